Context: an optimization exercise on an open-source flow, tuned for a short achievable clock period and few clock cycles. The choices shown serve that exercise and are no tape-out recipe.
At most, simulation tests tie the RTL to the original design; equivalence was not proved.
Order is by start time. A run may have started before the one above it ended, and the first run may already hold edits.
The series may have gaps, and a smaller design here may also do less where the tests do not look.
Function not checked in run 2: the RTL went through the layout flow alone.
Power figures rest on the tool's default switching activity, not on a simulated workload.

**flow/design.v**
```verilog
module pc(
    input wire clk,
    input wire reset,
    input wire [31:0] next_pc,
    output reg [31:0] pc_out
);
    always @(posedge clk) begin
        if (reset)
            pc_out <= 32'h00000000;
        else
            pc_out <= next_pc;
    end
endmodule
module cpu_fetch (
    input  wire        clk,
    input  wire        reset,
    input  wire        halt,            
    input  wire        jal,             
    input  wire        jalr,            
    input  wire        branch,          
    input  wire        branch_taken,    
    input  wire [31:0] branch_target,   
    input  wire [31:0] jalr_target,     
    output wire [31:0] pc_out
);
    wire [31:0] next_pc;
    pc pc_inst (
        .clk(clk),
        .reset(reset),
        .next_pc(next_pc),
        .pc_out(pc_out)
    );
    wire [31:0] pc_plus4 = pc_out + 4;
    assign next_pc = halt ? pc_out        :
                     jal  ? branch_target :
                     jalr ? jalr_target  :
                     (branch && branch_taken) ? branch_target :
                     pc_plus4;
endmodule
module regfile (
    input wire clk,
    input wire reset,
    input wire we,                          
    input wire [4:0] rs1, rs2, rd,          
    input wire [31:0] wd,                   
    output wire [31:0] rd1, rd2             
);
    reg [31:0] regs [0:31];
    assign rd1 = (rs1 == 0) ? 0 : regs[rs1];
    assign rd2 = (rs2 == 0) ? 0 : regs[rs2];
    integer i;
    always @(posedge clk) begin
        if (reset) begin
            for (i = 0; i < 32; i = i + 1)
                regs[i] <= 0;
        end else if (we && (rd != 0)) begin
            regs[rd] <= wd;
        end
    end
endmodule
module imm_gen (
    input wire [31:0] instr,
    output reg [31:0] imm_out
);
    always @(*) begin
        case (instr[6:0])
            7'b0010011,  
            7'b0000011,  
            7'b1100111:  
                imm_out = {{20{instr[31]}}, instr[31:20]};
            7'b0100011:  
                imm_out = {{20{instr[31]}}, instr[31:25], instr[11:7]};
            7'b1100011:  
                imm_out = {{19{instr[31]}}, instr[31], instr[7], instr[30:25], instr[11:8], 1'b0};
            7'b0110111,  
            7'b0010111:  
                imm_out = {instr[31:12], 12'b0};
            7'b1101111:  
                imm_out = {{11{instr[31]}}, instr[31], instr[19:12], instr[20], instr[30:21], 1'b0};
            default:
                imm_out = 32'b0;
        endcase
    end
endmodule
module alu_control (
    input wire [1:0] ALUOp,
    input wire [2:0] funct3,
    input wire [6:0] funct7,
    output reg [3:0] alu_control
);
    always @(*) begin
        case (ALUOp)
            2'b00: alu_control = 4'b0010;   
            2'b01: alu_control = 4'b0110;   
            2'b10: begin   
                case ({funct7, funct3})
                    10'b0000000_000: alu_control = 4'b0010;  
                    10'b0100000_000: alu_control = 4'b0110;  
                    10'b0000000_001: alu_control = 4'b0100;  
                    10'b0000000_010: alu_control = 4'b0111;  
                    10'b0000000_011: alu_control = 4'b1000;  
                    10'b0000000_100: alu_control = 4'b0011;  
                    10'b0000000_101: alu_control = 4'b0101;  
                    10'b0100000_101: alu_control = 4'b1101;  
                    10'b0000000_110: alu_control = 4'b0001;  
                    10'b0000000_111: alu_control = 4'b0000;  
                    10'b0000001_000: alu_control = 4'b1001;  
                    default: alu_control = 4'b1111;  
                endcase
            end
            2'b11: begin   
                case (funct3)
                    3'b000: alu_control = 4'b0010;  
                    3'b010: alu_control = 4'b0111;  
                    3'b011: alu_control = 4'b1000;  
                    3'b100: alu_control = 4'b0011;  
                    3'b110: alu_control = 4'b0001;  
                    3'b111: alu_control = 4'b0000;  
                    3'b001: alu_control = 4'b0100;  
                    3'b101: alu_control = (funct7[5]) ? 4'b1101 : 4'b0101;  
                    default: alu_control = 4'b1111;
                endcase
            end
            default: alu_control = 4'b1111;
        endcase
    end
endmodule
module control_unit(
    input  wire [6:0] opcode,
    input  wire [2:0] funct3,
    input  wire [6:0] funct7,
    output reg  [1:0] ALUOp,
    output reg  RegWrite,
    output reg  MemRead,
    output reg  MemWrite,
    output reg  Branch,
    output reg  Jump,
    output reg  ALUSrc,
    output wire alu_ctrl_relu,
    output wire alu_ctrl_matmul,
    output wire alu_ctrl_dotprod
);
    wire is_custom0 = (opcode == 7'b0001011);
    assign alu_ctrl_relu    = is_custom0 && (funct3 == 3'b000);
    assign alu_ctrl_matmul  = is_custom0 && (funct3 == 3'b001);
    assign alu_ctrl_dotprod = is_custom0 && (funct3 == 3'b010);
    always @(*) begin
        ALUOp    = 2'b00;
        RegWrite = 0;
        MemRead  = 0;
        MemWrite = 0;
        Branch   = 0;
        Jump     = 0;
        ALUSrc   = 0;
        case (opcode)
            7'b0110011: begin  
                RegWrite = 1;
                ALUOp    = 2'b10;
                ALUSrc   = 0;
            end
            7'b0010011: begin  
                RegWrite = 1;
                ALUOp    = 2'b11;
                ALUSrc   = 1;
            end
            7'b0000011: begin  
                RegWrite = 1;
                MemRead  = 1;
                ALUOp    = 2'b00;
                ALUSrc   = 1;
            end
            7'b0100011: begin  
                MemWrite = 1;
                ALUOp    = 2'b00;
                ALUSrc   = 1;
            end
            7'b1100011: begin  
                Branch   = 1;
                ALUOp    = 2'b01;
                ALUSrc   = 0;
            end
            7'b1101111: begin  
                Jump     = 1;
                RegWrite = 1;
            end
            7'b1100111: begin  
                Jump     = 1;
                RegWrite = 1;
                ALUSrc   = 1;
                ALUOp    = 2'b00;
            end
            7'b0001011: begin  
                RegWrite = 1;
                ALUOp    = 2'b10;
            end
            default: begin
            end
        endcase
    end
endmodule
module alu (
    input wire [31:0] a, b,
    input wire [3:0] alu_control,
    input wire alu_ctrl_relu,
    input wire alu_ctrl_matmul,
    input wire alu_ctrl_dotprod,
    output reg [31:0] result,
    output wire zero
);
    assign zero = (result == 0);
    wire [31:0] relu_out = (a[31] == 1'b1) ? 32'd0 : a;
    wire [15:0] aa = a[15:0];
    wire [15:0] bb = a[31:16];
    wire [15:0] cc = b[15:0];
    wire [15:0] dd = b[31:16];
    wire [31:0] dot_out    = $signed(aa)*$signed(cc) + $signed(bb)*$signed(dd);
    wire [31:0] matmul_out = dot_out;
    always @(*) begin
        case (1'b1)
            alu_ctrl_relu:    result = relu_out;
            alu_ctrl_matmul:  result = matmul_out;
            alu_ctrl_dotprod: result = dot_out;
            default: begin
                case (alu_control)
                    4'b0000: result = a & b;                      
                    4'b0001: result = a | b;                      
                    4'b0010: result = a + b;                      
                    4'b0110: result = a - b;                      
                    4'b0011: result = a ^ b;                      
                    4'b0100: result = a << b[4:0];                
                    4'b0101: result = a >> b[4:0];                
                    4'b1101: result = $signed(a) >>> b[4:0];      
                    4'b0111: result = ($signed(a) < $signed(b)) ? 1 : 0;  
                    4'b1000: result = (a < b) ? 1 : 0;            
                    4'b1001: result = a * b;                      
                    default: result = 0;
                endcase
            end
        endcase
    end
endmodule
module execute (
    input wire clk,
    input wire reset,
    input wire we,                      
    input wire [1:0] alu_op,           
    input wire [4:0] rs1, rs2, rd,     
    input wire [31:0] instr,           
    input wire alu_src,                
    input wire [2:0] funct3,
    input wire [6:0] funct7,
    input wire alu_ctrl_relu,
    input wire alu_ctrl_matmul,
    input wire alu_ctrl_dotprod,
    input wire [31:0] wb_data,         
    output wire [31:0] alu_result,
    output wire zero,
    output wire [31:0] rd1, rd2
);
    wire [31:0] op2;
    wire [3:0] alu_control;
    wire [31:0] imm;
    regfile rf (
        .clk(clk),
        .reset(reset),
        .we(we),
        .rs1(rs1),
        .rs2(rs2),
        .rd(rd),
        .wd(wb_data),
        .rd1(rd1),
        .rd2(rd2)
    );
    alu_control alu_ctl (
        .ALUOp(alu_op),
        .funct3(funct3),
        .funct7(funct7),
        .alu_control(alu_control)
    );
    imm_gen imm_generator (
        .instr(instr),
        .imm_out(imm)
    );
    assign op2 = (alu_src) ? imm : rd2;
    alu alu_core (
        .a(rd1),
        .b(op2),
        .alu_control(alu_control),
        .alu_ctrl_relu(alu_ctrl_relu),
        .alu_ctrl_matmul(alu_ctrl_matmul),
        .alu_ctrl_dotprod(alu_ctrl_dotprod),
        .result(alu_result),
        .zero(zero)
    );
endmodule
module cpu (
    input  wire        clk,
    input  wire        reset,
    output wire [31:0] imem_addr,
    input  wire [31:0] imem_rdata,
    output wire [31:0] dmem_addr,
    output wire [31:0] dmem_wdata,
    output wire        dmem_we,
    input  wire [31:0] dmem_rdata,
    output wire        halted
);
    wire [31:0] instr = imem_rdata;
    wire [31:0] pc_out;
    wire jal, jalr;
    wire branch_taken;
    wire [31:0] branch_target, jalr_target;
    wire halt = (instr == 32'h0010_0073);
    cpu_fetch fetch_unit(
        .clk(clk),
        .reset(reset),
        .halt(halt),
        .jal(jal),
        .jalr(jalr),
        .branch(Branch),
        .branch_taken(branch_taken),
        .branch_target(branch_target),
        .jalr_target(jalr_target),
        .pc_out(pc_out)
    );
    assign imem_addr = pc_out;
    assign halted    = halt;
    wire [6:0] opcode = instr[6:0];
    wire [2:0] funct3 = instr[14:12];
    wire [6:0] funct7 = instr[31:25];
    wire [4:0] rd  = instr[11:7];
    wire [4:0] rs1 = instr[19:15];
    wire [4:0] rs2 = instr[24:20];
    wire [31:0] imm;
    imm_gen imm_unit(
        .instr(instr),
        .imm_out(imm)
    );
    wire [1:0] ALUOp;
    wire RegWrite, MemRead, MemWrite, Branch, Jump, ALUSrc;
    wire alu_ctrl_relu, alu_ctrl_matmul, alu_ctrl_dotprod;
    control_unit cu(
        .opcode(opcode),
        .funct3(funct3),
        .funct7(funct7),
        .ALUOp(ALUOp),
        .RegWrite(RegWrite),
        .MemRead(MemRead),
        .MemWrite(MemWrite),
        .Branch(Branch),
        .Jump(Jump),
        .ALUSrc(ALUSrc),
        .alu_ctrl_relu(alu_ctrl_relu),
        .alu_ctrl_matmul(alu_ctrl_matmul),
        .alu_ctrl_dotprod(alu_ctrl_dotprod)
    );
    wire [31:0] alu_result;
    wire zero;
    wire [31:0] rd1, rd2;
    wire [31:0] write_back_data;
    wire [31:0] mem_data = dmem_rdata;
    assign dmem_addr  = alu_result;
    assign dmem_wdata = rd2;
    assign dmem_we    = MemWrite;
    execute exec_unit(
        .clk(clk),
        .reset(reset),
        .we(RegWrite),
        .alu_op(ALUOp),
        .rs1(rs1),
        .rs2(rs2),
        .rd(rd),
        .instr(instr),
        .alu_src(ALUSrc),
        .funct3(funct3),
        .funct7(funct7),
        .alu_ctrl_relu(alu_ctrl_relu),
        .alu_ctrl_matmul(alu_ctrl_matmul),
        .alu_ctrl_dotprod(alu_ctrl_dotprod),
        .wb_data(write_back_data),
        .alu_result(alu_result),
        .zero(zero),
        .rd1(rd1),
        .rd2(rd2)
    );
    wire [31:0] pc_plus4 = pc_out + 4;
    assign branch_target = pc_out + imm;
    assign jalr_target   = (rd1 + imm) & 32'hffff_fffe;
    wire eq      = (rd1 == rd2);
    wire slt     = ($signed(rd1) < $signed(rd2));
    wire sltu    = (rd1 < rd2);
    reg branch_cond;
    always @(*) begin
        case (funct3)
            3'b000: branch_cond = eq;           
            3'b001: branch_cond = !eq;          
            3'b100: branch_cond = slt;          
            3'b101: branch_cond = !slt;         
            3'b110: branch_cond = sltu;         
            3'b111: branch_cond = !sltu;        
            default: branch_cond = 1'b0;
        endcase
    end
    assign branch_taken = Branch && branch_cond;
    assign jal  = Jump && (opcode == 7'b1101111);
    assign jalr = Jump && (opcode == 7'b1100111);
    assign write_back_data = jal | jalr ? pc_plus4 :
                              MemRead    ? mem_data  :
                              alu_result;
endmodule
```
**flow/run.sh**
```bash
#!/bin/bash
# synth_recipe.tcl (not shown) runs the flow's synth.tcl, then flattens the netlist and writes it again
# the make line also repeats each setting of config.mk as NAME=value (left out here)
make -C /OpenROAD-flow-scripts/flow DESIGN_CONFIG=/design/flow/config.mk WORK_HOME=/design/flow/orfs CLKGATE_MAP_FILE= SYNTH_SCRIPT=/design/flow/synth_recipe.tcl finish
```
**flow/config.mk**
```make
export PLATFORM = sky130hd
export DESIGN_NAME = cpu
export DESIGN_NICKNAME = cpu
export VERILOG_FILES = /design/flow/design.v
export SDC_FILE = /design/flow/constraint.sdc
export NUM_CORES = 4
export LEC_CHECK = 0
export ABC_AREA = 0
export CAP_MARGIN = 20
export CORE_MARGIN = 2
export CORE_UTILIZATION = 40
export SLEW_MARGIN = 20
```
**flow/constraint.sdc**
```tcl
create_clock -name core_clock -period 24.0 [get_ports {clk}]
set_input_delay 4.8000 -clock core_clock [delete_from_list [all_inputs] [get_ports {clk}]]
set_output_delay 4.8000 -clock core_clock [all_outputs]
set_load 0.01 [all_outputs]
```
==> impl_metrics.env, run 1 <==
export IMPL_outcome="timing/DRC/antenna clean"
export IMPL_critPathKind="input pin to output port"
export IMPL_max_freq_ghz=0.0430
export IMPL_fp_row_count=184
export IMPL_max_slew_margin=0.0992
export IMPL_fp_dieW_microns=506
export IMPL_wire_per_inst_microns=37.6
export IMPL_place_congestion=1.08
export IMPL_final_seq_area_sq_um=31400
export IMPL_cts_tree="built"
export IMPL_num_fill_cells=23700
export IMPL_syn_avg_cell_area_sq_um=10.5
export IMPL_dp_cells=12800
export IMPL_initial_core_util=0.401
export IMPL_layout_cells_non_filler=13000
export IMPL_async_flop_share=0
export IMPL_worstReg2RegStart="exec_unit.rf.regs[13][5]"
export IMPL_min_period_ns=23.24
export IMPL_insertion_delay_ns=0.76
export IMPL_synth_compound_area_frac=0.0914
export IMPL_ant_nets=0
export IMPL_area_growth_pct=9.68
export IMPL_synth_main_ff_cell="edfxtp_1"
export IMPL_synth_top_family_by_area="adder cells"
export IMPL_ys_seq_area_frac=0.312
export IMPL_synth_edf_count=1024
export IMPL_ys_seq_elements=1056
export IMPL_cts_buffers=104
export IMPL_core_sq_um=251000
export IMPL_worst_pin_slew_ns=1.35
export IMPL_startpoint_type="input pin"
export IMPL_grt_pass1_vias=85300
export IMPL_dr_first_iter_drc_count=11900
export IMPL_cp_end_kind="output port"
export IMPL_htree_levels=3
export IMPL_skew_ns=0.0304
export IMPL_synthTopCellsByArea="edfxtp_1 (31%), fa_1 (18%), mux4_2 (12%), nor2_1 (5.7%), ha_1 (5.6%)"
export IMPL_hp_start="fetch_unit.pc_inst.pc_out[14]"
export IMPL_multi_input_area_sq_um=62400
export IMPL_crit_path_max_incr_delay_ns=0.95
export IMPL_slowest_stage="clkinv_1"
export IMPL_cts_root_buffer="clkbuf_16"
export IMPL_hold_buffers=0
export IMPL_period_share=0.968
export IMPL_synth_xor_area_frac=0.0203
export IMPL_cp_common_cell="fa_1"
export IMPL_drive_gt1_frac=0.138
export IMPL_port_buffers=163
export IMPL_pin_count=164
export IMPL_cts_resized=0
export IMPL_path_clk_slew_ns=0.06
export IMPL_hp_class="register to register"
export IMPL_vias=84600
export IMPL_die_area_sq_um=256000
export IMPL_post_cts_repair_setup_buffers=0
export IMPL_cp_required_ns=19.20
export IMPL_die_h_microns=506
export IMPL_tns_ns=0
export IMPL_synth_most_common_cell="nor2_1"
export IMPL_grt_util_all_layers=0.379
export IMPL_syn_instance_count=9591
export IMPL_grt_pass1_wl_microns=675000
export IMPL_ys_top_cells_by_count="nor2_1 (1,533), inv_1 (1,144), edfxtp_1 (1,024)"
export IMPL_place_hpwl_microns=351000
export IMPL_yosys_area_top_type="edfxtp_1"
export IMPL_cap_viol_max_count=0
export IMPL_first_pass_iters=7
export IMPL_overflow=0
export IMPL_yosys_area_share_adder=0.234
export IMPL_setup_violations_final=0
export IMPL_arrival_ns=18.44
export IMPL_synthDistinctLibCells=106
export IMPL_slew_viol_final=0
export IMPL_drc_errors=0
export IMPL_clkSinkCount=1056
export IMPL_crit_start="imem_rdata[20]"
export IMPL_grt_max_degree=84
export IMPL_routed_wl_microns=490000
export IMPL_rsz0062_at_grt="false"
export IMPL_hold_viol=0
export IMPL_synthMuxAreaShare=0.144
export IMPL_synth_simple_area_share=0.122
export IMPL_syn_area_sq_um=101000
export IMPL_path_max_fanout=69
export IMPL_viasPerCell=6.49
export IMPL_antenna_found_initial=31
export IMPL_yosysTopAreaCellShare=0.306
export IMPL_clk_path_buf_depth=3
export IMPL_ys_warn_count=7
export IMPL_final_nets=11000
## critical path, delay by kind of cell
family,cells,cell delay (ns)
compound gates,10,3.51
xor+xnor,1,0.43
simple gates,2,0.46
mux,1,0.58
buf+inv,12,3.82
fa+ha+maj,10,4.69
## area by class of cell
class,count,area share
Antenna cell,26,0.000590
Timing Repair Buffer,544,0.0417
Multi-Input combinational cell,6698,0.565
Tap cell,3348,0.0380
Sequential cell,1056,0.284
Inverter,1175,0.0400
Clock buffer,131,0.0247
Clock inverter,57,0.00532
## metrics by stage
step / cell area, sq um / util / hold slack [ns] / setup slack, ns
4_1_cts: 110000 / 0.440 / 0.552 / 1.08
3_3_place_gp: 107000 / 0.427 / 0.529 / 0.860
3_5_place_dp: 107000 / 0.427 / 0.540 / 1.10
5_1_grt: 110000 / 0.440 / 0.571 / 0.460
2_1_floorplan: 101000 / - / 0.514 / 4.38
6_report: 110000 / 0.440 / 0.556 / 0.761
## cell usage in the layout, fill, tap and decap left out, types with 91 or more instances in the layout
master           netlist  routed
nor2_1              1533    1521
inv_1               1144    1137
edfxtp_1            1024    1024
fa_1                 898     898
nand2_1              791     728
mux4_2               520     520
ha_1                 449     449
buf_4                 54     375
a21oi_1              334     320
o21ai_0              247     238
nor3_1               219     214
mux2i_1              184     183
xnor2_1              171     171
clkdlybuf4s50_1        0     152
a21o_1               106     106
clkbuf_16              0     105
nand3_1               91      91
## flip-flops by register name (all words and copies together), names as in the netlist
name,cells
exec_unit.rf.regs,1024
fetch_unit.pc_inst.pc_out,32
## path summary, 6_finish.rpt
check	end	slack, ns	cells after the start
worst min register to register	fetch_unit.pc_inst.pc_out[14]	0.56	2
worst max register to register	exec_unit.rf.regs[17][23]	10.51	34
worst max-delay path	dmem_addr[31]	0.76	36
worst min-delay path	fetch_unit.pc_inst.pc_out[14]	0.56	2
## logic make-up after synthesis
group | after synthesis
adder cells (fa/ha/maj) | 1347
AO/OA/AOI/OAI | 1369
multiplexers | 788
other | 1
AND/OR/NAND/NOR | 2933
flip-flops | 1056
buffers and inverters | 1868
XOR/XNOR | 229
## layer usage
layer  track usage  share of wire  vias to the layer above  wire [microns]
li1              -              -                    33100               -
met1         0.449           0.34                    42800          165000
met2         0.566           0.43                     6786          212000
met3         0.111           0.12                     1918           61000
met4         0.323           0.11                       18           52000
met5             0        0.00024                        -             117
Testbench counts, summed over its fixed seeds: cycles 50,059.
Power of run 1 is not shown: default switching activity piles up to over one toggle a cycle in this logic, so the estimate is an artifact.
## Run 2: large edit since run 1, in outline
flow/design.v: 409 -> 2360 lines; modules unchanged: 0
  mul_s1: new, 908 lines, not shown
  mul_s2: new, 121 lines
  dot_s1: new, 934 lines, shown in part
  dot_s2: new, 125 lines
  cpu: edited, 114 -> 272 lines
  removed: pc, cpu_fetch, regfile, imm_gen, alu_control, control_unit, alu, execute
==> module mul_s2 as of run 2 <==
module mul_s2 (input wire [121:0] cs, output wire [31:0] p);
  wire mul_b0 = cs[6]^cs[7];
  wire mul_b1 = cs[6]&cs[7];
  wire mul_b2 = cs[10]^cs[11]^cs[12];
  wire mul_b3 = (cs[10]&cs[11])|(cs[10]&cs[12])|(cs[11]&cs[12]);
  wire mul_b4 = cs[14]^cs[15]^cs[16];
  wire mul_b5 = (cs[14]&cs[15])|(cs[14]&cs[16])|(cs[15]&cs[16]);
  wire mul_b6 = cs[18]^cs[19]^cs[20];
  wire mul_b7 = (cs[18]&cs[19])|(cs[18]&cs[20])|(cs[19]&cs[20]);
  wire mul_b8 = cs[22]^cs[23]^cs[24];
  wire mul_b9 = (cs[22]&cs[23])|(cs[22]&cs[24])|(cs[23]&cs[24]);
  wire mul_b10 = cs[26]^cs[27]^cs[28];
  wire mul_b11 = (cs[26]&cs[27])|(cs[26]&cs[28])|(cs[27]&cs[28]);
  wire mul_b12 = cs[30]^cs[31]^cs[32];
  wire mul_b13 = (cs[30]&cs[31])|(cs[30]&cs[32])|(cs[31]&cs[32]);
  wire mul_b14 = cs[34]^cs[35]^cs[36];
  wire mul_b15 = (cs[34]&cs[35])|(cs[34]&cs[36])|(cs[35]&cs[36]);
  wire mul_b16 = cs[38]^cs[39]^cs[40];
  wire mul_b17 = (cs[38]&cs[39])|(cs[38]&cs[40])|(cs[39]&cs[40]);
  wire mul_b18 = cs[42]^cs[43]^cs[44];
  wire mul_b19 = (cs[42]&cs[43])|(cs[42]&cs[44])|(cs[43]&cs[44]);
  wire mul_b20 = cs[46]^cs[47]^cs[48];
  wire mul_b21 = (cs[46]&cs[47])|(cs[46]&cs[48])|(cs[47]&cs[48]);
  wire mul_b22 = cs[50]^cs[51]^cs[52];
  wire mul_b23 = (cs[50]&cs[51])|(cs[50]&cs[52])|(cs[51]&cs[52]);
  wire mul_b24 = cs[54]^cs[55]^cs[56];
  wire mul_b25 = (cs[54]&cs[55])|(cs[54]&cs[56])|(cs[55]&cs[56]);
  wire mul_b26 = cs[58]^cs[59]^cs[60];
  wire mul_b27 = (cs[58]&cs[59])|(cs[58]&cs[60])|(cs[59]&cs[60]);
  wire mul_b28 = cs[62]^cs[63]^cs[64];
  wire mul_b29 = (cs[62]&cs[63])|(cs[62]&cs[64])|(cs[63]&cs[64]);
  wire mul_b30 = cs[66]^cs[67]^cs[68];
  wire mul_b31 = (cs[66]&cs[67])|(cs[66]&cs[68])|(cs[67]&cs[68]);
  wire mul_b32 = cs[70]^cs[71]^cs[72];
  wire mul_b33 = (cs[70]&cs[71])|(cs[70]&cs[72])|(cs[71]&cs[72]);
  wire mul_b34 = cs[74]^cs[75]^cs[76];
  wire mul_b35 = (cs[74]&cs[75])|(cs[74]&cs[76])|(cs[75]&cs[76]);
  wire mul_b36 = cs[78]^cs[79]^cs[80];
  wire mul_b37 = (cs[78]&cs[79])|(cs[78]&cs[80])|(cs[79]&cs[80]);
  wire mul_b38 = cs[82]^cs[83]^cs[84];
  wire mul_b39 = (cs[82]&cs[83])|(cs[82]&cs[84])|(cs[83]&cs[84]);
  wire mul_b40 = cs[86]^cs[87]^cs[88];
  wire mul_b41 = (cs[86]&cs[87])|(cs[86]&cs[88])|(cs[87]&cs[88]);
  wire mul_b42 = cs[90]^cs[91]^cs[92];
  wire mul_b43 = (cs[90]&cs[91])|(cs[90]&cs[92])|(cs[91]&cs[92]);
  wire mul_b44 = cs[94]^cs[95]^cs[96];
  wire mul_b45 = (cs[94]&cs[95])|(cs[94]&cs[96])|(cs[95]&cs[96]);
  wire mul_b46 = cs[98]^cs[99]^cs[100];
  wire mul_b47 = (cs[98]&cs[99])|(cs[98]&cs[100])|(cs[99]&cs[100]);
  wire mul_b48 = cs[102]^cs[103]^cs[104];
  wire mul_b49 = (cs[102]&cs[103])|(cs[102]&cs[104])|(cs[103]&cs[104]);
  wire mul_b50 = cs[106]^cs[107]^cs[108];
  wire mul_b51 = (cs[106]&cs[107])|(cs[106]&cs[108])|(cs[107]&cs[108]);
  wire mul_b52 = cs[110]^cs[111]^cs[112];
  wire mul_b53 = (cs[110]&cs[111])|(cs[110]&cs[112])|(cs[111]&cs[112]);
  wire mul_b54 = cs[114]^cs[115]^cs[116];
  wire mul_b55 = (cs[114]&cs[115])|(cs[114]&cs[116])|(cs[115]&cs[116]);
  wire mul_b56 = cs[118]^cs[119]^cs[120];
  wire mul_b57 = cs[3]^cs[4];
  wire mul_b58 = cs[3]&cs[4];
  wire mul_b59 = mul_b0^cs[8]^cs[9];
  wire mul_b60 = (mul_b0&cs[8])|(mul_b0&cs[9])|(cs[8]&cs[9]);
  wire mul_b61 = mul_b1^mul_b2^cs[13];
  wire mul_b62 = (mul_b1&mul_b2)|(mul_b1&cs[13])|(mul_b2&cs[13]);
  wire mul_b63 = mul_b3^mul_b4^cs[17];
  wire mul_b64 = (mul_b3&mul_b4)|(mul_b3&cs[17])|(mul_b4&cs[17]);
  wire mul_b65 = mul_b5^mul_b6^cs[21];
  wire mul_b66 = (mul_b5&mul_b6)|(mul_b5&cs[21])|(mul_b6&cs[21]);
  wire mul_b67 = mul_b7^mul_b8^cs[25];
  wire mul_b68 = (mul_b7&mul_b8)|(mul_b7&cs[25])|(mul_b8&cs[25]);
  wire mul_b69 = mul_b9^mul_b10^cs[29];
  wire mul_b70 = (mul_b9&mul_b10)|(mul_b9&cs[29])|(mul_b10&cs[29]);
  wire mul_b71 = mul_b11^mul_b12^cs[33];
  wire mul_b72 = (mul_b11&mul_b12)|(mul_b11&cs[33])|(mul_b12&cs[33]);
  wire mul_b73 = mul_b13^mul_b14^cs[37];
  wire mul_b74 = (mul_b13&mul_b14)|(mul_b13&cs[37])|(mul_b14&cs[37]);
  wire mul_b75 = mul_b15^mul_b16^cs[41];
  wire mul_b76 = (mul_b15&mul_b16)|(mul_b15&cs[41])|(mul_b16&cs[41]);
  wire mul_b77 = mul_b17^mul_b18^cs[45];
  wire mul_b78 = (mul_b17&mul_b18)|(mul_b17&cs[45])|(mul_b18&cs[45]);
  wire mul_b79 = mul_b19^mul_b20^cs[49];
  wire mul_b80 = (mul_b19&mul_b20)|(mul_b19&cs[49])|(mul_b20&cs[49]);
  wire mul_b81 = mul_b21^mul_b22^cs[53];
  wire mul_b82 = (mul_b21&mul_b22)|(mul_b21&cs[53])|(mul_b22&cs[53]);
  wire mul_b83 = mul_b23^mul_b24^cs[57];
  wire mul_b84 = (mul_b23&mul_b24)|(mul_b23&cs[57])|(mul_b24&cs[57]);
  wire mul_b85 = mul_b25^mul_b26^cs[61];
  wire mul_b86 = (mul_b25&mul_b26)|(mul_b25&cs[61])|(mul_b26&cs[61]);
  wire mul_b87 = mul_b27^mul_b28^cs[65];
  wire mul_b88 = (mul_b27&mul_b28)|(mul_b27&cs[65])|(mul_b28&cs[65]);
  wire mul_b89 = mul_b29^mul_b30^cs[69];
  wire mul_b90 = (mul_b29&mul_b30)|(mul_b29&cs[69])|(mul_b30&cs[69]);
  wire mul_b91 = mul_b31^mul_b32^cs[73];
  wire mul_b92 = (mul_b31&mul_b32)|(mul_b31&cs[73])|(mul_b32&cs[73]);
  wire mul_b93 = mul_b33^mul_b34^cs[77];
  wire mul_b94 = (mul_b33&mul_b34)|(mul_b33&cs[77])|(mul_b34&cs[77]);
  wire mul_b95 = mul_b35^mul_b36^cs[81];
  wire mul_b96 = (mul_b35&mul_b36)|(mul_b35&cs[81])|(mul_b36&cs[81]);
  wire mul_b97 = mul_b37^mul_b38^cs[85];
  wire mul_b98 = (mul_b37&mul_b38)|(mul_b37&cs[85])|(mul_b38&cs[85]);
  wire mul_b99 = mul_b39^mul_b40^cs[89];
  wire mul_b100 = (mul_b39&mul_b40)|(mul_b39&cs[89])|(mul_b40&cs[89]);
  wire mul_b101 = mul_b41^mul_b42^cs[93];
  wire mul_b102 = (mul_b41&mul_b42)|(mul_b41&cs[93])|(mul_b42&cs[93]);
  wire mul_b103 = mul_b43^mul_b44^cs[97];
  wire mul_b104 = (mul_b43&mul_b44)|(mul_b43&cs[97])|(mul_b44&cs[97]);
  wire mul_b105 = mul_b45^mul_b46^cs[101];
  wire mul_b106 = (mul_b45&mul_b46)|(mul_b45&cs[101])|(mul_b46&cs[101]);
  wire mul_b107 = mul_b47^mul_b48^cs[105];
  wire mul_b108 = (mul_b47&mul_b48)|(mul_b47&cs[105])|(mul_b48&cs[105]);
  wire mul_b109 = mul_b49^mul_b50^cs[109];
  wire mul_b110 = (mul_b49&mul_b50)|(mul_b49&cs[109])|(mul_b50&cs[109]);
  wire mul_b111 = mul_b51^mul_b52^cs[113];
  wire mul_b112 = (mul_b51&mul_b52)|(mul_b51&cs[113])|(mul_b52&cs[113]);
  wire mul_b113 = mul_b53^mul_b54^cs[117];
  wire mul_b114 = (mul_b53&mul_b54)|(mul_b53&cs[117])|(mul_b54&cs[117]);
  wire mul_b115 = mul_b55^mul_b56^cs[121];
  wire [31:0] r0 = {mul_b114, mul_b112, mul_b110, mul_b108, mul_b106, mul_b104, mul_b102, mul_b100, mul_b98, mul_b96, mul_b94, mul_b92, mul_b90, mul_b88, mul_b86, mul_b84, mul_b82, mul_b80, mul_b78, mul_b76, mul_b74, mul_b72, mul_b70, mul_b68, mul_b66, mul_b64, mul_b62, mul_b60, mul_b58, mul_b57, cs[1], cs[0]};
  wire [31:0] r1 = {mul_b115, mul_b113, mul_b111, mul_b109, mul_b107, mul_b105, mul_b103, mul_b101, mul_b99, mul_b97, mul_b95, mul_b93, mul_b91, mul_b89, mul_b87, mul_b85, mul_b83, mul_b81, mul_b79, mul_b77, mul_b75, mul_b73, mul_b71, mul_b69, mul_b67, mul_b65, mul_b63, mul_b61, mul_b59, cs[5], cs[2], 1'b0};
  assign p = r0 + r1;
endmodule
==> module dot_s1 as of run 2, first 26 of 934 lines <==
module dot_s1 (input wire [31:0] a, input wire [31:0] b, output wire [121:0] cs);
  wire dot_a0 = (a[0]&b[14])^(a[1]&b[13])^(a[2]&b[12]);
  wire dot_a1 = ((a[0]&b[14])&(a[1]&b[13]))|((a[0]&b[14])&(a[2]&b[12]))|((a[1]&b[13])&(a[2]&b[12]));
  wire dot_a2 = (a[1]&b[14])^(a[2]&b[13])^(a[3]&b[12]);
  wire dot_a3 = ((a[1]&b[14])&(a[2]&b[13]))|((a[1]&b[14])&(a[3]&b[12]))|((a[2]&b[13])&(a[3]&b[12]));
  wire dot_a4 = (a[4]&b[11])^(a[5]&b[10])^(a[6]&b[9]);
  wire dot_a5 = ((a[4]&b[11])&(a[5]&b[10]))|((a[4]&b[11])&(a[6]&b[9]))|((a[5]&b[10])&(a[6]&b[9]));
  wire dot_a6 = (a[7]&b[8])^(a[8]&b[7]);
  wire dot_a7 = (a[7]&b[8])&(a[8]&b[7]);
  wire dot_a8 = (a[2]&b[14])^(a[3]&b[13])^(a[4]&b[12]);
  wire dot_a9 = ((a[2]&b[14])&(a[3]&b[13]))|((a[2]&b[14])&(a[4]&b[12]))|((a[3]&b[13])&(a[4]&b[12]));
  wire dot_a10 = (a[5]&b[11])^(a[6]&b[10])^(a[7]&b[9]);
  wire dot_a11 = ((a[5]&b[11])&(a[6]&b[10]))|((a[5]&b[11])&(a[7]&b[9]))|((a[6]&b[10])&(a[7]&b[9]));
  wire dot_a12 = (a[8]&b[8])^(a[9]&b[7]);
  wire dot_a13 = (a[8]&b[8])&(a[9]&b[7]);
  wire dot_a14 = (a[3]&b[14])^(a[4]&b[13])^(a[5]&b[12]);
  wire dot_a15 = ((a[3]&b[14])&(a[4]&b[13]))|((a[3]&b[14])&(a[5]&b[12]))|((a[4]&b[13])&(a[5]&b[12]));
  wire dot_a16 = (a[6]&b[11])^(a[7]&b[10])^(a[8]&b[9]);
  wire dot_a17 = ((a[6]&b[11])&(a[7]&b[10]))|((a[6]&b[11])&(a[8]&b[9]))|((a[7]&b[10])&(a[8]&b[9]));
  wire dot_a18 = (a[0]&b[9])^(a[1]&b[8]);
  wire dot_a19 = (a[0]&b[9])&(a[1]&b[8]);
  wire dot_a20 = (a[0]&b[10])^(a[1]&b[9])^(a[2]&b[8]);
  wire dot_a21 = ((a[0]&b[10])&(a[1]&b[9]))|((a[0]&b[10])&(a[2]&b[8]))|((a[1]&b[9])&(a[2]&b[8]));
  wire dot_a22 = (a[3]&b[7])^(a[4]&b[6])^(a[5]&b[5]);
  wire dot_a23 = ((a[3]&b[7])&(a[4]&b[6]))|((a[3]&b[7])&(a[5]&b[5]))|((a[4]&b[6])&(a[5]&b[5]));
  wire dot_a24 = (a[0]&b[11])^(a[1]&b[10])^(a[2]&b[9]);
==> module dot_s2 as of run 2 <==
module dot_s2 (input wire [121:0] cs, output wire [31:0] p);
  wire dot_b0 = cs[2]^cs[3];
  wire dot_b1 = cs[2]&cs[3];
  wire dot_b2 = cs[6]^cs[7]^cs[8];
  wire dot_b3 = (cs[6]&cs[7])|(cs[6]&cs[8])|(cs[7]&cs[8]);
  wire dot_b4 = cs[10]^cs[11]^cs[12];
  wire dot_b5 = (cs[10]&cs[11])|(cs[10]&cs[12])|(cs[11]&cs[12]);
  wire dot_b6 = cs[14]^cs[15]^cs[16];
  wire dot_b7 = (cs[14]&cs[15])|(cs[14]&cs[16])|(cs[15]&cs[16]);
  wire dot_b8 = cs[18]^cs[19]^cs[20];
  wire dot_b9 = (cs[18]&cs[19])|(cs[18]&cs[20])|(cs[19]&cs[20]);
  wire dot_b10 = cs[22]^cs[23]^cs[24];
  wire dot_b11 = (cs[22]&cs[23])|(cs[22]&cs[24])|(cs[23]&cs[24]);
  wire dot_b12 = cs[26]^cs[27]^cs[28];
  wire dot_b13 = (cs[26]&cs[27])|(cs[26]&cs[28])|(cs[27]&cs[28]);
  wire dot_b14 = cs[30]^cs[31]^cs[32];
  wire dot_b15 = (cs[30]&cs[31])|(cs[30]&cs[32])|(cs[31]&cs[32]);
  wire dot_b16 = cs[34]^cs[35]^cs[36];
  wire dot_b17 = (cs[34]&cs[35])|(cs[34]&cs[36])|(cs[35]&cs[36]);
  wire dot_b18 = cs[38]^cs[39]^cs[40];
  wire dot_b19 = (cs[38]&cs[39])|(cs[38]&cs[40])|(cs[39]&cs[40]);
  wire dot_b20 = cs[42]^cs[43]^cs[44];
  wire dot_b21 = (cs[42]&cs[43])|(cs[42]&cs[44])|(cs[43]&cs[44]);
  wire dot_b22 = cs[46]^cs[47]^cs[48];
  wire dot_b23 = (cs[46]&cs[47])|(cs[46]&cs[48])|(cs[47]&cs[48]);
  wire dot_b24 = cs[50]^cs[51]^cs[52];
  wire dot_b25 = (cs[50]&cs[51])|(cs[50]&cs[52])|(cs[51]&cs[52]);
  wire dot_b26 = cs[54]^cs[55]^cs[56];
  wire dot_b27 = (cs[54]&cs[55])|(cs[54]&cs[56])|(cs[55]&cs[56]);
  wire dot_b28 = cs[58]^cs[59]^cs[60];
  wire dot_b29 = (cs[58]&cs[59])|(cs[58]&cs[60])|(cs[59]&cs[60]);
  wire dot_b30 = cs[62]^cs[63]^cs[64];
  wire dot_b31 = (cs[62]&cs[63])|(cs[62]&cs[64])|(cs[63]&cs[64]);
  wire dot_b32 = cs[66]^cs[67]^cs[68];
  wire dot_b33 = (cs[66]&cs[67])|(cs[66]&cs[68])|(cs[67]&cs[68]);
  wire dot_b34 = cs[70]^cs[71]^cs[72];
  wire dot_b35 = (cs[70]&cs[71])|(cs[70]&cs[72])|(cs[71]&cs[72]);
  wire dot_b36 = cs[74]^cs[75]^cs[76];
  wire dot_b37 = (cs[74]&cs[75])|(cs[74]&cs[76])|(cs[75]&cs[76]);
  wire dot_b38 = cs[78]^cs[79]^cs[80];
  wire dot_b39 = (cs[78]&cs[79])|(cs[78]&cs[80])|(cs[79]&cs[80]);
  wire dot_b40 = cs[82]^cs[83]^cs[84];
  wire dot_b41 = (cs[82]&cs[83])|(cs[82]&cs[84])|(cs[83]&cs[84]);
  wire dot_b42 = cs[86]^cs[87]^cs[88];
  wire dot_b43 = (cs[86]&cs[87])|(cs[86]&cs[88])|(cs[87]&cs[88]);
  wire dot_b44 = cs[90]^cs[91]^cs[92];
  wire dot_b45 = (cs[90]&cs[91])|(cs[90]&cs[92])|(cs[91]&cs[92]);
  wire dot_b46 = cs[94]^cs[95]^cs[96];
  wire dot_b47 = (cs[94]&cs[95])|(cs[94]&cs[96])|(cs[95]&cs[96]);
  wire dot_b48 = cs[98]^cs[99]^cs[100];
  wire dot_b49 = (cs[98]&cs[99])|(cs[98]&cs[100])|(cs[99]&cs[100]);
  wire dot_b50 = cs[102]^cs[103]^cs[104];
  wire dot_b51 = (cs[102]&cs[103])|(cs[102]&cs[104])|(cs[103]&cs[104]);
  wire dot_b52 = cs[106]^cs[107]^cs[108];
  wire dot_b53 = (cs[106]&cs[107])|(cs[106]&cs[108])|(cs[107]&cs[108]);
  wire dot_b54 = cs[110]^cs[111]^cs[112];
  wire dot_b55 = (cs[110]&cs[111])|(cs[110]&cs[112])|(cs[111]&cs[112]);
  wire dot_b56 = cs[114]^cs[115]^cs[116];
  wire dot_b57 = (cs[114]&cs[115])|(cs[114]&cs[116])|(cs[115]&cs[116]);
  wire dot_b58 = cs[118]^cs[119]^cs[120];
  wire dot_b59 = (cs[118]&cs[119])|(cs[118]&cs[120])|(cs[119]&cs[120]);
  wire dot_b60 = dot_b0^cs[4];
  wire dot_b61 = dot_b0&cs[4];
  wire dot_b62 = dot_b1^dot_b2^cs[9];
  wire dot_b63 = (dot_b1&dot_b2)|(dot_b1&cs[9])|(dot_b2&cs[9]);
  wire dot_b64 = dot_b3^dot_b4^cs[13];
  wire dot_b65 = (dot_b3&dot_b4)|(dot_b3&cs[13])|(dot_b4&cs[13]);
  wire dot_b66 = dot_b5^dot_b6^cs[17];
  wire dot_b67 = (dot_b5&dot_b6)|(dot_b5&cs[17])|(dot_b6&cs[17]);
  wire dot_b68 = dot_b7^dot_b8^cs[21];
  wire dot_b69 = (dot_b7&dot_b8)|(dot_b7&cs[21])|(dot_b8&cs[21]);
  wire dot_b70 = dot_b9^dot_b10^cs[25];
  wire dot_b71 = (dot_b9&dot_b10)|(dot_b9&cs[25])|(dot_b10&cs[25]);
  wire dot_b72 = dot_b11^dot_b12^cs[29];
  wire dot_b73 = (dot_b11&dot_b12)|(dot_b11&cs[29])|(dot_b12&cs[29]);
  wire dot_b74 = dot_b13^dot_b14^cs[33];
  wire dot_b75 = (dot_b13&dot_b14)|(dot_b13&cs[33])|(dot_b14&cs[33]);
  wire dot_b76 = dot_b15^dot_b16^cs[37];
  wire dot_b77 = (dot_b15&dot_b16)|(dot_b15&cs[37])|(dot_b16&cs[37]);
  wire dot_b78 = dot_b17^dot_b18^cs[41];
  wire dot_b79 = (dot_b17&dot_b18)|(dot_b17&cs[41])|(dot_b18&cs[41]);
  wire dot_b80 = dot_b19^dot_b20^cs[45];
  wire dot_b81 = (dot_b19&dot_b20)|(dot_b19&cs[45])|(dot_b20&cs[45]);
  wire dot_b82 = dot_b21^dot_b22^cs[49];
  wire dot_b83 = (dot_b21&dot_b22)|(dot_b21&cs[49])|(dot_b22&cs[49]);
  wire dot_b84 = dot_b23^dot_b24^cs[53];
  wire dot_b85 = (dot_b23&dot_b24)|(dot_b23&cs[53])|(dot_b24&cs[53]);
  wire dot_b86 = dot_b25^dot_b26^cs[57];
  wire dot_b87 = (dot_b25&dot_b26)|(dot_b25&cs[57])|(dot_b26&cs[57]);
  wire dot_b88 = dot_b27^dot_b28^cs[61];
  wire dot_b89 = (dot_b27&dot_b28)|(dot_b27&cs[61])|(dot_b28&cs[61]);
  wire dot_b90 = dot_b29^dot_b30^cs[65];
  wire dot_b91 = (dot_b29&dot_b30)|(dot_b29&cs[65])|(dot_b30&cs[65]);
  wire dot_b92 = dot_b31^dot_b32^cs[69];
  wire dot_b93 = (dot_b31&dot_b32)|(dot_b31&cs[69])|(dot_b32&cs[69]);
  wire dot_b94 = dot_b33^dot_b34^cs[73];
  wire dot_b95 = (dot_b33&dot_b34)|(dot_b33&cs[73])|(dot_b34&cs[73]);
  wire dot_b96 = dot_b35^dot_b36^cs[77];
  wire dot_b97 = (dot_b35&dot_b36)|(dot_b35&cs[77])|(dot_b36&cs[77]);
  wire dot_b98 = dot_b37^dot_b38^cs[81];
  wire dot_b99 = (dot_b37&dot_b38)|(dot_b37&cs[81])|(dot_b38&cs[81]);
  wire dot_b100 = dot_b39^dot_b40^cs[85];
  wire dot_b101 = (dot_b39&dot_b40)|(dot_b39&cs[85])|(dot_b40&cs[85]);
  wire dot_b102 = dot_b41^dot_b42^cs[89];
  wire dot_b103 = (dot_b41&dot_b42)|(dot_b41&cs[89])|(dot_b42&cs[89]);
  wire dot_b104 = dot_b43^dot_b44^cs[93];
  wire dot_b105 = (dot_b43&dot_b44)|(dot_b43&cs[93])|(dot_b44&cs[93]);
  wire dot_b106 = dot_b45^dot_b46^cs[97];
  wire dot_b107 = (dot_b45&dot_b46)|(dot_b45&cs[97])|(dot_b46&cs[97]);
  wire dot_b108 = dot_b47^dot_b48^cs[101];
  wire dot_b109 = (dot_b47&dot_b48)|(dot_b47&cs[101])|(dot_b48&cs[101]);
  wire dot_b110 = dot_b49^dot_b50^cs[105];
  wire dot_b111 = (dot_b49&dot_b50)|(dot_b49&cs[105])|(dot_b50&cs[105]);
  wire dot_b112 = dot_b51^dot_b52^cs[109];
  wire dot_b113 = (dot_b51&dot_b52)|(dot_b51&cs[109])|(dot_b52&cs[109]);
  wire dot_b114 = dot_b53^dot_b54^cs[113];
  wire dot_b115 = (dot_b53&dot_b54)|(dot_b53&cs[113])|(dot_b54&cs[113]);
  wire dot_b116 = dot_b55^dot_b56^cs[117];
  wire dot_b117 = (dot_b55&dot_b56)|(dot_b55&cs[117])|(dot_b56&cs[117]);
  wire dot_b118 = dot_b57^dot_b58^cs[121];
  wire dot_b119 = (dot_b57&dot_b58)|(dot_b57&cs[121])|(dot_b58&cs[121]);
  wire [31:0] r0 = {dot_b119, dot_b117, dot_b115, dot_b113, dot_b111, dot_b109, dot_b107, dot_b105, dot_b103, dot_b101, dot_b99, dot_b97, dot_b95, dot_b93, dot_b91, dot_b89, dot_b87, dot_b85, dot_b83, dot_b81, dot_b79, dot_b77, dot_b75, dot_b73, dot_b71, dot_b69, dot_b67, dot_b65, dot_b63, dot_b61, dot_b60, cs[0]};
  wire [31:0] r1 = {dot_b59, dot_b118, dot_b116, dot_b114, dot_b112, dot_b110, dot_b108, dot_b106, dot_b104, dot_b102, dot_b100, dot_b98, dot_b96, dot_b94, dot_b92, dot_b90, dot_b88, dot_b86, dot_b84, dot_b82, dot_b80, dot_b78, dot_b76, dot_b74, dot_b72, dot_b70, dot_b68, dot_b66, dot_b64, dot_b62, cs[5], cs[1]};
  assign p = r0 + r1;
endmodule
==> module cpu as of run 2 <==
module cpu (
    input  wire        clk,
    input  wire        reset,
    output wire [31:0] imem_addr,
    input  wire [31:0] imem_rdata,
    output wire [31:0] dmem_addr,
    output wire [31:0] dmem_wdata,
    output wire        dmem_we,
    input  wire [31:0] dmem_rdata,
    output wire        halted
);
    localparam MUL_W = 122;
    localparam DOT_W = 122;
    reg  [31:0] pc_f;
    reg  [31:0] imem_addr_r;    
    reg         halted_o;       
    reg         rst_q;          
    reg         v_x;
    reg  [31:0] op1_x, op2_x, opb_x;    
    reg  [31:0] link_x;                 
    reg  [31:0] alt_x;                  
    reg         pred_x;
    reg  [4:0]  rd_x;
    reg         wx_x;                   
    reg         wl_x;                   
    reg         ld_x, st_x, br_x, jalr_x, dot_x, mulop_x, ebreak_x;
    reg         stall_x;                
    reg         fix1_x, fix2_x, fixb_x;  
    reg  [5:0]  bc_x;                   
    reg  [12:0] sel_x;                  
    reg         halted_r;
    reg  [31:0] dmem_addr_r;
    reg  [31:0] dmem_wdata_r;
    reg         dmem_we_r;
    reg         m_load;
    reg         m_mul;
    reg         m_dot;
    reg  [4:0]  m_rd;
    reg  [MUL_W-1:0] m_mcs;
    reg  [DOT_W-1:0] m_dcs;
    reg  [31:0] regs [0:31];
    assign imem_addr  = imem_addr_r;
    assign dmem_addr  = dmem_addr_r;
    assign dmem_wdata = dmem_wdata_r;
    assign dmem_we    = dmem_we_r;
    assign halted     = halted_o;
    wire stall = v_x & stall_x;
    wire ex    = v_x & ~stall_x & ~halted_r;
    wire [31:0] sum  = op1_x + opb_x;
    wire [31:0] diff = op1_x - opb_x;
    wire        lts  = $signed(op1_x) < $signed(opb_x);
    wire        ltu  = op1_x < opb_x;
    wire [31:0] shl  = op1_x << opb_x[4:0];
    wire [31:0] shr  = {{32{sel_x[7] & op1_x[31]}}, op1_x} >> opb_x[4:0];
    wire [31:0] relu = op1_x[31] ? 32'd0 : op1_x;
    wire [31:0] wa_val = ({32{sel_x[0]}}  & sum)
                       | ({32{sel_x[1]}}  & diff)
                       | ({32{sel_x[2]}}  & shl)
                       | ({32{sel_x[3]}}  & {31'd0, lts})
                       | ({32{sel_x[4]}}  & {31'd0, ltu})
                       | ({32{sel_x[5]}}  & (op1_x ^ opb_x))
                       | ({32{sel_x[6] | sel_x[7]}} & shr)
                       | ({32{sel_x[8]}}  & (op1_x | opb_x))
                       | ({32{sel_x[9]}}  & (op1_x & opb_x))
                       | ({32{sel_x[10]}} & relu)
                       | ({32{sel_x[11]}} & link_x);
    wire wa_en = ex & wx_x;
    wire beq  = op1_x == op2_x;
    wire blt  = $signed(op1_x) < $signed(op2_x);
    wire bltu = op1_x < op2_x;
    wire bcond = (bc_x[0] & beq) | (bc_x[1] & ~beq) | (bc_x[2] & blt) |
                 (bc_x[3] & ~blt) | (bc_x[4] & bltu) | (bc_x[5] & ~bltu);
    wire redirect = ex & ((br_x & (bcond ^ pred_x)) | (jalr_x & ~pred_x));
    wire [31:0] redirect_pc = jalr_x ? {sum[31:1], 1'b0} : alt_x;
    wire halt_now = ex & ebreak_x;
    wire [MUL_W-1:0] mcs;
    wire [DOT_W-1:0] dcs;
    mul_s1 u_mul1 (.a(op1_x), .b(op2_x), .cs(mcs));
    dot_s1 u_dot1 (.a(op1_x), .b(op2_x), .cs(dcs));
    wire [31:0] mul_p, dot_p;
    mul_s2 u_mul2 (.cs(m_mcs), .p(mul_p));
    dot_s2 u_dot2 (.cs(m_dcs), .p(dot_p));
    wire        wb_en  = m_load | m_mul;
    wire [31:0] wb_val = m_load ? dmem_rdata : (m_dot ? dot_p : mul_p);
    wire [31:0] fi = imem_rdata;
    wire [6:0] f_opc = fi[6:0];
    wire [2:0] f_f3  = fi[14:12];
    wire [6:0] f_f7  = fi[31:25];
    wire [4:0] f_rd  = fi[11:7];
    wire [4:0] f_rs1 = fi[19:15];
    wire [4:0] f_rs2 = fi[24:20];
    wire f_r      = f_opc == 7'b0110011;
    wire f_i      = f_opc == 7'b0010011;
    wire f_load   = f_opc == 7'b0000011;
    wire f_store  = f_opc == 7'b0100011;
    wire f_branch = f_opc == 7'b1100011;
    wire f_jal    = f_opc == 7'b1101111;
    wire f_jalr   = f_opc == 7'b1100111;
    wire f_cust   = f_opc == 7'b0001011;
    wire f_ebreak = fi == 32'h0010_0073;
    wire f_mul  = f_r & ({f_f7, f_f3} == 10'b0000001_000);
    wire f_dot  = f_cust & (f_f3 == 3'b001 | f_f3 == 3'b010);
    wire f_relu = f_cust & (f_f3 == 3'b000);
    wire f_rtab = (f_r & ~f_mul) | (f_cust & (f_f3[2] | f_f3 == 3'b011));
    wire f_rdnz = f_rd != 5'd0;
    wire f_wx   = (f_r & ~f_mul) | f_i | f_jal | f_jalr | (f_cust & ~f_dot);
    wire f_wl   = f_load | f_mul | f_dot;
    wire f_use1 = f_r | f_i | f_load | f_store | f_branch | f_jalr | f_cust;
    wire f_use2 = f_r | f_store | f_branch | f_cust;
    wire f_immb = f_i | f_load | f_store | f_jalr;    
    wire [31:0] f_imm_i = {{20{fi[31]}}, fi[31:20]};
    wire [31:0] f_imm_s = {{20{fi[31]}}, fi[31:25], fi[11:7]};
    wire [31:0] f_imm_b = {{19{fi[31]}}, fi[31], fi[7], fi[30:25], fi[11:8], 1'b0};
    wire [31:0] f_imm_j = {{11{fi[31]}}, fi[31], fi[19:12], fi[20], fi[30:21], 1'b0};
    wire [31:0] f_imm   = f_store ? f_imm_s : f_imm_i;
    reg [9:0] f_tab;    
    always @(*) begin
        f_tab = 10'd0;
        case ({f_f7, f_f3})
            10'b0000000_000: f_tab[0] = 1'b1;
            10'b0100000_000: f_tab[1] = 1'b1;
            10'b0000000_001: f_tab[2] = 1'b1;
            10'b0000000_010: f_tab[3] = 1'b1;
            10'b0000000_011: f_tab[4] = 1'b1;
            10'b0000000_100: f_tab[5] = 1'b1;
            10'b0000000_101: f_tab[6] = 1'b1;
            10'b0100000_101: f_tab[7] = 1'b1;
            10'b0000000_110: f_tab[8] = 1'b1;
            10'b0000000_111: f_tab[9] = 1'b1;
            default: ;
        endcase
    end
    reg [9:0] f_itab;   
    always @(*) begin
        f_itab = 10'd0;
        case (f_f3)
            3'b000: f_itab[0] = 1'b1;
            3'b001: f_itab[2] = 1'b1;
            3'b010: f_itab[3] = 1'b1;
            3'b011: f_itab[4] = 1'b1;
            3'b100: f_itab[5] = 1'b1;
            3'b101: if (f_f7[5]) f_itab[7] = 1'b1; else f_itab[6] = 1'b1;
            3'b110: f_itab[8] = 1'b1;
            default: f_itab[9] = 1'b1;
        endcase
    end
    wire [12:0] f_sel = {1'b0, f_jal | f_jalr, f_relu,
                         ({10{f_i}} & f_itab) | ({10{f_rtab}} & f_tab)};
    wire [5:0] f_bc = {6{f_branch}} & {f_f3 == 3'b111, f_f3 == 3'b110, f_f3 == 3'b101,
                                        f_f3 == 3'b100, f_f3 == 3'b001, f_f3 == 3'b000};
    wire byx1 = wa_en & (rd_x == f_rs1);
    wire byx2 = wa_en & (rd_x == f_rs2);
    wire bym1 = wb_en & (m_rd == f_rs1);
    wire bym2 = wb_en & (m_rd == f_rs2);
    wire [31:0] rf1 = rst_q ? 32'd0 : regs[f_rs1];
    wire [31:0] rf2 = rst_q ? 32'd0 : regs[f_rs2];
    wire [31:0] f_rv1 = byx1 ? wa_val : bym1 ? wb_val : rf1;
    wire [31:0] f_rv2 = byx2 ? wa_val : bym2 ? wb_val : rf2;
    wire late_x = ex & wl_x;
    wire f_w1 = late_x & f_use1 & (rd_x == f_rs1);
    wire f_w2 = late_x & f_use2 & (rd_x == f_rs2);
    wire [31:0] f_seq = pc_f + 32'd4;
    wire [19:0] pcb_hi   = pc_f[31:12];
    wire [19:0] pcb_inc  = pcb_hi + 20'd1;
    wire [19:0] pcb_dec  = pcb_hi - 20'd1;
    wire [12:0] bsum     = {1'b0, pc_f[11:0]} + {1'b0, fi[7], fi[30:25], fi[11:8], 1'b0};
    wire [19:0] bhi      = (fi[31] == bsum[12]) ? pcb_hi : (bsum[12] ? pcb_inc : pcb_dec);
    wire [31:0] f_tgt_b  = {bhi, bsum[11:0]};
    wire [11:0] pcj_hi   = pc_f[31:20];
    wire [11:0] pcj_inc  = pcj_hi + 12'd1;
    wire [11:0] pcj_dec  = pcj_hi - 12'd1;
    wire [20:0] jsum     = {1'b0, pc_f[19:0]} + {1'b0, fi[19:12], fi[20], fi[30:21], 1'b0};
    wire [11:0] jhi      = (fi[31] == jsum[20]) ? pcj_hi : (jsum[20] ? pcj_inc : pcj_dec);
    wire [31:0] f_tgt_j  = {jhi, jsum[19:0]};
    wire [31:0] f_tgt    = f_jal ? f_tgt_j : f_tgt_b;
    wire x_add  = wa_en & sel_x[0];             
    wire f_fast = x_add & (rd_x == f_rs1);      
    wire [31:0] f_jtgt = sum + f_imm_i;
    wire sum_z = sum == 32'd0;
    reg  f_bz;    
    always @(*) begin
        case (f_f3)
            3'b000:  f_bz = sum_z;
            3'b001:  f_bz = ~sum_z;
            3'b100:  f_bz = sum[31];
            3'b101:  f_bz = ~sum[31];
            3'b111:  f_bz = 1'b1;
            default: f_bz = 1'b0;
        endcase
    end
    wire f_bfast  = f_branch & f_fast & (f_rs2 == 5'd0);
    wire f_jfast  = f_jalr & f_fast;
    wire f_bstat  = fi[31] & (f_f3[2:1] != 2'b01);
    wire f_pred   = f_jal | f_jfast | (f_branch & (f_bfast ? f_bz : f_bstat));
    wire [31:0] f_npc = f_jfast ? {f_jtgt[31:1], 1'b0} : f_pred ? f_tgt : f_seq;
    wire hold = halted_r | halt_now | stall;
    always @(posedge clk) begin
        rst_q <= reset;
        if (reset) begin
            pc_f      <= 32'd0;
            imem_addr_r <= 32'd0;
            halted_o  <= 1'b0;
            v_x       <= 1'b0;
            stall_x   <= 1'b0;
            halted_r  <= 1'b0;
            dmem_we_r <= 1'b0;
            m_load    <= 1'b0;
            m_mul     <= 1'b0;
        end else begin
            if (halt_now)
                halted_r <= 1'b1;
            if (v_x & ~stall_x & ebreak_x)
                halted_o <= 1'b1;
            if (!(halt_now | stall))
                imem_addr_r <= redirect ? redirect_pc : f_npc;
            if (!hold) begin
                pc_f    <= redirect ? redirect_pc : f_npc;
                v_x     <= ~redirect;
                stall_x <= f_w1 | f_w2;
            end else if (stall) begin
                stall_x <= 1'b0;
            end
            dmem_we_r <= ex & st_x;
            m_load    <= ex & ld_x & wl_x;
            m_mul     <= ex & mulop_x & wl_x;
        end
        if (!hold) begin
            op1_x    <= f_rv1;
            op2_x    <= f_rv2;
            opb_x    <= f_immb ? f_imm : f_rv2;
            link_x   <= f_seq;
            alt_x    <= f_pred ? f_seq : f_tgt;
            pred_x   <= f_pred;
            rd_x     <= f_rd;
            wx_x     <= f_wx & f_rdnz;
            wl_x     <= f_wl & f_rdnz;
            ld_x     <= f_load;
            st_x     <= f_store;
            br_x     <= f_branch;
            jalr_x   <= f_jalr;
            dot_x    <= f_dot;
            mulop_x  <= f_mul | f_dot;
            ebreak_x <= f_ebreak;
            fix1_x   <= f_w1;
            fix2_x   <= f_w2;
            fixb_x   <= f_w2 & ~f_immb;
            bc_x     <= f_bc;
            sel_x    <= f_sel;
        end else if (stall) begin
            if (fix1_x) op1_x <= wb_val;
            if (fix2_x) op2_x <= wb_val;
            if (fixb_x) opb_x <= wb_val;
        end
        dmem_addr_r  <= sum;
        dmem_wdata_r <= op2_x;
        m_dot        <= dot_x;
        m_rd         <= rd_x;
        m_mcs        <= mcs;
        m_dcs        <= dcs;
    end
    integer i;
    always @(posedge clk) begin
        for (i = 0; i < 32; i = i + 1) begin
            if (rst_q || i == 0)
                regs[i] <= 32'd0;
            else if (wa_en && rd_x == i)
                regs[i] <= wa_val;
            else if (wb_en && m_rd == i)
                regs[i] <= wb_val;
        end
    end
endmodule
removed: flow/run.sh
==> flow/flow/run.sh (new file) <==
#!/bin/bash
# Standard ORFS layout, with timing repair aimed below the clock period so that
# the optimiser keeps working after the constraint is met.
set -o pipefail
MARGIN=$(cat flow/margin.txt)
bash standard.sh SETUP_SLACK_MARGIN=$MARGIN finish > flow_make.log 2>&1
==> flow/flow/margin.txt (new file) <==
18
==> flow/standard.sh (new file) <==
#!/bin/bash
# synth_recipe.tcl (not shown) runs the flow's synth.tcl, then flattens the netlist and writes it again
# the make line also repeats each setting of config.mk as NAME=value (left out here)
make -C /OpenROAD-flow-scripts/flow DESIGN_CONFIG=/design/flow/config.mk WORK_HOME=/design/flow/orfs CLKGATE_MAP_FILE= SYNTH_SCRIPT=/design/flow/synth_recipe.tcl "${@:-finish}"
--- a/flow/config.mk
+++ b/flow/config.mk
@@ -9,4 +9,6 @@
 export CAP_MARGIN = 20
 export CORE_MARGIN = 2
-export CORE_UTILIZATION = 40
+export CORE_UTILIZATION = 30
+export GPL_ROUTABILITY_DRIVEN = 1
+export MIN_ROUTING_LAYER = met2
 export SLEW_MARGIN = 20
==> run 2 against run 1 <==
The flow now stops in global routing; synthesized area rose by 14%; synthesized cell count rose by 44%.
==> impl_metrics.env, run 2 <==
export IMPL_place_hpwl_microns=488000
export IMPL_cts_root_buffer="clkbuf_16"
export IMPL_cts_buffers=197
export IMPL_grt_max_degree=100
export IMPL_place_area_sq_um=126000
export IMPL_synthDistinctLibCells=102
export IMPL_failed_stage="global routing"
export IMPL_ys_seq_elements=1570
export IMPL_fp_dieW_microns=623
export IMPL_port_buffers=163
export IMPL_clk_path_buf_depth=4
export IMPL_htree_levels=4
export IMPL_hold_buffers=0
export IMPL_clkSinkCount=1570
export IMPL_pin_count=164
export IMPL_synth_edf_count=195
export IMPL_ys_seq_area_frac=0.290
export IMPL_stop_error="[ERROR GRT-0116] Global routing finished with congestion. Check the congestion regions in the DRC Viewer."
export IMPL_ys_top_cells_by_count="nor2_1 (1,974), dfxtp_1 (1,375), clkbuf_1 (1,144)"
export IMPL_syn_area_sq_um=115000
export IMPL_synth_main_ff_cell="dfxtp_1"
export IMPL_yosys_area_top_type="dfxtp_1"
export IMPL_syn_avg_cell_area_sq_um=8.34
export IMPL_synth_most_common_cell="nor2_1"
export IMPL_outcome="aborted with a tool error"
export IMPL_synthTopCellsByArea="dfxtp_1 (24%), fa_1 (15%), a211oi_1 (6.7%), nor2_1 (6.4%), edfxtp_1 (5.1%)"
export IMPL_ys_warn_count=2
export IMPL_yosysTopAreaCellShare=0.239
export IMPL_syn_instance_count=13800
export IMPL_async_flop_share=0
export IMPL_initial_core_util=0.301
export IMPL_fp_row_count=227
export IMPL_place_congestion=1.15
export IMPL_die_h_microns=623
## run 2: changes by cell type after synthesis, sizes merged, moves of 313 or more
cell	change
a211oi	+962
a21oi	+380
dfxtp	+1343
nor2	+440
mux4	-495
a221oi	+325
clkbuf	+756
a22oi	+313
edfxtp	-829
o21ai	+621
## run 2: logic make-up after synthesis
family / after synthesis / share of synthesized area
and+or+nand+nor: 3857 / 0.141
AOI/OAI and AO/OA: 4489 / 0.272
muxes: 162 / 0.0171
buffers and inverters: 2246 / 0.0740
DFF: 1570 / 0.290
xor gates and xnor gates: 262 / 0.0200
adders and majority gates: 1199 / 0.186
## run 2: worst min-delay path by stage
stage	startpoint	to	slack, ns	cells past startpoint
after floorplan	dot_x	m_dot	0.32	0
after CTS	dot_x	m_dot	0.37	0
after global placement	dot_x	m_dot	0.35	0
after detailed placement	dot_x	m_dot	0.36	0
## run 2: through the flow
step / worst slack (ns) / instances
2_1_floorplan: 15.12 / 13800
3_3_place_gp: 12.85 / 18300
3_5_place_dp: 12.95 / 18300
4_1_cts: 15.36 / 19100
## run 2: repair_timing
action	CTS
resized for setup	1577
setup buffers	450
pin swaps	308
gates cloned	31
endpoints found under the setup margin	534
==> run 3, diff against run 2 <==
--- a/flow/design.v
+++ b/flow/design.v
@@ -2106,11 +2106,18 @@
     reg         v_x;
     reg  [31:0] op1_x, op2_x, opb_x;    
+    reg  [31:0] mop1_x, mop2_x;         
+    reg  [31:0] sh_x;                   
+    reg  [4:0]  shamt_x;                
     reg  [31:0] link_x;                 
-    reg  [31:0] alt_x;                  
+    reg  [31:0] pc_x;                   
+    reg  [31:0] immbj_x;                
+    reg         jal_x;
     reg         pred_x;
     reg  [4:0]  rd_x;
+    reg  [31:0] rdoh_x;                 
+    reg  [31:0] rdoh_m;                 
     reg         wx_x;                   
     reg         wl_x;                   
-    reg         ld_x, st_x, br_x, jalr_x, dot_x, mulop_x, ebreak_x;
+    reg         ld_x, st_x, br_x, jalr_x, dot_x, mulop_x, ebreak_x, shift_x;
     reg         stall_x;                
     reg         fix1_x, fix2_x, fixb_x;  
@@ -2139,6 +2146,6 @@
     wire        lts  = $signed(op1_x) < $signed(opb_x);
     wire        ltu  = op1_x < opb_x;
-    wire [31:0] shl  = op1_x << opb_x[4:0];
-    wire [31:0] shr  = {{32{sel_x[7] & op1_x[31]}}, op1_x} >> opb_x[4:0];
+    wire [31:0] shl  = sh_x << shamt_x;
+    wire [31:0] shr  = {{32{sel_x[7] & sh_x[31]}}, sh_x} >> shamt_x;
     wire [31:0] relu = op1_x[31] ? 32'd0 : op1_x;
     wire [31:0] wa_val = ({32{sel_x[0]}}  & sum)
@@ -2159,11 +2166,13 @@
     wire bcond = (bc_x[0] & beq) | (bc_x[1] & ~beq) | (bc_x[2] & blt) |
                  (bc_x[3] & ~blt) | (bc_x[4] & bltu) | (bc_x[5] & ~bltu);
-    wire redirect = ex & ((br_x & (bcond ^ pred_x)) | (jalr_x & ~pred_x));
-    wire [31:0] redirect_pc = jalr_x ? {sum[31:1], 1'b0} : alt_x;
+    wire [31:0] tgt_x    = pc_x + immbj_x;
+    wire redirect = ex & ((br_x & (bcond ^ pred_x)) | ((jalr_x | jal_x) & ~pred_x));
+    wire [31:0] redirect_pc = jalr_x ? {sum[31:1], 1'b0} :
+                              (jal_x | bcond) ? tgt_x : link_x;
     wire halt_now = ex & ebreak_x;
     wire [MUL_W-1:0] mcs;
     wire [DOT_W-1:0] dcs;
-    mul_s1 u_mul1 (.a(op1_x), .b(op2_x), .cs(mcs));
-    dot_s1 u_dot1 (.a(op1_x), .b(op2_x), .cs(dcs));
+    mul_s1 u_mul1 (.a(mop1_x), .b(mop2_x), .cs(mcs));
+    dot_s1 u_dot1 (.a(mop1_x), .b(mop2_x), .cs(dcs));
     wire [31:0] mul_p, dot_p;
     mul_s2 u_mul2 (.cs(m_mcs), .p(mul_p));
@@ -2233,14 +2242,45 @@
         endcase
     end
+    wire f_shift = (f_i & (f_f3 == 3'b001 | f_f3 == 3'b101)) | (f_rtab & (f_f3 == 3'b001 | f_f3 == 3'b101));
     wire [12:0] f_sel = {1'b0, f_jal | f_jalr, f_relu,
                          ({10{f_i}} & f_itab) | ({10{f_rtab}} & f_tab)};
     wire [5:0] f_bc = {6{f_branch}} & {f_f3 == 3'b111, f_f3 == 3'b110, f_f3 == 3'b101,
                                         f_f3 == 3'b100, f_f3 == 3'b001, f_f3 == 3'b000};
-    wire byx1 = wa_en & (rd_x == f_rs1);
-    wire byx2 = wa_en & (rd_x == f_rs2);
-    wire bym1 = wb_en & (m_rd == f_rs1);
-    wire bym2 = wb_en & (m_rd == f_rs2);
-    wire [31:0] rf1 = rst_q ? 32'd0 : regs[f_rs1];
-    wire [31:0] rf2 = rst_q ? 32'd0 : regs[f_rs2];
+    wire [31:0] rs1_oh, rs2_oh;
+    genvar g;
+    generate
+        for (g = 0; g < 32; g = g + 1) begin : g_dec
+            assign rs1_oh[g] = f_rs1 == g;
+            assign rs2_oh[g] = f_rs2 == g;
+        end
+    endgenerate
+    wire byx1 = wa_en & |(rs1_oh & rdoh_x);
+    wire byx2 = wa_en & |(rs2_oh & rdoh_x);
+    wire bym1 = |(rs1_oh & rdoh_m);
+    wire bym2 = |(rs2_oh & rdoh_m);
+    wire [31:0] t1a [0:15], t1b [0:15];
+    wire [31:0] t2a [0:7],  t2b [0:7];
+    wire [31:0] t3a [0:3],  t3b [0:3];
+    wire [31:0] t4a [0:1],  t4b [0:1];
+    generate
+        for (g = 0; g < 16; g = g + 1) begin : g_t1
+            assign t1a[g] = f_rs1[0] ? regs[2*g+1] : regs[2*g];
+            assign t1b[g] = f_rs2[0] ? regs[2*g+1] : regs[2*g];
+        end
+        for (g = 0; g < 8; g = g + 1) begin : g_t2
+            assign t2a[g] = f_rs1[1] ? t1a[2*g+1] : t1a[2*g];
+            assign t2b[g] = f_rs2[1] ? t1b[2*g+1] : t1b[2*g];
+        end
+        for (g = 0; g < 4; g = g + 1) begin : g_t3
+            assign t3a[g] = f_rs1[2] ? t2a[2*g+1] : t2a[2*g];
+            assign t3b[g] = f_rs2[2] ? t2b[2*g+1] : t2b[2*g];
+        end
+        for (g = 0; g < 2; g = g + 1) begin : g_t4
+            assign t4a[g] = f_rs1[3] ? t3a[2*g+1] : t3a[2*g];
+            assign t4b[g] = f_rs2[3] ? t3b[2*g+1] : t3b[2*g];
+        end
+    endgenerate
+    wire [31:0] rf1 = rst_q ? 32'd0 : (f_rs1[4] ? t4a[1] : t4a[0]);
+    wire [31:0] rf2 = rst_q ? 32'd0 : (f_rs2[4] ? t4b[1] : t4b[0]);
     wire [31:0] f_rv1 = byx1 ? wa_val : bym1 ? wb_val : rf1;
     wire [31:0] f_rv2 = byx2 ? wa_val : bym2 ? wb_val : rf2;
@@ -2249,21 +2289,20 @@
     wire f_w2 = late_x & f_use2 & (rd_x == f_rs2);
     wire [31:0] f_seq = pc_f + 32'd4;
-    wire [19:0] pcb_hi   = pc_f[31:12];
-    wire [19:0] pcb_inc  = pcb_hi + 20'd1;
-    wire [19:0] pcb_dec  = pcb_hi - 20'd1;
-    wire [12:0] bsum     = {1'b0, pc_f[11:0]} + {1'b0, fi[7], fi[30:25], fi[11:8], 1'b0};
-    wire [19:0] bhi      = (fi[31] == bsum[12]) ? pcb_hi : (bsum[12] ? pcb_inc : pcb_dec);
-    wire [31:0] f_tgt_b  = {bhi, bsum[11:0]};
-    wire [11:0] pcj_hi   = pc_f[31:20];
-    wire [11:0] pcj_inc  = pcj_hi + 12'd1;
-    wire [11:0] pcj_dec  = pcj_hi - 12'd1;
-    wire [20:0] jsum     = {1'b0, pc_f[19:0]} + {1'b0, fi[19:12], fi[20], fi[30:21], 1'b0};
-    wire [11:0] jhi      = (fi[31] == jsum[20]) ? pcj_hi : (jsum[20] ? pcj_inc : pcj_dec);
-    wire [31:0] f_tgt_j  = {jhi, jsum[19:0]};
-    wire [31:0] f_tgt    = f_jal ? f_tgt_j : f_tgt_b;
+    wire [10:0] lsum_b = {1'b0, pc_f[9:0]} + {1'b0, fi[29:25], fi[11:8], 1'b0};
+    wire [10:0] lsum_j = {1'b0, pc_f[9:0]} + {1'b0, fi[29:21], 1'b0};
+    wire f_ok_b = (fi[7] == fi[31]) & (fi[30] == fi[31]) & (lsum_b[10] == fi[31]);
+    wire f_ok_j = (fi[19:12] == {8{fi[31]}}) & (fi[20] == fi[31]) & (fi[30] == fi[31]) &
+                  (lsum_j[10] == fi[31]);
+    wire [9:0]  f_tlo  = f_jal ? lsum_j[9:0] : lsum_b[9:0];
+    wire [31:0] f_tgt  = {pc_f[31:10], f_tlo};
+    wire [31:0] f_immbj = f_jal ? f_imm_j : f_imm_b;
     wire x_add  = wa_en & sel_x[0];             
     wire f_fast = x_add & (rd_x == f_rs1);      
-    wire [31:0] f_jtgt = sum + f_imm_i;
-    wire sum_z = sum == 32'd0;
+    wire [10:0] jlo    = {1'b0, sum[9:0]} + {1'b0, fi[29:20]};
+    wire        f_ok_r = (fi[30] == fi[31]) & (jlo[10] == fi[31]);
+    wire [31:0] f_jtgt = {sum[31:10], jlo[9:0]};
+    wire [31:0] zx    = op1_x ^ opb_x;
+    wire [31:0] zo    = op1_x | opb_x;
+    wire sum_z = (zx ^ {zo[30:0], 1'b0}) == 32'd0;
     reg  f_bz;    
     always @(*) begin
@@ -2278,7 +2317,7 @@
     end
     wire f_bfast  = f_branch & f_fast & (f_rs2 == 5'd0);
-    wire f_jfast  = f_jalr & f_fast;
+    wire f_jfast  = f_jalr & f_fast & f_ok_r;
     wire f_bstat  = fi[31] & (f_f3[2:1] != 2'b01);
-    wire f_pred   = f_jal | f_jfast | (f_branch & (f_bfast ? f_bz : f_bstat));
+    wire f_pred   = (f_jal & f_ok_j) | f_jfast | (f_branch & f_ok_b & (f_bfast ? f_bz : f_bstat));
     wire [31:0] f_npc = f_jfast ? {f_jtgt[31:1], 1'b0} : f_pred ? f_tgt : f_seq;
     wire hold = halted_r | halt_now | stall;
@@ -2295,4 +2334,5 @@
             m_load    <= 1'b0;
             m_mul     <= 1'b0;
+            rdoh_m    <= 32'd0;
         end else begin
             if (halt_now)
@@ -2312,13 +2352,25 @@
             m_load    <= ex & ld_x & wl_x;
             m_mul     <= ex & mulop_x & wl_x;
+            rdoh_m    <= (ex & wl_x) ? (32'd1 << rd_x) : 32'd0;
         end
         if (!hold) begin
             op1_x    <= f_rv1;
             op2_x    <= f_rv2;
+            if (f_mul | f_dot) begin
+                mop1_x <= f_rv1;
+                mop2_x <= f_rv2;
+            end
+            if (f_shift) begin
+                sh_x    <= f_rv1;
+                shamt_x <= f_immb ? f_imm[4:0] : f_rv2[4:0];
+            end
             opb_x    <= f_immb ? f_imm : f_rv2;
             link_x   <= f_seq;
-            alt_x    <= f_pred ? f_seq : f_tgt;
+            pc_x     <= pc_f;
+            immbj_x  <= f_immbj;
+            jal_x    <= f_jal;
             pred_x   <= f_pred;
             rd_x     <= f_rd;
+            rdoh_x   <= (f_wx & f_rdnz) ? (32'd1 << f_rd) : 32'd0;
             wx_x     <= f_wx & f_rdnz;
             wl_x     <= f_wl & f_rdnz;
@@ -2329,4 +2381,5 @@
             dot_x    <= f_dot;
             mulop_x  <= f_mul | f_dot;
+            shift_x  <= f_shift;
             ebreak_x <= f_ebreak;
             fix1_x   <= f_w1;
@@ -2338,4 +2391,8 @@
             if (fix1_x) op1_x <= wb_val;
             if (fix2_x) op2_x <= wb_val;
+            if (fix1_x & mulop_x) mop1_x <= wb_val;
+            if (fix1_x & shift_x) sh_x <= wb_val;
+            if (fixb_x & shift_x) shamt_x <= wb_val[4:0];
+            if (fix2_x & mulop_x) mop2_x <= wb_val;
             if (fixb_x) opb_x <= wb_val;
         end
--- a/flow/config.mk
+++ b/flow/config.mk
@@ -10,5 +10,3 @@
 export CORE_MARGIN = 2
 export CORE_UTILIZATION = 30
-export GPL_ROUTABILITY_DRIVEN = 1
-export MIN_ROUTING_LAYER = met2
 export SLEW_MARGIN = 20
==> run 3 against run 2 <==
The run now finishes clean; synthesized cell count shrank 2.4%; synthesized area up 10%.
==> impl_metrics.env, run 3 <==
export IMPL_arrival_ns=7.61
export IMPL_vias=116000
export IMPL_worstRegToRegCells=16
export IMPL_max_slew_margin=0.152
export IMPL_synth_edf_count=349
export IMPL_wire_per_inst_microns=31.2
export IMPL_cts_root_buffer="clkbuf_16"
export IMPL_min_to="m_load"
export IMPL_r2r_slack_ns=18.03
export IMPL_hold_buffers=0
export IMPL_yosysTopAreaCellShare=0.222
export IMPL_overflow=0
export IMPL_largestRegisters="regs (992), m_dcs (122), m_mcs (119)"
export IMPL_dr_first_iter_drc_count=18800
export IMPL_slew_viol_final=0
export IMPL_grt_max_degree=202
export IMPL_hold_depth=1
export IMPL_cp_end_kind="register"
export IMPL_powerDensity_nw_per_um2=71.0
export IMPL_synthTopCellsByArea="dfxtp_1 (22%), fa_1 (13%), mux4_2 (11%), edfxtp_1 (8.3%), a211oi_1 (6.3%)"
export IMPL_routed_wl_microns=599000
export IMPL_tns_ns=0
export IMPL_rr_endpoint="op1_x[18]"
export IMPL_period_share=0.289
export IMPL_die_h_microns=654
export IMPL_async_flop_share=0
export IMPL_place_congestion=0.991
export IMPL_syn_avg_cell_area_sq_um=9.42
export IMPL_clk_path_buf_depth=4
export IMPL_largest_register="regs"
export IMPL_cts_buffers=205
export IMPL_syn_area_sq_um=127000
export IMPL_worstReg2RegStart="m_dcs[30]"
export IMPL_ys_seq_elements=1756
export IMPL_clkSinkCount=1756
export IMPL_mostFrequentLayoutCells="dfxtp_1 (1,329), nor2_1 (1,282), nand2_1 (1,148), a211oi_1 (1,042), inv_1 (1,041)"
export IMPL_core_sq_um=420000
export IMPL_synth_most_common_cell="dfxtp_1"
export IMPL_first_pass_iters=9
export IMPL_cp_top_family="multiplexers"
export IMPL_leakagePower_nw=57.3
export IMPL_path_max_fanout=51
export IMPL_die_area_sq_um=428000
export IMPL_final_common_cell="dfxtp_1"
export IMPL_critPathKind="input pin to register"
export IMPL_fp_row_count=238
export IMPL_grt_pass1_vias=110000
export IMPL_cts_tree="built"
export IMPL_cap_viol_max_count=0
export IMPL_ant_nets=0
export IMPL_synth_main_ff_cell="dfxtp_1"
export IMPL_num_fill_cells=41600
export IMPL_ys_warn_count=2
export IMPL_grt_util_all_layers=0.271
export IMPL_path_clk_slew_ns=0.06
export IMPL_drive_gt1_frac=0.188
export IMPL_pin_count=164
export IMPL_antenna_found_initial=48
export IMPL_syn_instance_count=13500
export IMPL_cp_required_ns=24.69
export IMPL_path_cells="buf_16 > buf_16 > buf_4 > buf_12 > mux4_2 > mux4_2 > nand2_2 > nand2_4 > a221oi_4 > a21oi_2 > a221o_1"
export IMPL_initial_core_util=0.301
export IMPL_viasPerCell=6.06
export IMPL_crit_path_max_incr_delay_ns=0.67
export IMPL_yosys_area_top_type="dfxtp_1"
export IMPL_worst_pin_slew_ns=1.26
export IMPL_area_growth_pct=19.9
export IMPL_ys_seq_area_frac=0.305
export IMPL_skew_ns=0.115
export IMPL_htree_levels=4
export IMPL_hp_class="register to register"
export IMPL_ys_top_cells_by_count="dfxtp_1 (1,407), nor2_1 (1,360), nand2_1 (1,184)"
export IMPL_vdd_ir_drop_max_uv=90.9
export IMPL_design_area_sq_um=152000
export IMPL_min_period_ns=6.93
export IMPL_place_area_sq_um=135000
export IMPL_place_hpwl_microns=373000
export IMPL_drc_errors=0
export IMPL_hold_viol=0
export IMPL_timing_critical_path_buf_inv=4
export IMPL_port_buffers=163
export IMPL_synthDistinctLibCells=109
export IMPL_insertion_delay_ns=1.00
export IMPL_setup_violations_final=0
export IMPL_outcome="timing/DRC/antenna clean"
export IMPL_startpoint_type="input pin"
export IMPL_rsz0062_at_grt="true"
export IMPL_max_freq_ghz=0.144
export IMPL_fp_dieW_microns=654
export IMPL_final_nets=14500
export IMPL_hp_start="ld_x"
export IMPL_slowest_stage="mux4_2"
export IMPL_largest_register_ffs=992
export IMPL_grt_pass1_wl_microns=837000
==> run 3: cell types whose count changed after synthesis, moves of 82 or more <==
| cell | change |
|---|---|
| buf_2 | +82 |
| clkbuf_1 | -102 |
| nand3_1 | -137 |
| mux4_2 | +588 |
| nand2_1 | +187 |
| a22oi_1 | -315 |
| inv_1 | +108 |
| and2_1 | +527 |
| nor2_1 | -614 |
| o21ai_0 | -355 |
| a221oi_1 | -167 |
| edfxtp_1 | +154 |
| a22o_1 | -241 |
==> run 3: report_power, final <==
part / internal [mW] / leakage (nW) / switching (mW) / total (mW)
clock network: 1.99 / 3.49 / 1.43 / 3.42
registers: 3.25 / 15.3 / 0.310 / 3.56
logic: 1.16 / 38.6 / 2.65 / 3.81
==> run 3: layer usage <==
| layer | track usage | vias up | share of wire |
|---|---|---|---|
| met1 | 0.331 | 57300 | 0.35 |
| met2 | 0.392 | 8940 | 0.41 |
| li1 | - | 47600 | - |
| met3 | 0.0946 | 2252 | 0.14 |
| met4 | 0.200 | 24 | 0.092 |
| met5 | 0 | - | 0.00033 |
==> run 3: worst max-delay path by stage <==
stage,start,end,slack (ns),depth (start not counted)
6_report,imem_rdata[21],opb_x[25],17.07,11
5_1_grt,imem_rdata[20],pc_f[20],16.98,16
4_1_cts,imem_rdata[20],pc_f[7],17.16,15
3_5_place_dp,imem_rdata[16],mop1_x[24],14.60,13
3_3_place_gp,imem_rdata[16],mop1_x[24],14.56,13
2_1_floorplan,imem_rdata[20],pc_f[7],16.15,17
==> run 3: cell type report <==
type                       instances  area (sq um)  share of cell area
multi-input combinational       9388         83400               0.549
sequential                      1756         38800               0.255
timing repair buffer             899         11400              0.0749
tap                             5640          7060              0.0464
clock buffer                     291          5950              0.0392
inverter                        1063          4120              0.0271
clock inverter                    84          1190             0.00786
antenna                           31          77.6            0.000511
timing repair inverter             5          51.3            0.000338
==> run 3: cells by family (layout without fill, tap and decap cells) <==
| logic type | after synthesis | after routing | share of synthesized area |
|---|---|---|---|
| and+or+nand+nor | 3752 | 3753 | 0.134 |
| AOI/OAI and AO/OA | 3420 | 3424 | 0.185 |
| buffers and inverters | 2311 | 2342 | 0.0699 |
| DFF | 1756 | 1756 | 0.305 |
| adders and majority gates | 1137 | 1137 | 0.162 |
| muxes | 811 | 811 | 0.125 |
| xor gates and xnor gates | 262 | 262 | 0.0181 |
| other | 1 | 32 | 0.0000296 |
==> run 3: through the flow <==
step	hold WS, ns	util	worst slack, ns	instances	power (mW)
2_1_floorplan	0.323	-	16.15	13500	5.33
3_3_place_gp	0.429	0.320	14.56	18300	6.91
3_5_place_dp	0.429	0.320	14.60	18300	6.90
4_1_cts	0.442	0.356	17.16	19000	10.5
5_1_grt	0.468	0.361	16.98	19100	11.0
6_report	0.449	0.361	17.07	19200	10.8
==> run 3: timing repair <==
| item | CTS | global route |
|---|---|---|
| setup endpoints to repair | 686 | 629 |
| gates cloned | 99 | 19 |
| setup buffers | 218 | 84 |
| resized for setup | 1299 | 272 |
| pin swaps | 128 | 107 |
Testbench counts for the RTL of run 3, summed over its fixed seeds: cycles 52,385.
==> run 4, diff against run 3 <==
--- a/flow/design.v
+++ b/flow/design.v
@@ -2113,4 +2113,6 @@
     reg  [31:0] immbj_x;                
     reg         jal_x;
+    reg         tbad_x;                 
+    reg         jbad_x;                 
     reg         pred_x;
     reg  [4:0]  rd_x;
@@ -2167,5 +2169,6 @@
                  (bc_x[3] & ~blt) | (bc_x[4] & bltu) | (bc_x[5] & ~bltu);
     wire [31:0] tgt_x    = pc_x + immbj_x;
-    wire redirect = ex & ((br_x & (bcond ^ pred_x)) | ((jalr_x | jal_x) & ~pred_x));
+    wire redirect = ex & ((br_x & ((bcond ^ pred_x) | (bcond & pred_x & tbad_x))) |
+                          (jal_x & (~pred_x | tbad_x)) | (jalr_x & (~pred_x | jbad_x)));
     wire [31:0] redirect_pc = jalr_x ? {sum[31:1], 1'b0} :
                               (jal_x | bcond) ? tgt_x : link_x;
@@ -2291,7 +2294,7 @@
     wire [10:0] lsum_b = {1'b0, pc_f[9:0]} + {1'b0, fi[29:25], fi[11:8], 1'b0};
     wire [10:0] lsum_j = {1'b0, pc_f[9:0]} + {1'b0, fi[29:21], 1'b0};
-    wire f_ok_b = (fi[7] == fi[31]) & (fi[30] == fi[31]) & (lsum_b[10] == fi[31]);
-    wire f_ok_j = (fi[19:12] == {8{fi[31]}}) & (fi[20] == fi[31]) & (fi[30] == fi[31]) &
-                  (lsum_j[10] == fi[31]);
+    wire f_ok_b = (fi[7] == fi[31]) & (fi[30] == fi[31]);
+    wire f_ok_j = (fi[19:12] == {8{fi[31]}}) & (fi[20] == fi[31]) & (fi[30] == fi[31]);
+    wire f_tbad = f_jal ? (lsum_j[10] != fi[31]) : (lsum_b[10] != fi[31]);
     wire [9:0]  f_tlo  = f_jal ? lsum_j[9:0] : lsum_b[9:0];
     wire [31:0] f_tgt  = {pc_f[31:10], f_tlo};
@@ -2300,5 +2303,6 @@
     wire f_fast = x_add & (rd_x == f_rs1);      
     wire [10:0] jlo    = {1'b0, sum[9:0]} + {1'b0, fi[29:20]};
-    wire        f_ok_r = (fi[30] == fi[31]) & (jlo[10] == fi[31]);
+    wire        f_ok_r = fi[30] == fi[31];
+    wire        f_jbad = jlo[10] != fi[31];     
     wire [31:0] f_jtgt = {sum[31:10], jlo[9:0]};
     wire [31:0] zx    = op1_x ^ opb_x;
@@ -2365,9 +2369,11 @@
                 shamt_x <= f_immb ? f_imm[4:0] : f_rv2[4:0];
             end
-            opb_x    <= f_immb ? f_imm : f_rv2;
+            opb_x    <= (byx2 & ~f_immb) ? wa_val : f_immb ? f_imm : bym2 ? wb_val : rf2;
             link_x   <= f_seq;
             pc_x     <= pc_f;
             immbj_x  <= f_immbj;
             jal_x    <= f_jal;
+            tbad_x   <= f_tbad;
+            jbad_x   <= f_jbad;
             pred_x   <= f_pred;
             rd_x     <= f_rd;
==> run 4 against run 3 <==
Still clean; first-iteration DRC count grew 12%; cell area is essentially flat; final cell count grew 0.75%; synthesized area grew 0.83%; sequential power grew 1%; sequential share of layout area grew 0.065 points; clock-buffer cell count shrank 8; register-to-register slack lost 0.27 ns; total power shrank 0.80%; global-route usage grew 0.55 points; non-clock buffer count shrank 44; combinational power shrank 3%; critical endpoint is now sh_x[27].
==> impl_metrics.env, run 4 <==
export IMPL_ys_seq_elements=1758
export IMPL_arrival_ns=8.01
export IMPL_synth_main_ff_cell="dfxtp_1"
export IMPL_largest_register_ffs=992
export IMPL_multi_input_area_sq_um=84200
export IMPL_hp_class="register to register"
export IMPL_design_area_sq_um=152000
export IMPL_slowest_stage="nor3_4"
export IMPL_hold_viol=0
export IMPL_drc_errors=0
export IMPL_cp_required_ns=24.73
export IMPL_final_common_cell="dfxtp_1"
export IMPL_final_nets=14600
export IMPL_grt_pass1_vias=114000
export IMPL_yosysTopAreaCellShare=0.220
export IMPL_cp_end_kind="register"
export IMPL_worstRegToRegCells=16
export IMPL_leakagePower_nw=57.2
export IMPL_fp_row_count=239
export IMPL_wire_per_inst_microns=32.2
export IMPL_place_ws_ns=13.65
export IMPL_drive_gt1_frac=0.189
export IMPL_startpoint_type="input pin"
export IMPL_antenna_found_initial=57
export IMPL_routed_wl_microns=622000
export IMPL_finalPower_mw=10.7
export IMPL_endpoint="sh_x[27]"
export IMPL_initial_core_util=0.301
export IMPL_fp_dieW_microns=657
export IMPL_dr_first_iter_drc_count=21000
export IMPL_cts_buffers=206
export IMPL_place_hpwl_microns=381000
export IMPL_async_flop_share=0
export IMPL_outcome="timing/DRC/antenna clean"
export IMPL_synth_compound_area_frac=0.179
export IMPL_cts_root_buffer="clkbuf_16"
export IMPL_yosys_area_share_adder=0.161
export IMPL_num_fill_cells=42200
export IMPL_rr_endpoint="imem_addr_r[19]"
export IMPL_die_area_sq_um=431000
export IMPL_yosys_area_top_type="dfxtp_1"
export IMPL_grt_util_all_layers=0.276
export IMPL_synthMuxAreaShare=0.128
export IMPL_final_util=0.358
export IMPL_setup_violations_final=0
export IMPL_pin_count=164
export IMPL_cp_common_cell="buf_12"
export IMPL_ys_seq_area_frac=0.303
export IMPL_synth_edf_count=351
export IMPL_hold_buffers=0
export IMPL_cts_tree="built"
export IMPL_vias=120000
export IMPL_synth_simple_area_share=0.140
export IMPL_path_max_fanout=7
export IMPL_tns_ns=0
export IMPL_period_share=0.303
export IMPL_final_seq_area_sq_um=38800
export IMPL_max_slew_margin=0.111
export IMPL_synth_most_common_cell="dfxtp_1"
export IMPL_grt_pass1_wl_microns=865000
export IMPL_overflow=0
export IMPL_crit_path_max_incr_delay_ns=0.52
export IMPL_grt_max_degree=184
export IMPL_first_pass_iters=10
export IMPL_syn_area_sq_um=128000
export IMPL_skew_ns=0.100
export IMPL_synthDistinctLibCells=113
export IMPL_ant_nets=0
export IMPL_fin_ws_ns=16.72
export IMPL_place_congestion=0.999
export IMPL_syn_avg_cell_area_sq_um=9.40
export IMPL_synth_top_family_by_area="compound AO/OA/AOI/OAI gates"
export IMPL_critPathKind="input pin to register"
export IMPL_mostFrequentLayoutCells="dfxtp_1 (1,334), nand2_1 (1,327), nor2_1 (1,162), inv_1 (1,056), fa_1 (846)"
export IMPL_area_growth_pct=18.9
export IMPL_htree_levels=4
export IMPL_clk_path_buf_depth=4
export IMPL_place_area_sq_um=136000
export IMPL_ys_warn_count=2
export IMPL_port_buffers=163
export IMPL_cap_viol_max_count=0
export IMPL_insertion_delay_ns=0.99
export IMPL_synth_xor_area_frac=0.0168
export IMPL_viasPerCell=6.22
export IMPL_rsz0062_at_grt="true"
export IMPL_largest_register="regs"
export IMPL_powerDensity_nw_per_um2=70.4
export IMPL_path_clk_slew_ns=0.07
export IMPL_ys_top_cells_by_count="dfxtp_1 (1,407), nand2_1 (1,367), nor2_1 (1,268)"
export IMPL_cp_top_family="compound AO/OA/AOI/OAI gates"
export IMPL_vdd_ir_drop_max_uv=66.7
export IMPL_min_period_ns=7.28
export IMPL_die_h_microns=657
export IMPL_clkSinkCount=1758
export IMPL_crit_start="imem_rdata[19]"
export IMPL_worst_pin_slew_ns=1.33
export IMPL_max_freq_ghz=0.137
export IMPL_worstReg2RegStart="op1_x[31]"
export IMPL_syn_instance_count=13600
export IMPL_slew_viol_final=0
export IMPL_path_cells="buf_12 > buf_12 > and3b_2 > a32o_1 > a311oi_2 > o21ai_1 > and2_4 > o41ai_4 > buf_12 > or3b_4 > buf_12 > nor3_4 > a21oi_2 > o21ai_2"
export IMPL_cp_depth=14
export IMPL_core_sq_um=424000
export IMPL_timing_critical_path_buf_inv=4
export IMPL_largestRegisters="regs (992), m_dcs (122), m_mcs (119)"
export IMPL_synthTopCellsByArea="dfxtp_1 (22%), fa_1 (13%), mux4_2 (11%), edfxtp_1 (8.2%), a211oi_1 (4.9%)"
export IMPL_r2r_slack_ns=17.76
## run 4: cell types whose count changed in the layout (fill, tap and decap cells not counted), moves of 27 or more
cell and change:
nand2_1 +179, xnor2_1 -46, and2_1 +30, a21oi_1 +73, nand3_1 +53, a221oi_1 +87, nor2_4 +34, a211oi_1 -230
mux2_2 +28, nor2_1 -120, a211o_1 -32, a311oi_1 +63, a222oi_1 -27
## run 4: area by class of cell
class                           instances  area share
Timing Repair inverter                  4    0.000297
Multi-Input combinational cell       9535       0.554
Tap cell                             5663      0.0466
Timing Repair Buffer                  855      0.0686
Clock buffer                          283      0.0393
Sequential cell                      1758       0.256
Inverter                             1077      0.0274
Clock inverter                         96     0.00746
Antenna cell                           30    0.000494
## run 4: through the flow
step / cells / hold slack [ns]
after floorplan: 13600 / 0.323
after CTS: 19200 / 0.348
final: 19300 / 0.347
after global placement: 18500 / 0.331
after global routing: 19300 / 0.376
after detailed placement: 18500 / 0.332
## run 4: worst min path at each step
| stage | start | endpoint | slack (ns) | cells past startpoint |
|---|---|---|---|---|
| after floorplan | dot_x | m_dot | 0.32 | 0 |
| after global placement | dot_x | m_dot | 0.33 | 0 |
| after detailed placement | dot_x | m_dot | 0.33 | 0 |
| after CTS | dot_x | m_dot | 0.35 | 0 |
| after global routing | dot_x | m_dot | 0.38 | 0 |
| final | dot_x | m_dot | 0.35 | 0 |
## run 4: where the power goes
group	leakage (nW)	internal, mW	switching (mW)
registers	15.3	3.27	0.338
clock network	3.50	1.93	1.46
logic	38.4	1.14	2.55
## run 4: layer usage
layer / up-vias / GRT usage / share of wire
met2: 10300 / 0.393 / 0.40
met3: 2754 / 0.111 / 0.15
li1: 48100 / - / -
met5: - / 0.00676 / 0.00089
met4: 26 / 0.194 / 0.091
met1: 58900 / 0.338 / 0.35
## run 4: logic make-up (layout without fill, tap and decap cells)
group | count (synthesis) | after routing
AND/OR/NAND/NOR | 3946 | 3950
AO/OA/AOI/OAI | 3347 | 3350
buffers and inverters | 2313 | 2315
flip-flops | 1758 | 1758
adder cells (fa/ha/maj) | 1138 | 1138
multiplexers | 851 | 851
XOR/XNOR | 245 | 245
other | 1 | 31
## run 4: repair_timing
item	CTS	global route
buffers inserted	190	103
gates resized for setup	1157	316
cloned	82	13
pin swaps	160	144
endpoints found under the setup margin	735	692
## run 4: worst register-to-register path: stages (launching register included)
cell and delay, ns:
edfxtp_1 0.70, ha_1 0.74, nand4_1 0.25, o31ai_2 0.95, a211oi_1 0.13, nor2_1 0.14
buf_4 0.23, nand2_1 0.09, ha_1 0.27, a21oi_1 0.04, o221ai_1 0.22, and2_1 0.16
buf_4 0.40, nand2_1 0.71, or4_1 0.71, o211ai_1 0.18, o31a_1 0.19
Testbench counts for the RTL of run 4, summed over its fixed seeds: cycles 52,385.
==> run 5, diff against run 4 <==
--- a/flow/design.v
+++ b/flow/design.v
@@ -2369,5 +2369,5 @@
                 shamt_x <= f_immb ? f_imm[4:0] : f_rv2[4:0];
             end
-            opb_x    <= (byx2 & ~f_immb) ? wa_val : f_immb ? f_imm : bym2 ? wb_val : rf2;
+            opb_x    <= f_immb ? f_imm : f_rv2;
             link_x   <= f_seq;
             pc_x     <= pc_f;
==> run 5 against run 4 <==
Still clean on timing, DRC and antenna; clock skew rose by 0.027 ns; final cell count fell by 1.3%; sequential share of layout area rose by 0.29 points; sequential power fell by 2%; total power fell by 2.2%.
==> impl_metrics.env, run 5 <==
export IMPL_worst_pin_slew_ns=1.33
export IMPL_worstRegToRegCells=19
export IMPL_cp_required_ns=24.68
export IMPL_cts_buffers=205
export IMPL_vias=115000
export IMPL_leakagePower_nw=56.5
export IMPL_grt_pass1_vias=110000
export IMPL_path_clk_slew_ns=0.06
export IMPL_initial_core_util=0.302
export IMPL_finalPower_mw=10.5
export IMPL_antenna_found_initial=52
export IMPL_critPathKind="input pin to register"
export IMPL_fp_dieW_microns=654
export IMPL_arrival_ns=7.80
export IMPL_largest_register_ffs=992
export IMPL_syn_avg_cell_area_sq_um=9.41
export IMPL_ant_nets=0
export IMPL_final_util=0.357
export IMPL_hp_class="register to register"
export IMPL_vdd_ir_drop_max_uv=65.8
export IMPL_cap_viol_max_count=0
export IMPL_skew_ns=0.127
export IMPL_rsz0062_at_grt="true"
export IMPL_ys_seq_elements=1758
export IMPL_drc_errors=0
export IMPL_area_growth_pct=18.4
export IMPL_port_buffers=163
export IMPL_largest_register="regs"
export IMPL_die_h_microns=654
export IMPL_insertion_delay_ns=0.99
export IMPL_final_nets=14400
export IMPL_viasPerCell=6.05
export IMPL_synth_main_ff_cell="dfxtp_1"
export IMPL_period_share=0.297
export IMPL_powerDensity_nw_per_um2=69.7
export IMPL_min_period_ns=7.13
export IMPL_yosysTopAreaCellShare=0.222
export IMPL_yosys_area_top_type="dfxtp_1"
export IMPL_routed_wl_microns=591000
export IMPL_ys_top_cells_by_count="dfxtp_1 (1,407), nor2_1 (1,382), nand2_1 (1,220)"
export IMPL_async_flop_share=0
export IMPL_fp_row_count=238
export IMPL_max_freq_ghz=0.140
export IMPL_synthDistinctLibCells=114
export IMPL_wire_per_inst_microns=31.0
export IMPL_synth_edf_count=351
export IMPL_synth_most_common_cell="dfxtp_1"
export IMPL_hold_viol=0
export IMPL_die_area_sq_um=428000
export IMPL_grt_util_all_layers=0.266
export IMPL_synthTopCellsByArea="dfxtp_1 (22%), fa_1 (13%), mux4_2 (10%), edfxtp_1 (8.3%), a211oi_1 (6.7%)"
export IMPL_core_sq_um=420000
export IMPL_grt_pass1_wl_microns=824000
export IMPL_grt_max_degree=220
export IMPL_clk_path_buf_depth=4
export IMPL_drive_gt1_frac=0.183
export IMPL_syn_instance_count=13500
export IMPL_final_common_cell="dfxtp_1"
export IMPL_mostFrequentLayoutCells="dfxtp_1 (1,329), nor2_1 (1,275), nand2_1 (1,171), a211oi_1 (1,108), inv_1 (1,062)"
export IMPL_cp_end_kind="register"
export IMPL_max_slew_margin=0.113
export IMPL_ys_seq_area_frac=0.305
export IMPL_place_hpwl_microns=373000
export IMPL_cts_tree="built"
export IMPL_clkSinkCount=1758
export IMPL_overflow=0
export IMPL_syn_area_sq_um=127000
export IMPL_path_max_fanout=7
export IMPL_htree_levels=4
export IMPL_first_pass_iters=6
export IMPL_pin_count=164
export IMPL_ys_warn_count=2
export IMPL_num_fill_cells=41700
export IMPL_largestRegisters="regs (992), m_dcs (122), m_mcs (119)"
export IMPL_cts_root_buffer="clkbuf_16"
export IMPL_place_congestion=0.998
export IMPL_outcome="timing/DRC/antenna clean"
export IMPL_startpoint_type="input pin"
export IMPL_setup_violations_final=0
export IMPL_slew_viol_final=0
export IMPL_tns_ns=0
export IMPL_hold_depth=0
export IMPL_dr_first_iter_drc_count=18000
-- run 5: cell types whose count changed after synthesis, moves of 35 or more --
cell and delta:
o211ai_1 +35, nand2_1 -147, buf_2 -41, a311oi_1 -59, clkbuf_1 +78, nor2_1 +114, o21ai_0 -93, xnor2_1 +38
nand3_1 -45, a21oi_1 -105, a22o_1 -36, mux2i_1 +47, a211oi_1 +305
-- run 5: critical path, cell delays in order --
cell        delay [ns]
buf_16            0.13
buf_16            0.15
buf_12            0.14
buf_16            0.15
nor4b_4           0.49
a32oi_1           0.10
a21oi_1           0.22
nor4b_2           0.07
o211ai_1          0.21
clkbuf_16         0.27
clkinvlp_4        0.12
buf_12            0.15
o211ai_1          0.07
o21ai_1           0.10
mux2_4            0.31
mux2i_2           0.17
o311ai_2          0.13
-- run 5: layout make-up --
class / count / area, sq um / area share
multi-input cells: 9376 / 83200 / 0.554
flip-flops and latches: 1758 / 38800 / 0.259
repair buffers: 808 / 9820 / 0.0654
well taps: 5640 / 7060 / 0.0470
clock buffers: 275 / 5790 / 0.0386
inverters: 1083 / 4150 / 0.0276
clock inverters: 105 / 1310 / 0.00875
diodes: 11 / 27.5 / 0.000183
repair inverters: 1 / 7.51 / 0.0000500
-- run 5: cells by family (layout without fill, tap and decap cells) --
group	after synthesis	after routing	share of synthesized area
and+or+nand+nor	3794	3799	0.136
AOI/OAI and AO/OA	3340	3341	0.182
buffers and inverters	2348	2272	0.0716
DFF	1758	1758	0.305
adders and majority gates	1138	1138	0.162
muxes	843	843	0.125
xor gates and xnor gates	254	254	0.0175
other	1	12	0.0000296
-- run 5: power breakdown --
part / internal (mW) / leakage, nW / switching, mW
registers: 3.24 / 15.3 / 0.294
logic: 1.07 / 37.8 / 2.47
clock network: 1.96 / 3.49 / 1.43
-- run 5: what timing repair did --
action | CTS | global route
resized for setup | 1218 | 262
pin swaps | 106 | 101
endpoints found under the setup margin | 644 | 688
gates cloned | 68 | 16
buffers inserted | 162 | 75
hold buffers | 0 | 0
-- run 5: final timing paths --
kind	from	endpoint	slack, ns
worst max register to register	op2_x[11]	imem_addr_r[30]	17.68
worst max-delay path	imem_rdata[20]	shamt_x[0]	16.87
worst min-delay path	dot_x	m_dot	0.41
worst min register to register	dot_x	m_dot	0.41
-- run 5: layer usage --
| layer | GRT usage | vias up | wire length, microns |
|---|---|---|---|
| met5 | 0.00192 | - | 326 |
| met4 | 0.177 | 34 | 50100 |
| met3 | 0.0873 | 2248 | 83800 |
| met2 | 0.387 | 9023 | 245000 |
| met1 | 0.335 | 56600 | 212000 |
| li1 | - | 47400 | - |
-- run 5: metrics by stage --
stage                     cells  cell area (sq um)  worst slack, ns  hold WS, ns
after floorplan           13500             129000            16.57        0.323
after global placement    18300             135000            13.30        0.388
after detailed placement  18300             135000            13.28        0.376
after CTS                 19000             148000            17.04        0.413
after global routing      19100             150000            16.87        0.412
final                     19100             150000            16.87        0.410
Testbench counts for the RTL of run 5, summed over its fixed seeds: cycles 52,385.

## re-timing with driven ports
Ports are ideal in the flow. The routed layouts listed here were re-timed in OpenROAD. Step 1 (the two cells are an assumption about what drives the block):
set clk [get_ports {clk}]
set_driving_cell -lib_cell sky130_fd_sc_hd__clkbuf_16 $clk
set_driving_cell -lib_cell sky130_fd_sc_hd__buf_2 [delete_from_list [all_inputs] $clk]
Step 2 also shifts input and output timing later by t, the mid clock arrival at the registers, as if the neighbouring blocks saw the same clock. a / b / c = no drivers / after step 1 / after step 2; a / b = the first two.
run | t (ns) | setup slack, ns | hold WS [ns] | worst setup path at the end | worst register clock-pin slew, ns
run 1 | 0.819 | 0.761 / 0.695 / 0.695 | 0.556 / 0.556 / 0.556 | input to output | 0.07 / 0.07
run 3 | 1.059 | 17.075 / 16.810 / 15.751 | 0.449 / 0.449 / 0.449 | input to register | 0.07 / 0.07
run 4 | 1.057 | 16.718 / 16.556 / 15.499 | 0.347 / 0.347 / 0.347 | input to register | 0.07 / 0.07
run 5 | 1.040 | 16.873 / 16.782 / 15.741 | 0.410 / 0.410 / 0.410 | input to register | 0.07 / 0.07
After both steps every run listed still meets setup and hold. For run 3, which loses most, drivers alone change the setup slack by -0.265 ns; drivers and shift together by -1.324 ns.
